Source: an optimization exercise on an open RTL-to-GDS flow (aim: small area, a short achievable clock period and few clock cycles per item). Production flows keep margins and buffers that such runs may drop. Function was checked by simulation only, so behaviour that the tests miss may differ from the original. Runs are listed by start time; runs that overlapped did not see each other's results, and the first one shown may already differ from the original design. Some runs may be left out. An edit can pass the tests and still lose a function that they never use. Power and IR drop assume default switching activity.

### flow/config.mk
export PLATFORM = sky130hd
export DESIGN_NAME = Cpu
export DESIGN_NICKNAME = Cpu
export VERILOG_FILES = /design/flow/design.v
export SDC_FILE = /design/flow/constraint.sdc
export NUM_CORES = 4
export LEC_CHECK = 0
export CAP_MARGIN = 20
export CORE_MARGIN = 2
export CORE_UTILIZATION = 40
export PLACE_DENSITY = 0.6
export SLEW_MARGIN = 20
### flow/constraint.sdc
create_clock -name core_clock -period 15.0 [get_ports {clock}]
set_input_delay 3.0000 -clock core_clock [delete_from_list [all_inputs] [get_ports {clock}]]
set_output_delay 3.0000 -clock core_clock [all_outputs]
set_load 0.01 [all_outputs]
### flow/design.v
`timescale 1ns / 1ps
module Alu (
		input [31:0] inputA,
		input [31:0] inputB,
		input [3:0] operation,
		output [31:0] output_
	);
	assign output_ =
			operation == 0 ? $signed(inputA) + $signed(inputB)
			: operation == 10 ? inputA + inputB
			: operation == 1 ? $signed(inputA) - $signed(inputB)
			: operation == 11 ? inputA - inputB
			: operation == 4 ? inputA & inputB
			: operation == 5 ? inputA | inputB
			: operation == 6 ? inputA ^ inputB
			: operation == 7 ? ~(inputA | inputB)
			: operation == 12 ? inputB << inputA[4:0]
			: operation == 13 ? inputB >> inputA[4:0]
			: operation == 14 ? $unsigned($signed(inputB) >>> inputA[4:0])
			: operation == 2 ? {31'b0, $signed(inputA) < $signed(inputB)}
			: operation == 8 ? {31'b0, inputA < inputB}
			: operation == 3 ? inputB << 16
			: 32'b0;
endmodule
`timescale 1ns / 1ps
module Pc (
		input clock,
		input reset,
		input stall,
		input stall_beq,
		input [31:0] nextPc,
		output reg [31:0] pc
	);
	always @(posedge clock) begin
		if (reset) begin
			pc <= 0;
		end
		else if (stall || stall_beq) begin
			pc <= pc;
		end
		else begin
			pc <= nextPc;
		end
	end
endmodule
`timescale 1ns / 1ps
module IfStage (
		input [31:0] pc,
		input branchEnable,
		input [31:0] branchAddr,
		input [31:0] imem_data,
		output [31:0] pc_4,
		output [31:0] instruction,
		output [31:0] nextPc
	);
	assign pc_4 = pc + 4;
	assign instruction = imem_data;
	assign nextPc = branchEnable ? branchAddr : pc_4;
endmodule
`timescale 1ns / 1ps
module IfIdRegisters (
		input clock,
		input reset,
		input stall,
		input stall_beq,
		input jump_delect_pre_inst,
		input [31:0] if_pc_4,
		input [31:0] if_instruction,
		output reg [31:0] id_pc_4,
		output reg [31:0] id_instruction
	);
	always @(posedge clock) begin
		if (reset) begin
			id_pc_4 <= 0;
			id_instruction <= 0;
		end
		else if (stall || stall_beq) begin
			id_pc_4 <= id_pc_4;
			id_instruction <= id_instruction;
		end
		else if (jump_delect_pre_inst) begin
			id_pc_4 <= 0;
			id_instruction <= 0;
		end
		else begin
			id_pc_4 <= if_pc_4;
			id_instruction <= if_instruction;
		end
	end
endmodule
`timescale 1ns / 1ps
module RegisterFile (
		input clock,
		input reset,
		input [4:0] readAddressA,
		output [31:0] readDataA,
		input [4:0] readAddressB,
		output [31:0] readDataB,
		input shouldWrite,
		input [4:0] writeAddress,
		input [31:0] writeData,
		input wire [4:0] debug_addr,
		output wire [31:0] debug_data
	);
	reg [31:0] registers [1:31];
	wire bypassA = shouldWrite && writeAddress == readAddressA;
	wire bypassB = shouldWrite && writeAddress == readAddressB;
	wire bypassD = shouldWrite && writeAddress == debug_addr;
	assign readDataA = readAddressA == 0 ? 32'b0 : bypassA ? writeData : registers[readAddressA];
	assign readDataB = readAddressB == 0 ? 32'b0 : bypassB ? writeData : registers[readAddressB];
	integer j;
	always @(posedge clock) begin
		if (reset) begin
			for (j = 1; j < 32; j = j + 1) begin
				registers[j] <= 0;
			end
		end else if (shouldWrite && writeAddress != 0) begin
			registers[writeAddress] <= writeData;
		end
	end
	assign debug_data = (debug_addr == 0) ? 32'b0 : bypassD ? writeData : registers[debug_addr];
endmodule
`timescale 1ns / 1ps
module ControlUnit (
		input [31:0] instruction,
		input equal,
		input if_regw_ex,
		input if_regw_me,
		input [4:0] regw_addr_ex,
		input [4:0] regw_addr_me,
		input if_ex_lw,
		output isJumpIndex,
		output [25:0] jumpIndex,
		output isJR,
		output branchEnable,
		output isJAL,
		output signExtendEnable,
		output [3:0] ALUC,
		output shiftEnable,
		output immEnable,
		output writeRegEnable,
		output shouldWriteToRegisterRtElseRd,
		output mem2Reg,
		output writeMemoryEnable,
		output Stall,
		output stall_beq,
		output forwardA1,
		output forwardA2,
		output forwardA3,
		output forwardB1,
		output forwardB2,
		output forwardB3,
		input mem_mem2Reg,
		input ex_mem2Reg,
		output forward_memory
	);
	wire [5:0] code = instruction[31:26];
	wire [5:0] function_ = instruction[5:0];
	wire [4:0] rs = instruction[25:21];
	wire [4:0] rt = instruction[20:16];
	wire Id_use_Ex_Rs = if_regw_ex && regw_addr_ex == rs && rs != 0;
	wire Id_use_Ex_Rt = if_regw_ex && regw_addr_ex == rt && rt != 0;
	wire Id_use_Mem_Rs = if_regw_me && regw_addr_me == rs && rs != 0;
	wire Id_use_Mem_Rt = if_regw_me && regw_addr_me == rt && rt != 0;
	assign forwardA1 = Id_use_Ex_Rs && !ex_mem2Reg;
	assign forwardA2 = Id_use_Mem_Rs && !mem_mem2Reg;
	assign forwardA3 = Id_use_Mem_Rs && mem_mem2Reg;
	assign forwardB1 = Id_use_Ex_Rt && !ex_mem2Reg;
	assign forwardB2 = Id_use_Mem_Rt && !mem_mem2Reg;
	assign forwardB3 = Id_use_Mem_Rt && mem_mem2Reg;
	assign forward_memory = writeMemoryEnable && if_ex_lw && (rt == regw_addr_ex) && rt != 0;
	assign isJumpIndex = code == 6'b000010 || code == 6'b000011;
	assign jumpIndex = instruction[25:0];
	assign isJAL = code == 6'b000011;
	wire isRType = code == 6'b000000;
	assign isJR = isRType && function_ == 6'b001000;
	wire isBeq = code == 6'b000100;
	wire isBranch = isBeq || code == 6'b000101;
	wire shouldBranch = isBranch && (isBeq == equal);
	assign branchEnable = isJumpIndex || isJR || shouldBranch;
	assign stall_beq = isBranch && (Id_use_Ex_Rs || Id_use_Ex_Rt);
	assign Stall = if_ex_lw && (
						((!immEnable || isBranch) && (Id_use_Ex_Rs || Id_use_Ex_Rt)) ||
						((immEnable || isJR) && Id_use_Ex_Rs));
	assign signExtendEnable =
			code == 6'b001000
			|| code == 6'b001001
			|| code == 6'b100011
			|| code == 6'b101011
			|| code == 6'b000100
			|| code == 6'b000101
			|| code == 6'b001010;
	assign ALUC =
			isJAL ? 0
			: isRType ? (
				function_ == 6'b100000 ? 0
				: function_ == 6'b100001 ? 10
				: function_ == 6'b100010 ? 1
				: function_ == 6'b100011 ? 11
				: function_ == 6'b100100 ? 4
				: function_ == 6'b100101 ? 5
				: function_ == 6'b100110 ? 6
				: function_ == 6'b100111 ? 7
				: function_ == 6'b101010 ? 2
				: function_ == 6'b101011 ? 8
				: function_ == 6'b000000 ? 12
				: function_ == 6'b000010 ? 13
				: function_ == 6'b000011 ? 14
				: function_ == 6'b000100 ? 12
				: function_ == 6'b000110 ? 13
				: function_ == 6'b000111 ? 14
				: 15
			)
			: code == 6'b001000 ? 0
			: code == 6'b001001 ? 10
			: code == 6'b001100 ? 4
			: code == 6'b001101 ? 5
			: code == 6'b001110 ? 6
			: code == 6'b001111 ? 3
			: code == 6'b100011 ? 0
			: code == 6'b101011 ? 0
			: code == 6'b000100 ? 1
			: code == 6'b000101 ? 1
			: code == 6'b001010 ? 2
			: code == 6'b001011 ? 8
			: 15;
	assign shiftEnable =
			!isJAL
			&& (isRType && (
				function_ == 6'b000000
				|| function_ == 6'b000010
				|| function_ == 6'b000011
			));
	assign immEnable =
			!isJAL
			&& (
				code == 6'b001000
				|| code == 6'b001001
				|| code == 6'b001100
				|| code == 6'b001101
				|| code == 6'b001110
				|| code == 6'b001111
				|| code == 6'b100011
				|| code == 6'b101011
				|| code == 6'b001010
				|| code == 6'b001011
			);
	assign shouldWriteToRegisterRtElseRd =
			code == 6'b001000
			|| code == 6'b001001
			|| code == 6'b001100
			|| code == 6'b001101
			|| code == 6'b001110
			|| code == 6'b001111
			|| code == 6'b100011
			|| code == 6'b001010
			|| code == 6'b001011;
	assign writeRegEnable =
			(isRType && (
				function_ == 6'b100000
				|| function_ == 6'b100001
				|| function_ == 6'b100010
				|| function_ == 6'b100011
				|| function_ == 6'b100100
				|| function_ == 6'b100101
				|| function_ == 6'b100110
				|| function_ == 6'b100111
				|| function_ == 6'b101010
				|| function_ == 6'b101011
				|| function_ == 6'b000000
				|| function_ == 6'b000010
				|| function_ == 6'b000011
				|| function_ == 6'b000100
				|| function_ == 6'b000110
				|| function_ == 6'b000111
			))
			|| shouldWriteToRegisterRtElseRd
			|| isJAL;
	assign mem2Reg = code == 6'b100011;
	assign writeMemoryEnable = code == 6'b101011;
endmodule
`timescale 1ns / 1ps
module IdStage (
		input clock,
		input reset,
		input [31:0] pc_4,
		input [31:0] instruction,
		input if_regw_ex,
		input if_regw_me,
		input [4:0] regw_addr_ex,
		input [4:0] regw_addr_me,
		input if_ex_lw,
		output branchEnable,
		output [31:0] branchAddr,
		output [31:0] shiftAmount,
		output [31:0] immediate,
		output [31:0] registerRsOrPc_4,
		output [31:0] registerRtOrZero,
		output [3:0] ALUC,
		output shiftEnable,
		output immEnable,
		output writeRegEnable,
		output [4:0] writeRegAddr,
		output mem2Reg,
		output writeMemoryEnable,
		output Stall,
		output stall_beq,
		input wb_writeRegEnable,
		input [4:0] wb_writeRegAddr,
		input [31:0] wb_registerWriteData,
		input wire [4:0] debug_addr,
		output wire [31:0] debug_data,
		input ex_mem2Reg,
		input mem_mem2Reg,
		input [31:0] ex_aluOutput,
		input [31:0] mem_aluOutput,
		input [31:0] mem_memoryData,
		output forward_memory
	);
	wire forwardA1;
	wire forwardA2;
	wire forwardA3;
	wire forwardB1;
	wire forwardB2;
	wire forwardB3;
	wire [31:0] localRegisterRs;
	wire [31:0] localRegisterRt;
	wire [31:0] registerRs =
			forwardA1 ? ex_aluOutput
			: forwardA2 ? mem_aluOutput
			: forwardA3 ? mem_memoryData
			: localRegisterRs;
	wire [31:0] registerRt =
			forwardB1 ? ex_aluOutput
			: forwardB2 ? mem_aluOutput
			: forwardB3 ? mem_memoryData
			: localRegisterRt;
	wire isJumpIndex;
	wire [25:0] jumpIndex;
	wire isJR;
	wire equal;
	wire isJAL;
	wire signExtendEnable;
	wire shouldWriteToRegisterRtElseRd;
	ControlUnit controlUnit (
		.instruction(instruction[31:0]),
		.equal(equal),
		.if_regw_ex(if_regw_ex),
		.if_regw_me(if_regw_me),
		.regw_addr_ex(regw_addr_ex),
		.regw_addr_me(regw_addr_me),
		.if_ex_lw(if_ex_lw),
		.isJumpIndex(isJumpIndex),
		.jumpIndex(jumpIndex[25:0]),
		.isJR(isJR),
		.branchEnable(branchEnable),
		.isJAL(isJAL),
		.signExtendEnable(signExtendEnable),
		.ALUC(ALUC[3:0]),
		.shiftEnable(shiftEnable),
		.immEnable(immEnable),
		.writeRegEnable(writeRegEnable),
		.shouldWriteToRegisterRtElseRd(shouldWriteToRegisterRtElseRd),
		.mem2Reg(mem2Reg),
		.writeMemoryEnable(writeMemoryEnable),
		.Stall(Stall),
		.stall_beq(stall_beq),
		.forwardA1(forwardA1),
		.forwardA2(forwardA2),
		.forwardA3(forwardA3),
		.forwardB1(forwardB1),
		.forwardB2(forwardB2),
		.forwardB3(forwardB3),
		.mem_mem2Reg(mem_mem2Reg),
		.ex_mem2Reg(ex_mem2Reg),
		.forward_memory(forward_memory)
	);
	assign shiftAmount = {27'b0, instruction[10:6]};
	wire [15:0] instructionImmediate = instruction[15:0];
	assign immediate = {
			signExtendEnable ? {16{instructionImmediate[15]}} : 16'b0,
			instructionImmediate};
	wire [4:0] rs = instruction[25:21];
	wire [4:0] rt = instruction[20:16];
	wire [4:0] rd = instruction[15:11];
	assign writeRegAddr =
			isJAL ? 5'd31
			: shouldWriteToRegisterRtElseRd ? rt : rd;
	RegisterFile registerFile (
		.clock(clock),
		.reset(reset),
		.readAddressA(rs[4:0]),
		.readDataA(localRegisterRs[31:0]),
		.readAddressB(rt[4:0]),
		.readDataB(localRegisterRt[31:0]),
		.shouldWrite(wb_writeRegEnable & ~reset),
		.writeAddress(wb_writeRegAddr[4:0]),
		.writeData(wb_registerWriteData[31:0]),
		.debug_addr(debug_addr[4:0]),
		.debug_data(debug_data[31:0])
	);
	assign registerRsOrPc_4 = isJAL ? pc_4 : registerRs;
	assign registerRtOrZero = isJAL ? 32'b0 : registerRt;
	assign equal = registerRs == registerRt;
	wire [31:0] jumpIndexPc = {pc_4[31:28], jumpIndex, 2'b0};
	wire [31:0] branchPc = pc_4 + {immediate[29:0], 2'b0};
	assign branchAddr =
			isJR ? registerRs
			: isJumpIndex ? jumpIndexPc
			: branchPc;
endmodule
`timescale 1ns / 1ps
module IdExRegisters (
		input clock,
		input reset,
		input cache_stall,
		input [31:0] id_instruction,
		input [31:0] id_shiftAmount,
		input [31:0] id_immediate,
		input [31:0] id_registerRsOrPc_4,
		input [31:0] id_registerRtOrZero,
		input [3:0] id_ALUC,
		input id_shiftEnable,
		input id_immEnable,
		input id_writeRegEnable,
		input [4:0] id_writeRegAddr,
		input id_mem2Reg,
		input id_writeMemoryEnable,
		input Stall,
		input id_forward_memory,
		output reg ex_forward_memory,
		output reg [31:0] ex_instruction,
		output reg [31:0] ex_shiftAmount,
		output reg [31:0] ex_immediate,
		output reg [31:0] ex_registerRsOrPc_4,
		output reg [31:0] ex_registerRtOrZero,
		output reg [3:0] ex_ALUC,
		output reg ex_shiftEnable,
		output reg ex_immEnable,
		output reg ex_writeRegEnable,
		output reg [4:0] ex_writeRegAddr,
		output reg ex_mem2Reg,
		output reg ex_writeMemoryEnable
	);
	always @(posedge clock) begin
		if (reset || (Stall && !cache_stall)) begin
			ex_forward_memory <= 0;
			ex_instruction <= 0;
			ex_shiftAmount <= 0;
			ex_immediate <= 0;
			ex_registerRsOrPc_4 <= 0;
			ex_registerRtOrZero <= 0;
			ex_ALUC <= 0;
			ex_shiftEnable <= 0;
			ex_immEnable <= 0;
			ex_writeRegEnable <= 0;
			ex_writeRegAddr <= 0;
			ex_mem2Reg <= 0;
			ex_writeMemoryEnable <= 0;
		end
		else if (!cache_stall) begin
			ex_forward_memory <= id_forward_memory;
			ex_instruction <= id_instruction;
			ex_shiftAmount <= id_shiftAmount;
			ex_immediate <= id_immediate;
			ex_registerRsOrPc_4 <= id_registerRsOrPc_4;
			ex_registerRtOrZero <= id_registerRtOrZero;
			ex_ALUC <= id_ALUC;
			ex_shiftEnable <= id_shiftEnable;
			ex_immEnable <= id_immEnable;
			ex_writeRegEnable <= id_writeRegEnable;
			ex_writeRegAddr <= id_writeRegAddr;
			ex_mem2Reg <= id_mem2Reg;
			ex_writeMemoryEnable <= id_writeMemoryEnable;
		end
	end
endmodule
`timescale 1ns / 1ps
module ExStage (
		input [31:0] shiftAmount,
		input [31:0] immediate,
		input [3:0] ex_ALUC,
		input ex_shiftEnable,
		input ex_immEnable,
		input [31:0] registerRsOrPc_4,
		input [31:0] registerRtOrZero,
		input ex_forward_memory,
		input [31:0] mem_memoryData,
		output [31:0] exe_registerRtOrZero,
		output [31:0] aluOutput
	);
	wire [31:0] aluInputA = ex_shiftEnable ? shiftAmount : registerRsOrPc_4;
	wire [31:0] aluInputB = ex_immEnable ? immediate : registerRtOrZero;
	Alu alu (
		.inputA(aluInputA[31:0]),
		.inputB(aluInputB[31:0]),
		.operation(ex_ALUC[3:0]),
		.output_(aluOutput[31:0])
	);
	assign exe_registerRtOrZero = ex_forward_memory ? mem_memoryData : registerRtOrZero;
endmodule
`timescale 1ns / 1ps
module ExMemRegisters (
		input clock,
		input reset,
		input cache_stall,
		input [31:0] ex_instruction,
		input ex_writeRegEnable,
		input [4:0] ex_writeRegAddr,
		input ex_mem2Reg,
		input [31:0] ex_aluOutput,
		input ex_writeMemoryEnable,
		input [31:0] ex_registerRtOrZero,
		output reg [31:0] mem_instruction,
		output reg mem_writeRegEnable,
		output reg [4:0] mem_writeRegAddr,
		output reg mem_mem2Reg,
		output reg [31:0] mem_aluOutput,
		output reg mem_writeMemoryEnable,
		output reg [31:0] mem_registerRtOrZero
	);
	always @(posedge clock) begin
		if (reset) begin
			mem_instruction <= 0;
			mem_writeRegEnable <= 0;
			mem_writeRegAddr <= 0;
			mem_mem2Reg <= 0;
			mem_aluOutput <= 0;
			mem_writeMemoryEnable <= 0;
			mem_registerRtOrZero <= 0;
		end
		else if (cache_stall) begin
			mem_instruction <= mem_instruction;
			mem_writeRegEnable <= mem_writeRegEnable;
			mem_writeRegAddr <= mem_writeRegAddr;
			mem_mem2Reg <= mem_mem2Reg;
			mem_aluOutput <= mem_aluOutput;
			mem_writeMemoryEnable <= mem_writeMemoryEnable;
			mem_registerRtOrZero <= mem_registerRtOrZero;
		end
		else begin
			mem_instruction <= ex_instruction;
			mem_writeRegEnable <= ex_writeRegEnable;
			mem_writeRegAddr <= ex_writeRegAddr;
			mem_mem2Reg <= ex_mem2Reg;
			mem_aluOutput <= ex_aluOutput;
			mem_writeMemoryEnable <= ex_writeMemoryEnable;
			mem_registerRtOrZero <= ex_registerRtOrZero;
		end
	end
endmodule
`timescale 1ns / 1ps
module cache(
		input cpu_rst,
		input clock,
		input write_en,
		input read_en,
		input [31:0] cpu_addr,
		input ack,
		input [31:0] storedata,
		input [31:0] fetchdata,
		output [31:0] memory_addr,
		output reg [31:0] memory_data,
		output reg writeMemoryEnable,
		output reg cs,
		output [31:0] data_read,
		output cmd_stall
	);
	reg [2:0] state;
	reg [31:0] cache_data1 [7:0];
	reg [31:0] cache_data2 [7:0];
	reg [31:0] cache_data3 [7:0];
	reg [31:0] cache_data4 [7:0];
	reg [24:0] tag [3:0];
	reg [3:0] valid;
	reg [3:0] dirty;
	reg [29:0] mem_word;
	assign memory_addr = {mem_word, 2'b00};
	wire [2:0] offset;
	wire [1:0] index;
	wire [24:0] addr_tag;
	reg [2:0] count;
	assign offset = cpu_addr[4:2];
	assign index = cpu_addr[6:5];
	assign addr_tag = cpu_addr[31:7];
	wire hit = valid[index] && tag[index] == addr_tag;
	assign data_read = index==0 ? cache_data1[offset]:
					   index==1 ? cache_data2[offset]:
					   index==2 ? cache_data3[offset]:
					   cache_data4[offset];
	assign cmd_stall = (read_en || write_en) && (state != 0 || !hit);
	always @(posedge clock) begin
		if (cpu_rst) begin
			state <= 0;
			valid <= 0;
			dirty <= 0;
			count <= 0;
			cs <= 0;
			writeMemoryEnable <= 0;
		end
		else if (read_en || write_en) begin
		case (state)
		0: begin
			if (hit) begin
				if (write_en) begin
					case (index)
					0: cache_data1[offset] <= storedata;
					1: cache_data2[offset] <= storedata;
					2: cache_data3[offset] <= storedata;
					3: cache_data4[offset] <= storedata;
					endcase
					dirty[index] <= 1;
				end
			end
			else begin
				state <= valid[index] && dirty[index] ? 1 : 2;
			end
		end
		1: begin
			cs <= 1;
			mem_word[29:5] <= tag[index];
			mem_word[4:3] <= index;
			mem_word[2:0] <= count;
			memory_data <= index==0 ? cache_data1[count]:
						   index==1 ? cache_data2[count]:
						   index==2 ? cache_data3[count]:
						   cache_data4[count];
			writeMemoryEnable <= 1;
			count <= ack ? count + 1 : count;
			state <= count == 7 && ack ? 3 : 1;
		end
		2: begin
			cs <= 1;
			mem_word[29:3] <= cpu_addr[31:5];
			mem_word[2:0] <= ack ? count + 3'd1 : count;
			if (ack) begin
				case (index)
				0: cache_data1[count] <= fetchdata;
				1: cache_data2[count] <= fetchdata;
				2: cache_data3[count] <= fetchdata;
				3: cache_data4[count] <= fetchdata;
				endcase
			end
			count <= ack ? count + 1 : count;
			state <= count == 7 && ack ? 4 : 2;
		end
		3: begin
			cs <= 0;
			writeMemoryEnable <= 0;
			valid[index] <= 0;
			dirty[index] <= 0;
			state <= 2;
			count <= 0;
		end
		4: begin
			cs <= 0;
			valid[index] <= 1;
			dirty[index] <= 0;
			tag[index] <= addr_tag[24:0];
			state <= 0;
			count <= 0;
		end
		default: state <= 0;
		endcase
		end
	end
endmodule
`timescale 1ns / 1ps
module MemStage (
		input clock,
		input reset,
		input [31:0] aluOutput,
		input writeMemoryEnable,
		input read_en,
		input [31:0] registerRtOrZero,
		output [31:0] memoryData,
		output cache_stall,
		output dmem_cs,
		output dmem_we,
		output [31:0] dmem_addr,
		output [31:0] dmem_wdata,
		input dmem_ack,
		input [31:0] dmem_rdata
	);
	wire memery_we;
	cache cac(
		.cpu_rst(reset),
		.clock(clock),
		.write_en(writeMemoryEnable),
		.read_en(read_en),
		.cpu_addr(aluOutput),
		.storedata(registerRtOrZero),
		.fetchdata(dmem_rdata),
		.ack(dmem_ack),
		.memory_addr(dmem_addr),
		.memory_data(dmem_wdata),
		.cs(dmem_cs),
		.writeMemoryEnable(memery_we),
		.data_read(memoryData),
		.cmd_stall(cache_stall)
	);
	assign dmem_we = memery_we & ~reset;
endmodule
`timescale 1ns / 1ps
module MemWbRegisters (
		input clock,
		input reset,
		input cache_stall,
		input [31:0] mem_instruction,
		input mem_writeRegEnable,
		input [4:0] mem_writeRegAddr,
		input mem_mem2Reg,
		input [31:0] mem_memoryData,
		input [31:0] mem_aluOutput,
		output reg [31:0] wb_instruction,
		output reg wb_writeRegEnable,
		output reg [4:0] wb_writeRegAddr,
		output reg wb_mem2Reg,
		output reg [31:0] wb_memoryData,
		output reg [31:0] wb_aluOutput
	);
	always @(posedge clock) begin
		if (reset || cache_stall) begin
			wb_instruction <= 0;
			wb_writeRegEnable <= 0;
			wb_writeRegAddr <= 0;
			wb_mem2Reg <= 0;
			wb_memoryData <= 0;
			wb_aluOutput <= 0;
		end else begin
			wb_instruction <= mem_instruction;
			wb_writeRegEnable <= mem_writeRegEnable;
			wb_writeRegAddr <= mem_writeRegAddr;
			wb_mem2Reg <= mem_mem2Reg;
			wb_memoryData <= mem_memoryData;
			wb_aluOutput <= mem_aluOutput;
		end
	end
endmodule
`timescale 1ns / 1ps
module WbStage (
		input mem2Reg,
		input [31:0] memoryData,
		input [31:0] aluOutput,
		output [31:0] registerWriteData
	);
	assign registerWriteData = mem2Reg ? memoryData : aluOutput;
endmodule
`timescale 1ns / 1ps
module Cpu (
		input clock,
		input reset,
		output [31:0] imem_addr,
		input [31:0] imem_data,
		output dmem_cs,
		output dmem_we,
		output [31:0] dmem_addr,
		output [31:0] dmem_wdata,
		input dmem_ack,
		input [31:0] dmem_rdata,
		input wire [4:0] debug_addr,
		output wire [31:0] debug_data
	);
	wire clk = clock;
	wire [31:0] if_pc;
	wire [31:0] if_pc_4;
	wire [31:0] if_instruction;
	wire [31:0] if_nextPc;
	wire [31:0] id_pc_4;
	wire [31:0] id_instruction;
	wire branchEnable;
	wire [31:0] branchAddr;
	wire [31:0] id_shiftAmount;
	wire [31:0] id_immediate;
	wire [31:0] id_registerRsOrPc_4;
	wire [31:0] id_registerRtOrZero;
	wire [3:0] id_ALUC;
	wire id_shiftEnable;
	wire id_immEnable;
	wire id_writeRegEnable;
	wire [4:0] id_writeRegAddr;
	wire id_mem2Reg;
	wire id_writeMemoryEnable;
	wire [31:0] ex_instruction;
	wire [31:0] ex_shiftAmount;
	wire [31:0] ex_immediate;
	wire [31:0] ex_registerRsOrPc_4;
	wire [31:0] ex_registerRtOrZero;
	wire [31:0] exe_registerRtOrZero_new;
	wire [3:0] ex_ALUC;
	wire ex_shiftEnable;
	wire ex_immEnable;
	wire ex_writeRegEnable;
	wire [4:0] ex_writeRegAddr;
	wire ex_mem2Reg;
	wire ex_writeMemoryEnable;
	wire [31:0] ex_aluOutput;
	wire [31:0] mem_instruction;
	wire mem_writeRegEnable;
	wire [4:0] mem_writeRegAddr;
	wire mem_mem2Reg;
	wire [31:0] mem_aluOutput;
	wire mem_writeMemoryEnable;
	wire [31:0] mem_registerRtOrZero;
	wire [31:0] mem_memoryData;
	wire [31:0] wb_instruction;
	wire wb_writeRegEnable;
	wire [4:0] wb_writeRegAddr;
	wire wb_mem2Reg;
	wire [31:0] wb_memoryData;
	wire [31:0] wb_aluOutput;
	wire [31:0] wb_registerWriteData;
	wire stall;
	wire stall_beq;
	wire cache_stall;
	assign imem_addr = if_pc;
	Pc pc (
		.clock(clk),
		.reset(reset),
		.stall(stall || cache_stall),
		.stall_beq(stall_beq),
		.nextPc(if_nextPc[31:0]),
		.pc(if_pc[31:0])
	);
	IfStage ifStage (
		.pc(if_pc[31:0]),
		.branchEnable(branchEnable),
		.branchAddr(branchAddr[31:0]),
		.imem_data(imem_data[31:0]),
		.pc_4(if_pc_4[31:0]),
		.instruction(if_instruction[31:0]),
		.nextPc(if_nextPc[31:0])
	);
	IfIdRegisters ifIdRegisters (
		.clock(clk),
		.reset(reset),
		.stall(stall || cache_stall),
		.stall_beq(stall_beq),
		.jump_delect_pre_inst(branchEnable),
		.if_pc_4(if_pc_4[31:0]),
		.if_instruction(if_instruction[31:0]),
		.id_pc_4(id_pc_4[31:0]),
		.id_instruction(id_instruction[31:0])
	);
	wire id_forward_memory;
	wire ex_forward_memory;
	IdStage idStage (
		.clock(clk),
		.reset(reset),
		.pc_4(id_pc_4[31:0]),
		.instruction(id_instruction[31:0]),
		.if_regw_ex(ex_writeRegEnable),
		.if_regw_me(mem_writeRegEnable),
		.regw_addr_ex(ex_writeRegAddr[4:0]),
		.regw_addr_me(mem_writeRegAddr[4:0]),
		.if_ex_lw(ex_mem2Reg),
		.branchEnable(branchEnable),
		.branchAddr(branchAddr[31:0]),
		.shiftAmount(id_shiftAmount[31:0]),
		.immediate(id_immediate[31:0]),
		.registerRsOrPc_4(id_registerRsOrPc_4[31:0]),
		.registerRtOrZero(id_registerRtOrZero[31:0]),
		.ALUC(id_ALUC[3:0]),
		.shiftEnable(id_shiftEnable),
		.immEnable(id_immEnable),
		.writeRegEnable(id_writeRegEnable),
		.writeRegAddr(id_writeRegAddr[4:0]),
		.mem2Reg(id_mem2Reg),
		.writeMemoryEnable(id_writeMemoryEnable),
		.Stall(stall),
		.stall_beq(stall_beq),
		.wb_writeRegEnable(wb_writeRegEnable),
		.wb_writeRegAddr(wb_writeRegAddr[4:0]),
		.wb_registerWriteData(wb_registerWriteData[31:0]),
		.debug_addr(debug_addr[4:0]),
		.debug_data(debug_data[31:0]),
		.ex_mem2Reg(ex_mem2Reg),
		.mem_mem2Reg(mem_mem2Reg),
		.ex_aluOutput(ex_aluOutput[31:0]),
		.mem_aluOutput(mem_aluOutput[31:0]),
		.mem_memoryData(mem_memoryData[31:0]),
		.forward_memory(id_forward_memory)
	);
	IdExRegisters idExRegisters (
		.clock(clk),
		.reset(reset),
		.cache_stall(cache_stall),
		.id_instruction(id_instruction[31:0]),
		.id_shiftAmount(id_shiftAmount[31:0]),
		.id_immediate(id_immediate[31:0]),
		.id_registerRsOrPc_4(id_registerRsOrPc_4[31:0]),
		.id_registerRtOrZero(id_registerRtOrZero[31:0]),
		.id_ALUC(id_ALUC[3:0]),
		.id_shiftEnable(id_shiftEnable),
		.id_immEnable(id_immEnable),
		.id_writeRegEnable(id_writeRegEnable),
		.id_writeRegAddr(id_writeRegAddr[4:0]),
		.id_mem2Reg(id_mem2Reg),
		.id_writeMemoryEnable(id_writeMemoryEnable),
		.Stall(stall),
		.id_forward_memory(id_forward_memory),
		.ex_forward_memory(ex_forward_memory),
		.ex_instruction(ex_instruction[31:0]),
		.ex_shiftAmount(ex_shiftAmount[31:0]),
		.ex_immediate(ex_immediate[31:0]),
		.ex_registerRsOrPc_4(ex_registerRsOrPc_4[31:0]),
		.ex_registerRtOrZero(ex_registerRtOrZero[31:0]),
		.ex_ALUC(ex_ALUC[3:0]),
		.ex_shiftEnable(ex_shiftEnable),
		.ex_immEnable(ex_immEnable),
		.ex_writeRegEnable(ex_writeRegEnable),
		.ex_writeRegAddr(ex_writeRegAddr[4:0]),
		.ex_mem2Reg(ex_mem2Reg),
		.ex_writeMemoryEnable(ex_writeMemoryEnable)
	);
	ExStage exStage (
		.shiftAmount(ex_shiftAmount[31:0]),
		.immediate(ex_immediate[31:0]),
		.ex_ALUC(ex_ALUC[3:0]),
		.ex_shiftEnable(ex_shiftEnable),
		.ex_immEnable(ex_immEnable),
		.registerRsOrPc_4(ex_registerRsOrPc_4[31:0]),
		.registerRtOrZero(ex_registerRtOrZero[31:0]),
		.ex_forward_memory(ex_forward_memory),
		.mem_memoryData(mem_memoryData[31:0]),
		.exe_registerRtOrZero(exe_registerRtOrZero_new[31:0]),
		.aluOutput(ex_aluOutput[31:0])
	);
	ExMemRegisters exMemRegisters (
		.clock(clk),
		.reset(reset),
		.cache_stall(cache_stall),
		.ex_instruction(ex_instruction[31:0]),
		.ex_writeRegEnable(ex_writeRegEnable),
		.ex_writeRegAddr(ex_writeRegAddr[4:0]),
		.ex_mem2Reg(ex_mem2Reg),
		.ex_aluOutput(ex_aluOutput[31:0]),
		.ex_writeMemoryEnable(ex_writeMemoryEnable),
		.ex_registerRtOrZero(exe_registerRtOrZero_new[31:0]),
		.mem_instruction(mem_instruction[31:0]),
		.mem_writeRegEnable(mem_writeRegEnable),
		.mem_writeRegAddr(mem_writeRegAddr[4:0]),
		.mem_mem2Reg(mem_mem2Reg),
		.mem_aluOutput(mem_aluOutput[31:0]),
		.mem_writeMemoryEnable(mem_writeMemoryEnable),
		.mem_registerRtOrZero(mem_registerRtOrZero[31:0])
	);
	MemStage memStage (
		.clock(clk),
		.reset(reset),
		.aluOutput(mem_aluOutput[31:0]),
		.writeMemoryEnable(mem_writeMemoryEnable),
		.read_en(mem_mem2Reg),
		.registerRtOrZero(mem_registerRtOrZero[31:0]),
		.memoryData(mem_memoryData[31:0]),
		.cache_stall(cache_stall),
		.dmem_cs(dmem_cs),
		.dmem_we(dmem_we),
		.dmem_addr(dmem_addr),
		.dmem_wdata(dmem_wdata),
		.dmem_ack(dmem_ack),
		.dmem_rdata(dmem_rdata)
	);
	MemWbRegisters memWbRegisters (
		.clock(clk),
		.reset(reset),
		.cache_stall(cache_stall),
		.mem_instruction(mem_instruction[31:0]),
		.mem_writeRegEnable(mem_writeRegEnable),
		.mem_writeRegAddr(mem_writeRegAddr[4:0]),
		.mem_mem2Reg(mem_mem2Reg),
		.mem_memoryData(mem_memoryData[31:0]),
		.mem_aluOutput(mem_aluOutput[31:0]),
		.wb_instruction(wb_instruction[31:0]),
		.wb_writeRegEnable(wb_writeRegEnable),
		.wb_writeRegAddr(wb_writeRegAddr[4:0]),
		.wb_mem2Reg(wb_mem2Reg),
		.wb_memoryData(wb_memoryData[31:0]),
		.wb_aluOutput(wb_aluOutput[31:0])
	);
	WbStage wbStage (
		.mem2Reg(wb_mem2Reg),
		.memoryData(wb_memoryData[31:0]),
		.aluOutput(wb_aluOutput[31:0]),
		.registerWriteData(wb_registerWriteData[31:0])
	);
endmodule
### flow/run.sh
#!/bin/bash
# synth_recipe.tcl (not shown) runs the flow's synth.tcl, then flattens the netlist and writes it again
# the make line also repeats each setting of config.mk as NAME=value (left out here)
make -C /OpenROAD-flow-scripts/flow DESIGN_CONFIG=/design/flow/config.mk WORK_HOME=/design/flow/orfs CLKGATE_MAP_FILE= SYNTH_SCRIPT=/design/flow/synth_recipe.tcl finish
==> metrics.md, run 1 <==
| Metric | Value |
|---|---|
| Final instance area | `165000 um^2` |
| Worst-Margin Slew | `1.26 ns` |
| Placed Area | `155000 um^2` |
| Clock tree sinks | `2579` |
| Routed Antenna Nets | `0` |
| Top-area cell type share of the netlist area | `45.4%` |
| Top cells by area, synth | `edfxtp_1 45%, mux4_2 22%, dfxtp_1 5.1%, nor2_1 4.0%, mux2i_1 2.6%` |
| Top sig layer | `met5` |
| Clock transition at the registers of the reported paths | `0.05 ns` |
| Routed WL per cell | `40.3 um` |
| Die area | `370000 um^2` |
| Final #Nets | `11200` |
| RSZ-0062 raised after global routing | `false` |
| Most frequent cell after synthesis | `edfxtp_1` |
| Ys flop type | `edfxtp_1` |
| WP data arrival | `7.26 ns` |
| Psw | `6.79 mW` |
| Antenna violations before repair | `43` |
| DR vias | `111000` |
| Clock latency on the worst-skew pair | `0.96 ns` |
| Worst slew margin | `15.5%` |
| Synth unique cells | `100` |
| Pre-antenna DRT Iters | `9` |
| Metal2 WL | `286000 um` |
| Yosys top cell by area | `edfxtp_1` |
| Fin util | `45.1%` |
| Post-synthesis sequential area ratio | `50.4%` |
| Core area | `365000 um^2` |
| Data required, critical path | `12.00 ns` |
| Root buffer cell | `clkbuf_16` |
| Setup-failing EPs final | `0` |
| Clock Tree Buf Depth | `4` |
| Max cap viols | `0` |
| H-tree levels | `5` |
| Crit path time final | `10.26 ns` |
| Rows | `222` |
| Hold path startpoint | `idExRegisters.ex_ALUC[3]$_SDFFE_PP0N_` |
| Post-DP HPWL | `426000 um` |
| Worst hold path type | `register to register` |
| Avg Inst Size Synth | `13.3 um^2` |
| Pin count of the biggest net entering global routing | `114` |
| CP startpoint | `debug_addr[1]` |
| Post-synth EDFFs | `2210` |
| Clk pwr share | `34.7%` |
| Met1 WL | `226000 um` |
| PwrDens | `125 nW/um^2` |
| Yosys warning count | `7` |
| # hold bufs at CTS | `0` |
| Fin crit share | `68.4%` |
| Highest Clock Rate | `97.5 MHz` |
| FFs w/ async S/R, synth | `0%` |
| WHS | `0.456 ns` |
| Final Hold Violating Endpoints | `0` |
| Mapped Area | `146000 um^2` |
| Setup CP Type | `input port to output port` |
| Inserted Clock Buffers | `295` |
| GP Congestion | `1.02` |
| Reg area | `73800 um^2` |
| Total wire length | `646000 um` |
| DRT iter0 DRCs | `17000` |
| Synth Register Bits | `2579` |
| Startpoint class of the critical path | `input port` |
| Metal3 WL | `80000 um` |
| Top cells by instance count after synthesis | `2210 x edfxtp_1, 1562 x nor2_1, 1442 x mux4_2` |
| Area of the multi-input gates | `69100 um^2` |
| P_int | `13.8 mW` |
| Post-CTS Setup Inserts | `0` |
| Vias in the first global route | `109000` |
| Port Buf Inserts | `199` |
| Sequential fraction of design power | `40.6%` |
| GR Util All Layers | `34.1%` |
| Final Max Slew Viols | `0` |
| Static leakage power | `53.6 nW` |
| Share of layout cells above drive strength 1 | `25.2%` |
| Filler instances | `32300` |
| Congestion Overflow GR | `0` |
| Num ports | `202` |
| # resized after CTS | `0` |
| First-pass GRT wire length | `887000 um` |
| Sw Ratio | `32.9%` |
| Vias/cell | `6.93` |
| Die Y | `609 um` |
| Peak VDD IR | `0.102 mV` |
| Clock skew | `0.0911 ns` |
| Worst Path Max Fanout | `74` |
| Status | `complete, no violations` |
| Crit. End Element | `output port` |
| Die span in x | `609 um` |
| Final setup TNS | `0 ns` |
| Cells after synthesis | `11000` |
| # DRC | `0` |
| Initial Utilization | `40.1%` |
| TritonCTS clock tree | `yes` |
| Comb power frac | `24.7%` |
| Area grow syn2layout | `12.5%` |
[through the flow]
step	setup WS (ns)	power [mW]	instances
after global placement	4.60	13.4	15500
after CTS	5.09	20.5	16000
after detailed placement	5.04	13.4	15500
after floorplan	5.88	11.1	11100
final	4.74	20.6	16000
after global routing	4.90	21.0	16000
[worst max-delay path, cell delays in order]
cell and delay [ns]:
buf_8 0.52, buf_4 0.80, mux4_2 0.37, mux4_2 0.23, nor2b_1 0.17, a211oi_1 0.12
a211oi_1 1.08, clkdlybuf4s50_1 0.74
[placed cells by master (no fill, tap or decap), types with 36 or more instances in the layout]
master / n
edfxtp_1: 2210
nor2_1: 1511
mux4_2: 1442
nand2_1: 633
a21oi_1: 483
buf_4: 425
dfxtp_1: 345
mux2i_1: 322
clkbuf_16: 304
a22oi_1: 230
o21ai_0: 213
mux2_2: 197
clkdlybuf4s50_1: 193
a211oi_1: 187
inv_1: 159
nand3_1: 159
nor3_1: 142
ha_1: 128
o22ai_1: 123
xnor2_1: 106
nor2b_1: 96
o211ai_1: 95
and3_1: 72
xor2_1: 69
clkbuf_1: 69
a31oi_1: 67
nand2_2: 63
nand2b_1: 53
clkinv_2: 49
clkinv_1: 47
or2_2: 42
nor2_4: 41
or3_1: 39
mux2i_4: 36
[cell families (layout without fill, tap and decap cells)]
group / Yosys count / count (layout) / share of synthesized area [%]
multiplexers: 2020 / 2020 / 26.3
flip-flops: 2579 / 2579 / 50.4
XOR/XNOR: 175 / 175 / 1.05
AO/OA/AOI/OAI: 1867 / 1867 / 8.61
adder cells (fa/ha/maj): 131 / 131 / 1.14
AND/OR/NAND/NOR: 3065 / 3065 / 9.11
other: 1 / 59 / 0.00256
buffers and inverters: 1187 / 1332 / 3.32
[power groups by stage]
| stage | logic, mW | registers, mW | clock network [mW] |
|---|---|---|---|
| 4_1_cts | 4.91 | 8.36 | 7.19 |
| 3_3_place_gp | 4.88 | 8.50 | 0 |
| 5_1_grt | 5.19 | 8.39 | 7.46 |
| 6_report | 5.10 | 8.37 | 7.15 |
| 2_1_floorplan | 2.81 | 8.30 | 0 |
| 3_5_place_dp | 4.89 | 8.51 | 0 |
[worst paths after layout]
path,endpoint,cells past startpoint,slack [ns]
worst min register to register,idExRegisters.ex_ALUC[3]$_SDFFE_PP0N_,2,0.46
worst max register to register,pc.pc[24]$_SDFFE_PP0N_,21,5.84
worst min-delay path,idExRegisters.ex_ALUC[3]$_SDFFE_PP0N_,2,0.46
worst max-delay path,debug_data[2],8,4.74
[routing by layer]
metal  up-vias  track usage, %
li1      43400               -
met1     57100            42.5
met2      8558            51.5
met3      2176            9.68
met4        24            23.6
met5         -           0.129
[registers in the layout (all words and copies together) (netlist names), 100 cells and up, named ones only]
register and cells:
idStage.registerFile.registers 1024, memStage.cac.cache_data1 256, memStage.cac.cache_data2 256, memStage.cac.cache_data3 256, memStage.cac.cache_data4 256, memStage.cac.tag 100
[layout make-up]
| type | instances | share of cell area, % |
|---|---|---|
| sequential | 2579 | 44.9 |
| multi-input combinational | 7292 | 42.0 |
| clock buffer | 384 | 4.87 |
| tap | 4816 | 3.66 |
| timing repair buffer | 645 | 3.43 |
| clock inverter | 135 | 0.774 |
| inverter | 168 | 0.384 |
| antenna | 25 | 0.0380 |
Testbench counts, summed over its fixed seeds: cycles 190,248, instrs 67,724.
==> inputs of run 2 (changes only) <==
==> flow/design.v (replaced) <==
`timescale 1ns / 1ps
module Alu (
		input [31:0] a,
		input [31:0] b,
		input sub,
		input [1:0] sel,
		input unsignedCompare,
		input [1:0] logicOp,
		input isLui,
		input [1:0] shiftOp,
		input [4:0] shiftAmount,
		output [31:0] sum,
		output [31:0] result
	);
	wire [31:0] bx = sub ? ~b : b;
	wire [32:0] full = {1'b0, a} + {1'b0, bx} + {32'b0, sub};
	assign sum = full[31:0];
	wire lessSigned = (a[31] != b[31]) ? a[31] : full[31];
	wire lessUnsigned = ~full[32];
	wire less = unsignedCompare ? lessUnsigned : lessSigned;
	reg [31:0] logicResult;
	always @(*) begin
		case (logicOp)
			2'd0: logicResult = a & b;
			2'd1: logicResult = a | b;
			2'd2: logicResult = a ^ b;
			default: logicResult = isLui ? {b[15:0], 16'b0} : ~(a | b);
		endcase
	end
	reg [31:0] shiftResult;
	always @(*) begin
		case (shiftOp)
			2'd0: shiftResult = b << shiftAmount;
			2'd3: shiftResult = $unsigned($signed(b) >>> shiftAmount);
			default: shiftResult = b >> shiftAmount;
		endcase
	end
	assign result =
			sel == 2'd0 ? sum
			: sel == 2'd1 ? {31'b0, less}
			: sel == 2'd2 ? logicResult
			: shiftResult;
endmodule
`timescale 1ns / 1ps
module RegisterFile (
		input clock,
		input reset,
		input [4:0] readAddressA,
		output [31:0] readDataA,
		input [4:0] readAddressB,
		output [31:0] readDataB,
		input shouldWrite,
		input [4:0] writeAddress,
		input [31:0] writeData,
		input [4:0] debug_addr,
		output [31:0] debug_data
	);
	reg [31:0] registers [1:31];
	reg [31:1] valid;
	wire [31:0] validAll = {valid, 1'b0};
	always @(posedge clock) begin
		if (shouldWrite && writeAddress != 0)
			registers[writeAddress] <= writeData;
	end
	always @(posedge clock) begin
		if (reset)
			valid <= 0;
		else if (shouldWrite && writeAddress != 0)
			valid[writeAddress] <= 1'b1;
	end
	assign readDataA = validAll[readAddressA] ? registers[readAddressA] : 32'b0;
	assign readDataB = validAll[readAddressB] ? registers[readAddressB] : 32'b0;
	assign debug_data = validAll[debug_addr] ? registers[debug_addr] : 32'b0;
endmodule
`timescale 1ns / 1ps
module cache (
		input clock,
		input reset,
		input isLoad,
		input isStore,
		input [11:2] addr,
		input [31:0] storeData,
		output loadHit,
		output [31:0] loadData,
		output storeWait,
		output dmem_cs,
		output dmem_we,
		output [31:0] dmem_addr,
		output [31:0] dmem_wdata,
		input dmem_ack,
		input [31:0] dmem_rdata
	);
	reg [31:0] line [0:7];
	reg [7:0] lineValid;
	reg [11:5] lineTag;
	reg filling;
	reg [2:0] fillWord;
	reg storePending;
	reg [11:2] storeAddr;
	reg [31:0] storeBuf;
	reg [3:0] ackCount;
	wire [2:0] word = addr[4:2];
	wire tagEqual = lineTag == addr[11:5];
	wire bufferHit = tagEqual && lineValid[word];
	wire fillAck = dmem_ack && filling && !storePending;
	wire busHit = fillAck && tagEqual && fillWord == word;
	assign loadHit = bufferHit || busHit;
	assign loadData = bufferHit ? line[word] : dmem_rdata;
	wire loadMiss = isLoad && !loadHit;
	wire storeDone = storePending && dmem_ack;
	assign storeWait = storePending && !dmem_ack;
	wire storeIssue = isStore && !storeWait;
	assign dmem_cs = !reset && ackCount != 4'd9
			&& (storePending || filling || isLoad || isStore);
	assign dmem_we = storePending;
	assign dmem_addr = {20'b0, storePending ? storeAddr : {lineTag, fillWord}, 2'b00};
	assign dmem_wdata = storeBuf;
	wire [7:0] fillBit = 8'b1 << fillWord;
	wire [7:0] wordBit = 8'b1 << word;
	always @(posedge clock) begin
		if (reset)
			ackCount <= 0;
		else if (!dmem_cs)
			ackCount <= 0;
		else if (dmem_ack)
			ackCount <= ackCount + 4'd1;
	end
	always @(posedge clock) begin
		if (fillAck)
			line[fillWord] <= dmem_rdata;
	end
	always @(posedge clock) begin
		if (reset) begin
			lineValid <= 0;
			filling <= 0;
		end else begin
			if (fillAck) begin
				lineValid <= lineValid | fillBit;
				fillWord <= fillWord + 3'd1;
				if ((lineValid | fillBit) == 8'hff)
					filling <= 0;
			end
			if (storeIssue && tagEqual)
				lineValid <= (fillAck ? lineValid | fillBit : lineValid) & ~wordBit;
			if (loadMiss) begin
				lineTag <= addr[11:5];
				fillWord <= word;
				filling <= 1;
				if (!tagEqual)
					lineValid <= 0;
			end
		end
	end
	always @(posedge clock) begin
		if (reset)
			storePending <= 0;
		else if (storeIssue)
			storePending <= 1;
		else if (storeDone)
			storePending <= 0;
	end
	always @(posedge clock) begin
		if (storeIssue) begin
			storeAddr <= addr;
			storeBuf <= storeData;
		end
	end
endmodule
`timescale 1ns / 1ps
module Cpu (
		input clock,
		input reset,
		output [31:0] imem_addr,
		input [31:0] imem_data,
		output dmem_cs,
		output dmem_we,
		output [31:0] dmem_addr,
		output [31:0] dmem_wdata,
		input dmem_ack,
		input [31:0] dmem_rdata,
		input wire [4:0] debug_addr,
		output wire [31:0] debug_data
	);
	reg [31:0] pc;
	assign imem_addr = pc;
	wire [31:0] ins = imem_data;
	wire [5:0] op = ins[31:26];
	wire [4:0] rs = ins[25:21];
	wire [4:0] rt = ins[20:16];
	wire [4:0] rd = ins[15:11];
	wire [4:0] shamt = ins[10:6];
	wire [5:0] fn = ins[5:0];
	wire [15:0] imm = ins[15:0];
	wire isR = op == 6'b000000;
	wire isJr = isR && fn == 6'b001000;
	wire isImm = op[5:3] == 3'b001;
	wire isLoad = op == 6'b100011;
	wire isStore = op == 6'b101011;
	wire isBeq = op == 6'b000100;
	wire isBne = op == 6'b000101;
	wire isJ = op == 6'b000010;
	wire isJal = op == 6'b000011;
	wire zeroExtend = isImm && (op[2] || op[1:0] == 2'b11);
	wire [31:0] immediate = {zeroExtend ? 16'b0 : {16{imm[15]}}, imm};
	wire [31:0] rsValue;
	wire [31:0] rtValue;
	wire sub = isR ? fn[1] : (isImm && op[1] && !op[2]);
	wire [1:0] sel =
			isR ? (!fn[5] ? 2'd3 : fn[2] ? 2'd2 : fn[3] ? 2'd1 : 2'd0)
			: isImm ? (op[2] ? 2'd2 : op[1] ? 2'd1 : 2'd0)
			: 2'd0;
	wire unsignedCompare = isR ? fn[0] : op[0];
	wire [1:0] logicOp = isR ? fn[1:0] : op[1:0];
	wire isLui = !isR;
	wire [4:0] shiftAmount = fn[2] ? rsValue[4:0] : shamt;
	wire [31:0] aluB = isR ? rtValue : immediate;
	wire [31:0] sum;
	wire [31:0] aluResult;
	Alu alu (
		.a(rsValue),
		.b(aluB),
		.sub(sub),
		.sel(sel),
		.unsignedCompare(unsignedCompare),
		.logicOp(logicOp),
		.isLui(isLui),
		.shiftOp(fn[1:0]),
		.shiftAmount(shiftAmount),
		.sum(sum),
		.result(aluResult)
	);
	wire loadHit;
	wire [31:0] loadData;
	wire storeWait;
	cache dataMemory (
		.clock(clock),
		.reset(reset),
		.isLoad(isLoad),
		.isStore(isStore),
		.addr(sum[11:2]),
		.storeData(rtValue),
		.loadHit(loadHit),
		.loadData(loadData),
		.storeWait(storeWait),
		.dmem_cs(dmem_cs),
		.dmem_we(dmem_we),
		.dmem_addr(dmem_addr),
		.dmem_wdata(dmem_wdata),
		.dmem_ack(dmem_ack),
		.dmem_rdata(dmem_rdata)
	);
	wire stall = (isLoad && !loadHit) || (isStore && storeWait);
	wire [31:0] pc4 = pc + 32'd4;
	wire writeEnable = (isR && !isJr) || isImm || isJal || (isLoad && loadHit);
	wire [4:0] writeAddress = isJal ? 5'd31 : isR ? rd : rt;
	wire [31:0] writeData = isJal ? pc4 : isLoad ? loadData : aluResult;
	RegisterFile registerFile (
		.clock(clock),
		.reset(reset),
		.readAddressA(rs),
		.readDataA(rsValue),
		.readAddressB(rt),
		.readDataB(rtValue),
		.shouldWrite(writeEnable),
		.writeAddress(writeAddress),
		.writeData(writeData),
		.debug_addr(debug_addr),
		.debug_data(debug_data)
	);
	wire equal = rsValue == rtValue;
	wire taken = (isBeq && equal) || (isBne && !equal);
	wire [31:0] branchTarget = pc4 + {{14{imm[15]}}, imm, 2'b00};
	wire [31:0] jumpTarget = {pc4[31:28], ins[25:0], 2'b00};
	always @(posedge clock) begin
		if (reset)
			pc <= 0;
		else if (!stall)
			pc <= isJr ? rsValue
					: (isJ || isJal) ? jumpTarget
					: taken ? branchTarget
					: pc4;
	end
endmodule
==> metrics.md, run 2 <==
| Metric | Value |
|---|---|
| Data required, critical path | `15.45 ns (+3.45 ns)` |
| Comb power frac | `18.8% (-5.9 points)` |
| Clk pwr share | `38.8% (+4.1 points)` |
| Setup CP Type | `input port to register` |
| Top-area cell type share of the netlist area | `46.0% (+0.61 points)` |
| GR Util All Layers | `31.6% (-2.5 points)` |
| Final #Nets | `6566 (-41%)` |
| PwrDens | `108 nW/um^2 (-14%)` |
| Synth Register Bits | `1377 (-47%)` |
| Rows | `169 (-24%)` |
| Clock latency on the worst-skew pair | `0.84 ns (-0.12 ns)` |
| Congestion Overflow GR | `0 (unchanged)` |
| Initial Utilization | `40.1% (+0.044 points)` |
| Clock transition at the registers of the reported paths | `0.07 ns (+0.02 ns)` |
| Pin count of the biggest net entering global routing | `120 (+5.3%)` |
| WHS Path Cells | `1 (-1)` |
| Mapped Area | `84900 um^2 (-42%)` |
| Worst slew margin | `14.5% (-1.0 points)` |
| Peak VDD IR | `0.120 mV (+18%)` |
| Inserted Clock Buffers | `153 (-48%)` |
| Yosys top cell by area | `edfxtp_1` |
| Synth unique cells | `120 (+20%)` |
| WP data arrival | `12.71 ns (+5.45 ns)` |
| Crit path time final | `12.26 ns (+2.00 ns)` |
| Routed WL per cell | `37.5 um (-6.9%)` |
| Worst-Margin Slew | `1.28 ns (+0.0138 ns)` |
| DRT iter0 DRCs | `10500 (-38%)` |
| Final Hold Violating Endpoints | `0 (unchanged)` |
| Port Buf Inserts | `179 (-10%)` |
| Most frequent cell after synthesis | `edfxtp_1` |
| Area grow syn2layout | `12.7%` |
| Num ports | `202 (unchanged)` |
| GP Congestion | `1.01 (-1.4%)` |
| Routed Antenna Nets | `0 (unchanged)` |
| Total chip power | `10.4 mW (-50%)` |
| Fin crit share | `81.7% (+13 points)` |
| Sequential fraction of design power | `42.4% (+1.8 points)` |
| Psw | `3.01 mW (-56%)` |
| RSZ-0062 raised after global routing | `false` |
| Post-synthesis sequential area ratio | `47.8% (-2.6 points)` |
| Worst hold path type | `register to register` |
| # hold bufs at CTS | `0 (unchanged)` |
| Max reg flops | `992 (-3.1%)` |
| Top cells by area, synth | `edfxtp_1 46%, mux4_2 20%, mux2i_1 5.7%, ha_1 2.2%, nor2_1 2.0%` |
| DR vias | `63800 (-43%)` |
| Setup-failing EPs final | `0 (unchanged)` |
| Post-CTS Setup Inserts | `0 (unchanged)` |
| Clock Tree Buf Depth | `3 (-1)` |
| Total wire length | `349000 um (-46%)` |
| TritonCTS clock tree | `yes` |
| H-tree levels | `4 (-1)` |
| # resized after CTS | `0 (unchanged)` |
| Startpoint class of the critical path | `input port` |
| CP dominant cell by count | `buf_4` |
| Status | `complete, no violations` |
| Most frequent cells in the layout | `1300 x edfxtp_1, 754 x mux4_2, 479 x mux2i_1` |
| Stages on the worst setup path | `26 (+18)` |
| Regs by FF count | `registerFile.registers x992, dataMemory.line x256` |
| Delay-heaviest family, CP | `simple AND/OR/NAND/NOR gates` |
| Clock skew | `0.0755 ns (-0.0156 ns)` |
| Avg Inst Size Synth | `13.6 um^2 (+2.4%)` |
| Pre-antenna DRT Iters | `6 (-3)` |
| Share of layout cells above drive strength 1 | `23.1% (-2.1 points)` |
| Worst Path Max Fanout | `60 (-19%)` |
| Crit path largest cell delay | `0.97 ns (-0.11 ns)` |
| Ys flop type | `edfxtp_1` |
| P_int | `7.34 mW (-47%)` |
| Final Max Slew Viols | `0 (unchanged)` |
| Commonest non-fill, non-tap cell in the layout | `edfxtp_1` |
| Vias/cell | `6.87 (-0.99%)` |
| Root buffer cell | `clkbuf_16` |
| Sw Ratio | `29.1% (-3.8 points)` |
| Top cells by instance count after synthesis | `1300 x edfxtp_1, 754 x mux4_2, 480 x mux2i_1` |
| R2R depth | `22 (+4.8%)` |
| Die Y | `465 um (-24%)` |
| Static leakage power | `32.2 nW (-40%)` |
| Core area | `211000 um^2 (-42%)` |
| Largest register by flop count | `registerFile.registers` |
| Post-DP HPWL | `234000 um (-45%)` |
| Highest Clock Rate | `81.6 MHz (-16%)` |
| Clock tree sinks | `1377 (-47%)` |
| Cells after synthesis | `6247 (-43%)` |
| Max cap viols | `0 (unchanged)` |
| Die span in x | `465 um (-24%)` |
| Post-synth EDFFs | `1300 (-41%)` |
| Crit. End Element | `register` |
| Yosys warning count | `4 (-3)` |
| Vias in the first global route | `61200 (-44%)` |
| # DRC | `0 (unchanged)` |
| CP Buf/Inv Count | `6 (+3)` |
| First-pass GRT wire length | `484000 um (-45%)` |
| Slowest cell on the critical path | `nor2_4` |
| Final setup TNS | `0 ns (unchanged)` |
| Antenna violations before repair | `20 (-53%)` |
| FFs w/ async S/R, synth | `0% (unchanged)` |
| Die area | `216000 um^2 (-42%)` |
==> run 2: cell types whose count changed in the layout (fill, tap and decap cells not counted), moves of 132 or more <==
cell	before	now
buf_4	425	242
a22oi_1	230	42
nor2_1	1511	413
dfxtp_1	345	77
mux2_2	197	65
mux4_2	1442	754
nand2_1	633	383
clkbuf_16	304	154
edfxtp_1	2210	1300
a21oi_1	483	314
mux2i_1	322	479
==> run 2: layout make-up <==
class / count / area [um^2]
inverters: 115 / 434
fillers: 18700 / 116000
flip-flops and latches: 1377 / 40600
clock buffers: 172 / 3920
repair buffers: 440 / 4030
multi-input cells: 4258 / 41700
clock inverters: 108 / 1450
diodes: 6 / 15.0
well taps: 2821 / 3530
==> run 2: per-stage QoR <==
step	utilization, %	cell area, um^2	cells	worst slack, ns	hold slack (ns)
final	45.3	95700	9297	2.74	0.504
after CTS	45.2	95700	9291	2.90	0.501
after global routing	45.2	95700	9293	2.37	0.516
after detailed placement	42.7	90300	9011	2.05	0.491
after floorplan	-	85000	6268	4.63	0.457
after global placement	42.7	90200	9008	2.00	0.485
==> run 2: cell families after synthesis <==
| family | after synthesis | synth area share, % |
|---|---|---|
| buffers and inverters | 633 | 4.01 |
| and+or+nand+nor | 1329 | 7.22 |
| adders and majority gates | 149 | 2.21 |
| other | 1 | 0.00442 |
| DFF | 1377 | 47.8 |
| muxes | 1311 | 26.9 |
| xor gates and xnor gates | 137 | 1.48 |
| AOI/OAI and AO/OA | 1310 | 10.4 |
==> run 2: worst reg2reg max path: stages, from the launching register on <==
cell	delay, ns
dfxtp_1	0.34
mux4_2	0.45
nand2b_1	0.16
o211ai_1	0.29
a41oi_2	0.23
buf_4	0.30
a21oi_1	0.75
nor2_1	0.28
fa_1	0.56
a21o_1	0.24
a221oi_1	0.56
o21bai_1	0.12
a21oi_1	0.27
xnor3_1	0.25
a2111o_1	0.29
a211o_1	0.23
a31oi_1	0.19
nand4b_2	0.36
o31ai_2	0.75
and2_1	0.40
nand2_1	0.52
nor2_4	0.97
buf_12	0.36
==> run 2: final timing paths <==
kind / startpoint / end / slack, ns
worst min register to register: registerFile.valid[27]$_SDFFE_PP0P_ / registerFile.valid[27]$_SDFFE_PP0P_ / 0.50
worst max-delay path: imem_data[16] / registerFile.registers[26][4]$_DFFE_PP_ / 2.74
worst min-delay path: registerFile.valid[27]$_SDFFE_PP0P_ / registerFile.valid[27]$_SDFFE_PP0P_ / 0.50
worst max register to register: registerFile.valid[4]$_SDFFE_PP0P_ / registerFile.registers[26][4]$_DFFE_PP_ / 5.70
==> run 2: power by group through the flow <==
stage	Sequential, mW	Combinational (mW)	Clock [mW]
4_1_cts	4.38	1.90	4.06
3_5_place_dp	4.47	1.89	0
3_3_place_gp	4.47	1.88	0
5_1_grt	4.38	2.01	4.20
2_1_floorplan	4.47	1.13	0
6_report	4.39	1.95	4.02
==> run 2: routing by layer <==
layer  routed length [um]  GRT usage, %  vias up
met5                  172         0.290        -
met4                25100          18.9       14
met3                39900          8.10     1004
met2               155000          47.8     4653
met1               128000          40.8    32700
li1                     -             -    25500
Testbench counts for the RTL of run 2, summed over its fixed seeds: cycles 79,183, instrs 67,724.
==> inputs of run 3 (changes only) <==
==> flow/design.v (replaced) <==
`timescale 1ns / 1ps
module Alu (
		input [31:0] a,
		input [31:0] bx,
		input sub,
		input [1:0] sel,
		input unsignedCompare,
		input [1:0] logicOp,
		input isLui,
		input [1:0] shiftOp,
		input [4:0] shiftAmount,
		output [31:0] sum,
		output [31:0] result
	);
	wire [31:0] b = bx;
	wire b31 = bx[31] ^ sub;
	wire [32:0] full = {1'b0, a} + {1'b0, bx} + {32'b0, sub};
	assign sum = full[31:0];
	wire lessSigned = (a[31] != b31) ? a[31] : full[31];
	wire lessUnsigned = ~full[32];
	wire less = unsignedCompare ? lessUnsigned : lessSigned;
	reg [31:0] logicResult;
	always @(*) begin
		case (logicOp)
			2'd0: logicResult = a & b;
			2'd1: logicResult = a | b;
			2'd2: logicResult = a ^ b;
			default: logicResult = isLui ? {b[15:0], 16'b0} : ~(a | b);
		endcase
	end
	function [31:0] reverse(input [31:0] x);
		integer k;
		for (k = 0; k < 32; k = k + 1)
			reverse[k] = x[31 - k];
	endfunction
	wire shiftLeft = !shiftOp[1];
	wire [31:0] shiftIn = shiftLeft ? reverse(b) : b;
	wire shiftFill = shiftOp[0] && shiftOp[1] && b[31];
	wire [63:0] shifted = {{32{shiftFill}}, shiftIn} >> shiftAmount;
	wire [31:0] shiftResult = shiftLeft ? reverse(shifted[31:0]) : shifted[31:0];
	assign result =
			sel == 2'd0 ? sum
			: sel == 2'd1 ? {31'b0, less}
			: sel == 2'd2 ? logicResult
			: shiftResult;
endmodule
`timescale 1ns / 1ps
module RegisterFile (
		input clock,
		input reset,
		input [4:0] readAddressA,
		output [31:0] readDataA,
		input [4:0] readAddressB,
		output [31:0] readDataB,
		input shouldWrite,
		input [4:0] writeAddress,
		input [31:0] writeData,
		input [4:0] debug_addr,
		output [31:0] debug_data
	);
	reg [31:0] registers [1:31];
	reg [31:1] valid;
	wire [31:0] validAll = {valid, 1'b0};
	always @(posedge clock) begin
		if (shouldWrite && writeAddress != 0)
			registers[writeAddress] <= writeData;
	end
	always @(posedge clock) begin
		if (reset)
			valid <= 0;
		else if (shouldWrite && writeAddress != 0)
			valid[writeAddress] <= 1'b1;
	end
	assign readDataA = validAll[readAddressA] ? registers[readAddressA] : 32'b0;
	assign readDataB = validAll[readAddressB] ? registers[readAddressB] : 32'b0;
	wire [31:0] debugOr [0:31];
	assign debugOr[0] = 32'b0;
	genvar i;
	generate
		for (i = 1; i < 32; i = i + 1) begin : d
			wire select = debug_addr == i && valid[i];
			assign debugOr[i] = debugOr[i - 1] | ({32{select}} & registers[i]);
		end
	endgenerate
	assign debug_data = debugOr[31];
endmodule
`timescale 1ns / 1ps
module cache #(parameter W = 2) (
		input clock,
		input reset,
		input isLoad,
		input isStore,
		input [11:2] addr,
		input [31:0] storeData,
		output loadHit,
		output [31:0] loadData,
		output storeWait,
		output dmem_cs,
		output dmem_we,
		output [31:0] dmem_addr,
		output [31:0] dmem_wdata,
		input dmem_ack,
		input [31:0] dmem_rdata
	);
	reg [31:0] line [0:(1 << W) - 1];
	reg [(1 << W) - 1:0] lineValid;
	reg [11:W + 2] lineTag;
	reg filling;
	reg [W - 1:0] fillWord;
	reg storePending;
	reg [11:2] storeAddr;
	reg [31:0] storeBuf;
	reg [3:0] ackCount;
	wire [W - 1:0] word = addr[W + 1:2];
	wire tagEqual = lineTag == addr[11:W + 2];
	wire bufferHit = tagEqual && lineValid[word];
	wire busAccess = !storePending && (isLoad || isStore);
	wire busFill = !storePending && !isLoad && !isStore && filling;
	wire fillAck = dmem_ack && busFill;
	wire loadAck = dmem_ack && busAccess && isLoad;
	assign loadHit = bufferHit || loadAck;
	assign loadData = bufferHit ? line[word] : dmem_rdata;
	wire loadMiss = isLoad && !bufferHit;
	wire storeDone = storePending && dmem_ack;
	assign storeWait = storePending && !dmem_ack;
	wire storeIssue = isStore && !storeWait;
	wire storeBuffered = storeIssue && !(busAccess && dmem_ack);
	assign dmem_cs = !reset && ackCount != 4'd9;
	assign dmem_we = storePending || busAccess && isStore;
	assign dmem_addr = {20'b0,
			storePending ? storeAddr : busAccess ? addr : {lineTag, fillWord},
			2'b00};
	assign dmem_wdata = storePending ? storeBuf : storeData;
	wire [(1 << W) - 1:0] fillBit = 1 << fillWord;
	wire [(1 << W) - 1:0] wordBit = 1 << word;
	always @(posedge clock) begin
		if (reset || !dmem_cs)
			ackCount <= 0;
		else if (dmem_ack)
			ackCount <= ackCount + 4'd1;
	end
	always @(posedge clock) begin
		if (fillAck)
			line[fillWord] <= dmem_rdata;
		else if (loadAck)
			line[word] <= dmem_rdata;
	end
	always @(posedge clock) begin
		if (reset) begin
			lineValid <= 0;
			filling <= 0;
		end else if (isLoad && loadHit && &word) begin
			lineTag <= addr[11:W + 2] + 1'b1;
			filling <= 1;
			lineValid <= 0;
			fillWord <= 0;
		end else if (loadMiss) begin
			lineTag <= addr[11:W + 2];
			filling <= 1;
			lineValid <= (tagEqual ? lineValid : 0) | (loadAck ? wordBit : 0);
			fillWord <= loadAck ? word + 1'b1 : word;
		end else begin
			if (fillAck) begin
				lineValid <= lineValid | fillBit;
				fillWord <= fillWord + 1'b1;
				if (&(lineValid | fillBit))
					filling <= 0;
			end
			if (storeIssue && tagEqual)
				lineValid <= lineValid & ~wordBit;
		end
	end
	always @(posedge clock) begin
		if (reset)
			storePending <= 0;
		else if (storeBuffered)
			storePending <= 1;
		else if (storeDone)
			storePending <= 0;
	end
	always @(posedge clock) begin
		if (storeBuffered) begin
			storeAddr <= addr;
			storeBuf <= storeData;
		end
	end
endmodule
`timescale 1ns / 1ps
module Cpu (
		input clock,
		input reset,
		output [31:0] imem_addr,
		input [31:0] imem_data,
		output dmem_cs,
		output dmem_we,
		output [31:0] dmem_addr,
		output [31:0] dmem_wdata,
		input dmem_ack,
		input [31:0] dmem_rdata,
		input wire [4:0] debug_addr,
		output wire [31:0] debug_data
	);
	reg [31:0] pc;
	assign imem_addr = pc;
	wire [31:0] fetched = imem_data;
	wire [5:0] op = fetched[31:26];
	wire [4:0] rs = fetched[25:21];
	wire [4:0] rt = fetched[20:16];
	wire [4:0] rd = fetched[15:11];
	wire [5:0] fn = fetched[5:0];
	wire [15:0] imm = fetched[15:0];
	wire fetchJump = op[5:1] == 5'b00001;
	wire [31:0] pc4 = pc + 32'd4;
	wire [31:0] jumpTarget = {pc4[31:28], fetched[25:0], 2'b00};
	wire [31:0] branchTarget = pc4 + {{14{imm[15]}}, imm, 2'b00};
	wire isR = op == 6'b000000;
	wire isJr = isR && fn == 6'b001000;
	wire isImm = op[5:3] == 3'b001;
	wire isJal = op == 6'b000011;
	wire zeroExtend = isImm && (op[2] || op[1:0] == 2'b11);
	wire [31:0] immediate = {zeroExtend ? 16'b0 : {16{imm[15]}}, imm};
	wire sub = isR ? (fn[5] && !fn[2] && fn[1]) : (isImm && op[1] && !op[2]);
	wire [1:0] sel =
			isR ? (!fn[5] ? 2'd3 : fn[2] ? 2'd2 : fn[3] ? 2'd1 : 2'd0)
			: isImm ? (op[2] ? 2'd2 : op[1] ? 2'd1 : 2'd0)
			: 2'd0;
	wire [31:0] rsRead;
	wire [31:0] rtRead;
	wire writeEnable;
	wire [31:0] writeData;
	reg [4:0] writeAddress;
	wire forwardRs = writeEnable && writeAddress == rs && rs != 0;
	wire forwardRt = writeEnable && writeAddress == rt && rt != 0;
	wire [31:0] rsNext = forwardRs ? writeData : rsRead;
	wire [31:0] rtNext = forwardRt ? writeData : rtRead;
	wire equal = rsNext == rtNext;
	wire taken = (op == 6'b000100 && equal) || (op == 6'b000101 && !equal);
	wire [31:0] nextPc = isJr ? rsNext : fetchJump ? jumpTarget : taken ? branchTarget : pc4;
	reg valid;
	reg [31:0] rsValue;
	reg [31:0] rtValue;
	reg [31:0] bValue;
	reg [4:0] shiftAmount;
	reg subtract;
	reg [1:0] aluSelect;
	reg unsignedCompare;
	reg [1:0] logicOp;
	reg isLui;
	reg [1:0] shiftOp;
	reg loadOp;
	reg storeOp;
	reg jalOp;
	reg writes;
	wire [31:0] sum;
	wire [31:0] aluResult;
	Alu alu (
		.a(rsValue),
		.bx(bValue),
		.sub(subtract),
		.sel(aluSelect),
		.unsignedCompare(unsignedCompare),
		.logicOp(logicOp),
		.isLui(isLui),
		.shiftOp(shiftOp),
		.shiftAmount(shiftAmount),
		.sum(sum),
		.result(aluResult)
	);
	wire isLoad = valid && loadOp;
	wire isStore = valid && storeOp;
	wire loadHit;
	wire [31:0] loadData;
	wire storeWait;
	cache dataMemory (
		.clock(clock),
		.reset(reset),
		.isLoad(isLoad),
		.isStore(isStore),
		.addr(sum[11:2]),
		.storeData(rtValue),
		.loadHit(loadHit),
		.loadData(loadData),
		.storeWait(storeWait),
		.dmem_cs(dmem_cs),
		.dmem_we(dmem_we),
		.dmem_addr(dmem_addr),
		.dmem_wdata(dmem_wdata),
		.dmem_ack(dmem_ack),
		.dmem_rdata(dmem_rdata)
	);
	wire stall = (isLoad && !loadHit) || (isStore && storeWait);
	assign writeEnable = valid && (writes || (loadOp && loadHit));
	assign writeData = jalOp ? bValue : loadOp ? loadData : aluResult;
	RegisterFile registerFile (
		.clock(clock),
		.reset(reset),
		.readAddressA(rs),
		.readDataA(rsRead),
		.readAddressB(rt),
		.readDataB(rtRead),
		.shouldWrite(writeEnable),
		.writeAddress(writeAddress),
		.writeData(writeData),
		.debug_addr(debug_addr),
		.debug_data(debug_data)
	);
	always @(posedge clock) begin
		if (reset) begin
			pc <= 0;
			valid <= 0;
		end else if (!stall) begin
			pc <= nextPc;
			valid <= 1;
		end
	end
	always @(posedge clock) begin
		if (!stall) begin
			rsValue <= rsNext;
			rtValue <= rtNext;
			bValue <= isJal ? pc4 : (isR ? rtNext : immediate) ^ {32{sub}};
			shiftAmount <= fn[2] ? rsNext[4:0] : fetched[10:6];
			subtract <= sub;
			aluSelect <= sel;
			unsignedCompare <= isR ? fn[0] : op[0];
			logicOp <= isR ? fn[1:0] : op[1:0];
			isLui <= !isR;
			shiftOp <= fn[1:0];
			loadOp <= op == 6'b100011;
			storeOp <= op == 6'b101011;
			jalOp <= isJal;
			writes <= (isR && !isJr) || isImm || isJal;
			writeAddress <= isJal ? 5'd31 : isR ? rd : rt;
		end
	end
endmodule
--- a/flow/config.mk
+++ b/flow/config.mk
@@ -10,3 +10,4 @@
 export CORE_UTILIZATION = 40
 export PLACE_DENSITY = 0.6
+export SETUP_SLACK_MARGIN = 5
 export SLEW_MARGIN = 20
==> metrics.md, run 3 <==
| Metric | Value |
|---|---|
| Cells after synthesis | `6058 (-3.0%)` |
| CP Buf/Inv Count | `3 (-3)` |
| Die area | `210000 um^2 (-2.7%)` |
| Synth unique cells | `114 (-5.0%)` |
| Max cap viols | `0 (unchanged)` |
| Worst Path Max Fanout | `18 (-70%)` |
| GR Util All Layers | `33.8% (+2.2 points)` |
| Final Max Slew Viols | `0 (unchanged)` |
| Crit. End Element | `output port` |
| Clock skew | `0.0842 ns (+0.00867 ns)` |
| Clock Tree Buf Depth | `3 (unchanged)` |
| Crit path time final | `10.03 ns (-2.23 ns)` |
| Final #Nets | `6309 (-3.9%)` |
| CP dominant cell by count | `clkdlybuf4s50_1` |
| # DRC | `0 (unchanged)` |
| Synth Register Bits | `1396 (+1.4%)` |
| Delay-heaviest family, CP | `simple AND/OR/NAND/NOR gates` |
| Fin util | `45.4% (+0.11 points)` |
| WHS | `0.446 ns (-0.0582 ns)` |
| First-pass GRT wire length | `499000 um (+3.1%)` |
| TritonCTS clock tree | `yes` |
| Largest register by flop count | `registerFile.registers` |
| Root buffer cell | `clkbuf_16` |
| Top cells by instance count after synthesis | `1322 x edfxtp_1, 737 x mux4_2, 342 x nand2_1` |
| Data required, critical path | `12.00 ns (-3.45 ns)` |
| Non-Filler Instances | `8942 (-3.8%)` |
| Final instance area | `92900 um^2 (-2.9%)` |
| PwrDens | `111 nW/um^2 (+2.3%)` |
| Yosys top cell by area | `edfxtp_1` |
| Core area | `205000 um^2 (-3.2%)` |
| Die Y | `458 um (-1.4%)` |
| Static leakage power | `31.0 nW (-3.9%)` |
| Pre-CTS setup slack | `4.49 ns (+2.45 ns)` |
| Placed Area | `87700 um^2 (-2.9%)` |
| CP Cell Sequence | `clkdlybuf4s50_1, nor3_1, and3_2, buf_4, a22o_1, a221oi_1, nand3_1, or4_1, clkdlybuf4s50_1` |
| Max reg flops | `1024 (+3.2%)` |
| Clock transition at the registers of the reported paths | `0.06 ns (about the same)` |
| Placed insts | `8645 (-4.1%)` |
| Peak VDD IR | `0.0927 mV (-23%)` |
| Port Buf Inserts | `179 (unchanged)` |
| Slowest cell on the critical path | `and3_2` |
| Mapped Area | `82500 um^2 (-2.8%)` |
| Worst-Margin Slew | `1.34 ns (+0.0642 ns)` |
| Routed Antenna Nets | `0 (unchanged)` |
| Vias in the first global route | `61600 (+0.76%)` |
| Status | `complete, no violations` |
| WHS Path Cells | `0 (-1)` |
| Top-area cell type share of the netlist area | `48.1% (+2.1 points)` |
| Met1 GRT Util | `41.3% (+0.42 points)` |
| M2 GR Usage | `50.5% (+2.6 points)` |
| Antenna violations before repair | `33 (+65%)` |
| Setup-failing EPs final | `0 (unchanged)` |
| GP Congestion | `1.02 (+1.6%)` |
| Total wire length | `363000 um (+4.1%)` |
| Post-DP HPWL | `225000 um (-3.7%)` |
| Crit path largest cell delay | `1.05 ns (+0.08 ns)` |
| Top cells by area, synth | `edfxtp_1 48%, mux4_2 20%, a22oi_1 3.0%, dfxtp_1 1.8%, ha_1 1.8%` |
| Setup slack after layout | `4.97 ns (+2.23 ns)` |
| Regs by FF count | `registerFile.registers x1024, dataMemory.line x128` |
| Area grow syn2layout | `12.6%` |
| Final Hold Violating Endpoints | `0 (unchanged)` |
| Clock latency on the worst-skew pair | `0.85 ns (about the same)` |
| Yosys warning count | `4 (unchanged)` |
| H-tree levels | `4 (unchanged)` |
| FFs w/ async S/R, synth | `0% (unchanged)` |
| Die span in x | `458 um (-1.4%)` |
| Most frequent cells in the layout | `1322 x edfxtp_1, 737 x mux4_2, 342 x nand2_1` |
| Post-synthesis sequential area ratio | `49.9% (+2.1 points)` |
| Rows | `166 (-1.8%)` |
| Share of layout cells above drive strength 1 | `23.0% (-0.047 points)` |
| Ys flop type | `edfxtp_1` |
| DR vias | `65100 (+2.0%)` |
| Most frequent cell after synthesis | `edfxtp_1` |
| Stages on the worst setup path | `9 (-65%)` |
| Filler instances | `18000 (-3.8%)` |
| WP data arrival | `7.03 ns (-5.68 ns)` |
| Fin crit share | `66.8% (-15 points)` |
| Highest Clock Rate | `99.7 MHz (+22%)` |
| Congestion Overflow GR | `0 (unchanged)` |
| Inserted Clock Buffers | `155 (+1.3%)` |
| Commonest non-fill, non-tap cell in the layout | `edfxtp_1` |
| Num ports | `202 (unchanged)` |
| Initial Utilization | `40.3% (+0.16 points)` |
| Gr busiest metal | `met2` |
| Register-to-Register Setup Slack | `6.45 ns (+0.75 ns)` |
| Final setup TNS | `0 ns (unchanged)` |
| Worst hold path type | `register to register` |
| Post-synth EDFFs | `1322 (+1.7%)` |
| Total chip power | `10.3 mW (-0.69%)` |
| RSZ-0062 raised after global routing | `false` |
| R2R depth | `22 (unchanged)` |
| Startpoint class of the critical path | `input port` |
| Avg Inst Size Synth | `13.6 um^2 (+0.28%)` |
| Clock tree sinks | `1396 (+1.4%)` |
| Setup CP Type | `input port to output port` |
| Worst slew margin | `9.77% (-4.7 points)` |
| GR Util met3 | `11.4% (+3.3 points)` |
| Pin count of the biggest net entering global routing | `95 (-21%)` |
| Vias/cell | `7.28 (+6.0%)` |
| Routed WL per cell | `40.6 um (+8.2%)` |
| Pre-antenna DRT Iters | `10 (+4)` |
| DRT iter0 DRCs | `12900 (+23%)` |
-- run 3: cell families after synthesis --
group                      synth area share (%)
other                                   0.00454
muxes                                      22.9
and+or+nand+nor                            7.23
AOI/OAI and AO/OA                          12.5
DFF                                        49.9
xor gates and xnor gates                   1.96
buffers and inverters                      3.70
adders and majority gates                  1.85
-- run 3: worst register-to-register path, stage by stage, from the launching register on --
cell and delay (ns):
edfxtp_1 0.35, buf_4 0.22, fa_1 0.60, a21o_1 0.23
a21oi_1 0.34, xnor2_4 0.16, buf_4 0.53, inv_2 0.32
mux4_2 0.45, nand4_2 0.08, buf_4 0.26, o21ai_4 0.39
nand2_2 0.55, mux2i_1 0.78, xor2_1 0.14, a2111oi_0 0.73
nand3_1 0.18, a2111oi_2 0.75, and3_1 0.27, buf_4 0.34
or2_4 0.40, nor3_1 0.11, o41ai_2 0.28
-- run 3: what timing repair did --
item                       in CTS  in global routing
resized for setup               0                  4
setup buffers                   0                  0
setup endpoints to repair       0                 15
hold buffers                    0                  0
-- run 3: final cells by class --
class / count / area (um^2) / share of cell area [%]
Sequential cell: 1396 / 41200 / 44.3
Multi-Input combinational cell: 4003 / 39100 / 42.0
Clock buffer: 184 / 4010 / 4.31
Timing Repair Buffer: 394 / 3540 / 3.81
Tap cell: 2688 / 3360 / 3.62
Clock inverter: 96 / 1090 / 1.17
Inverter: 167 / 639 / 0.688
Antenna cell: 14 / 35.0 / 0.0377
-- run 3: where the power goes --
| part | total [mW] | leakage [nW] | internal [mW] | switching (mW) |
|---|---|---|---|---|
| registers | 4.60 | 12.8 | 4.53 | 0.0645 |
| logic | 1.83 | 15.7 | 0.639 | 1.19 |
| clock network | 3.86 | 2.45 | 2.15 | 1.71 |
-- run 3: routing by layer --
metal,part of all wire [%],vias up
li1,-,24900
met1,33,32400
met2,44,6227
met3,15,1552
met4,8.9,36
met5,0.064,-
-- run 3: final timing paths --
path | start | endpoint
max | debug_addr[4] | debug_data[18]
min | rtValue[31]$_DFFE_PP_ | dataMemory.storeBuf[31]$_DFFE_PP_
max reg2reg | bValue[0]$_DFFE_PP_ | pc[29]$_SDFFE_PP0P_
min reg2reg | rtValue[31]$_DFFE_PP_ | dataMemory.storeBuf[31]$_DFFE_PP_
Testbench counts for the RTL of run 3, summed over its fixed seeds: cycles 71,445, instrs 67,724.
==> inputs of run 4 (changes only) <==
--- a/flow/design.v
+++ b/flow/design.v
@@ -74,14 +74,5 @@
 	assign readDataA = validAll[readAddressA] ? registers[readAddressA] : 32'b0;
 	assign readDataB = validAll[readAddressB] ? registers[readAddressB] : 32'b0;
-	wire [31:0] debugOr [0:31];
-	assign debugOr[0] = 32'b0;
-	genvar i;
-	generate
-		for (i = 1; i < 32; i = i + 1) begin : d
-			wire select = debug_addr == i && valid[i];
-			assign debugOr[i] = debugOr[i - 1] | ({32{select}} & registers[i]);
-		end
-	endgenerate
-	assign debug_data = debugOr[31];
+	assign debug_data = validAll[debug_addr] ? registers[debug_addr] : 32'b0;
 endmodule
 `timescale 1ns / 1ps
==> metrics.md, run 4 <==
| Metric | Value |
|---|---|
| Setup CP Type | `input port to output port` |
| Congestion Overflow GR | `0 (unchanged)` |
| Commonest non-fill, non-tap cell in the layout | `edfxtp_1` |
| CP Cell Sequence | `buf_8, buf_4, buf_6, mux4_2, mux4_2, mux2i_1, nor2_1, clkdlybuf4s50_1` |
| Pre-antenna DRT Iters | `8 (-2)` |
| Slowest cell on the critical path | `buf_4` |
| Most frequent cell after synthesis | `edfxtp_1` |
| # hold bufs at CTS | `0 (unchanged)` |
| Register-to-Register Setup Slack | `6.22 ns (-0.23 ns)` |
| Die Y | `464 um (+1.2%)` |
| Clock transition at the registers of the reported paths | `0.06 ns (about the same)` |
| Peak VDD IR | `0.125 mV (+35%)` |
| Inserted Clock Buffers | `152 (-1.9%)` |
| Fin crit share | `65.1% (-1.7 points)` |
| P_int | `7.34 mW (+0.22%)` |
| Avg Inst Size Synth | `13.7 um^2 (+0.90%)` |
| Synth unique cells | `113 (-0.88%)` |
| Final Max Slew Viols | `0 (unchanged)` |
| Final Hold Violating Endpoints | `0 (unchanged)` |
| Clock tree sinks | `1364 (-2.3%)` |
| Top-area cell type share of the netlist area | `45.8% (-2.2 points)` |
| Num ports | `202 (unchanged)` |
| Data required, critical path | `12.00 ns (about the same)` |
| WHS | `0.446 ns (+0.000816 ns)` |
| DR vias | `62100 (-4.5%)` |
| DRT iter0 DRCs | `9648 (-25%)` |
| CP dominant cell by count | `mux4_2` |
| Setup-failing EPs final | `0 (unchanged)` |
| Clk pwr share | `37.4% (about the same)` |
| Crit. End Element | `output port` |
| RSZ-0062 raised after global routing | `false` |
| Crit path time final | `9.76 ns (-0.262 ns)` |
| Total wire length | `333000 um (-8.2%)` |
| Static leakage power | `31.7 nW (+2.3%)` |
| Status | `complete, no violations` |
| Max reg flops | `992 (-3.1%)` |
| Top cells by instance count after synthesis | `1290 x edfxtp_1, 870 x mux4_2, 448 x nor2_1` |
| Pin count of the biggest net entering global routing | `105 (+11%)` |
| Clock Tree Buf Depth | `3 (unchanged)` |
| Delay-heaviest family, CP | `buffers and inverters` |
| First-pass GRT wire length | `468000 um (-6.2%)` |
| Antenna violations before repair | `16 (-52%)` |
| Die span in x | `464 um (+1.2%)` |
| Sequential fraction of design power | `42.9% (-1.8 points)` |
| TritonCTS clock tree | `yes` |
| Final setup TNS | `0 ns (unchanged)` |
| Post-CTS Setup Inserts | `0 (unchanged)` |
| FFs w/ async S/R, synth | `0% (unchanged)` |
| Clock skew | `0.0899 ns (+0.00572 ns)` |
| Yosys warning count | `4 (unchanged)` |
| Vias/cell | `6.83 (-6.1%)` |
| Ys flop type | `edfxtp_1` |
| # resized after CTS | `2 (+2)` |
| GR Util All Layers | `30.5% (-3.4 points)` |
| CP Buf/Inv Count | `4 (+1)` |
| Most frequent cells in the layout | `1290 x edfxtp_1, 870 x mux4_2, 420 x nor2_1` |
| Worst r2r dst | `pc[5]$_SDFFE_PP0P_` |
| Final #Nets | `6350 (+0.65%)` |
| Startpoint class of the critical path | `input port` |
| Area grow syn2layout | `12.3%` |
| Synth Register Bits | `1364 (-2.3%)` |
| Highest Clock Rate | `102 MHz (+2.7%)` |
| Post-synth EDFFs | `1290 (-2.4%)` |
| Worst Path Max Fanout | `70 (+52)` |
| Hold path startpoint | `rtValue[14]$_DFFE_PP_` |
| Port Buf Inserts | `179 (unchanged)` |
| GP Congestion | `1.01 (-1.8%)` |
| Yosys top cell by area | `edfxtp_1` |
| Routed Antenna Nets | `0 (unchanged)` |
| Worst-Margin Slew | `1.26 ns (-0.0838 ns)` |
| H-tree levels | `4 (unchanged)` |
| Initial Utilization | `40.3% (about the same)` |
| Non-Filler Instances | `9095 (+1.7%)` |
| Clock latency on the worst-skew pair | `0.86 ns (about the same)` |
| Post-DP HPWL | `217000 um (-3.7%)` |
| Worst slew margin | `15.4% (+5.6 points)` |
| Vias in the first global route | `59800 (-2.9%)` |
| Max cap viols | `0 (unchanged)` |
| Top cells by area, synth | `edfxtp_1 46%, mux4_2 23%, mux2i_1 4.5%, a21oi_1 2.1%, nor2_1 2.0%` |
| Share of layout cells above drive strength 1 | `24.4% (+1.4 points)` |
| Sw Ratio | `29.8% (+0.99 points)` |
| Root buffer cell | `clkbuf_16` |
| # DRC | `0 (unchanged)` |
| Post-synthesis sequential area ratio | `47.6% (-2.3 points)` |
| WHS Path Cells | `0 (unchanged)` |
| Comb power frac | `19.7% (+1.9 points)` |
| PwrDens | `110 nW/um^2 (-0.51%)` |
| Largest register by flop count | `registerFile.registers` |
| Mapped Area | `84500 um^2 (+2.4%)` |
| Core area | `210000 um^2 (+2.4%)` |
| Crit path largest cell delay | `0.58 ns (-0.47 ns)` |
| Rows | `168 (+1.2%)` |
| Worst reg2reg startpoint | `bValue[7]$_DFFE_PP_` |
| Worst hold path type | `register to register` |
| Cells after synthesis | `6146 (+1.5%)` |
| Psw | `3.11 mW (+5.1%)` |
| WP data arrival | `6.76 ns (-0.27 ns)` |
| Fin util | `45.2% (-0.13 points)` |
| Die area | `215000 um^2 (+2.3%)` |
| Filler instances | `18600 (+3.0%)` |
| Placed insts | `8806 (+1.9%)` |
| Routed WL per cell | `36.7 um (-9.7%)` |
| R2R depth | `21 (-4.5%)` |
| Hold path endpoint | `dataMemory.storeBuf[14]$_DFFE_PP_` |
| Regs by FF count | `registerFile.registers x992, dataMemory.line x128` |
[run 4: changes by cell type after synthesis, sizes merged, moves of 82 or more]
cell	before	now
mux4	737	870
a21oi	258	349
nor2	327	448
a22o	88	6
nand3	201	89
a22oi	326	24
mux2i	118	381
[run 4: final cells by class]
| cell class | count | area, um^2 | share of cell area [%] |
|---|---|---|---|
| antenna | 4 | 10.0 | 0.0105 |
| clock buffer | 181 | 4050 | 4.26 |
| clock inverter | 102 | 1160 | 1.22 |
| inverter | 177 | 672 | 0.708 |
| multi-input combinational | 4090 | 41800 | 44.1 |
| sequential | 1364 | 40200 | 42.4 |
| tap | 2805 | 3510 | 3.70 |
| timing repair buffer | 372 | 3440 | 3.63 |
[run 4: per-layer routing]
layer	part of all wire, %	global-route usage (%)
met5	0.023	0
met1	37	39.9
met4	6.3	16.2
met3	12	8.14
met2	45	46.3
[run 4: worst max-delay path by stage]
stage	start	endpoint	slack, ns	depth (start not counted)
floorplan	debug_addr[0]	debug_data[2]	6.17	10
global placement	imem_data[16]	pc[15]$_SDFFE_PP0P_	4.91	15
detailed placement	imem_data[16]	pc[12]$_SDFFE_PP0P_	4.91	16
CTS	debug_addr[0]	debug_data[21]	5.01	7
global route	debug_addr[0]	debug_data[14]	5.09	7
finish	debug_addr[1]	debug_data[29]	5.24	8
[run 4: kinds of logic after synthesis]
| logic type | synth area share [%] |
|---|---|
| buffers and inverters | 3.57 |
| adder cells (fa/ha/maj) | 1.82 |
| AO/OA/AOI/OAI | 9.65 |
| multiplexers | 28.9 |
| other | 0.00444 |
| AND/OR/NAND/NOR | 6.58 |
| XOR/XNOR | 1.83 |
| flip-flops | 47.6 |
[run 4: stage by stage]
| stage | cell area (um^2) | setup WS, ns | power [mW] |
|---|---|---|---|
| floorplan | 84600 | 6.17 | 5.74 |
| global placement | 89400 | 4.91 | 6.54 |
| detailed placement | 89600 | 4.91 | 6.55 |
| CTS | 94800 | 5.01 | 10.4 |
| global route | 94900 | 5.09 | 10.7 |
| finish | 94900 | 5.24 | 10.5 |
[run 4: power by group through the flow]
stage	logic, mW	registers (mW)	clock network (mW)
detailed placement	1.99	4.56	0
global placement	1.98	4.55	0
CTS	2.00	4.48	3.95
finish	2.06	4.48	3.91
global route	2.15	4.48	4.10
floorplan	1.22	4.52	0
Testbench counts for the RTL of run 4, summed over its fixed seeds: cycles 71,445, instrs 67,724.
==> inputs of run 5 (changes only) <==
==> flow/flow/run.sh (new file) <==
#!/bin/bash
set -euo pipefail
export SETUP_SLACK_MARGIN=7
bash standard.sh finish > standard_flow.log 2>&1
==> flow/standard.sh (new file) <==
#!/bin/bash
# synth_recipe.tcl (not shown) runs the flow's synth.tcl, then flattens the netlist and writes it again
# the make line also repeats each setting of config.mk as NAME=value (left out here)
make -C /OpenROAD-flow-scripts/flow DESIGN_CONFIG=/design/flow/config.mk WORK_HOME=/design/flow/orfs CLKGATE_MAP_FILE= SYNTH_SCRIPT=/design/flow/synth_recipe.tcl "${@:-finish}"
--- a/flow/config.mk
+++ b/flow/config.mk
@@ -9,5 +9,6 @@
 export CORE_MARGIN = 2
 export CORE_UTILIZATION = 40
+export CTS_BUF_LIST = sky130_fd_sc_hd__clkbuf_8
+export CTS_CLUSTER_SIZE = 30
 export PLACE_DENSITY = 0.6
-export SETUP_SLACK_MARGIN = 5
 export SLEW_MARGIN = 20
removed: flow/run.sh
==> metrics.md, run 5 <==
| Metric | Value |
|---|---|
| Status | `complete, no violations` |
| Synth Register Bits | `1364 (unchanged)` |
| Placed Area | `89400 um^2 (-0.18%)` |
| Worst Path Max Fanout | `63 (-10%)` |
| Clock Tree Buf Depth | `3 (unchanged)` |
| P_int | `6.85 mW (-6.6%)` |
| Startpoint class of the critical path | `input port` |
| # DRC | `0 (unchanged)` |
| Crit. End Element | `output port` |
| H-tree levels | `4 (unchanged)` |
| Clk pwr share | `33.7% (-3.7 points)` |
| Clock tree sinks | `1364 (unchanged)` |
| Die Y | `464 um (unchanged)` |
| DRT iter0 DRCs | `10600 (+9.7%)` |
| Worst hold path type | `register to register` |
| Die area | `215000 um^2 (unchanged)` |
| Sw Ratio | `31.4% (+1.6 points)` |
| Setup-failing EPs final | `0 (unchanged)` |
| Synth unique cells | `113 (unchanged)` |
| Antenna violations before repair | `22 (+6)` |
| Top cells by area, synth | `edfxtp_1 46%, mux4_2 23%, mux2i_1 4.5%, a21oi_1 2.1%, nor2_1 2.0%` |
| Max reg flops | `992 (unchanged)` |
| Top cells by instance count after synthesis | `1290 x edfxtp_1, 870 x mux4_2, 448 x nor2_1` |
| Inserted Clock Buffers | `228 (+50%)` |
| Post-DP HPWL | `214000 um (-1.5%)` |
| Setup CP Type | `input port to output port` |
| PwrDens | `104 nW/um^2 (-5.5%)` |
| FFs w/ async S/R, synth | `0% (unchanged)` |
| Share of layout cells above drive strength 1 | `27.0% (+2.6 points)` |
| Post-synthesis compound-gate area fraction | `9.65% (unchanged)` |
| Area grow syn2layout | `13.6%` |
| Avg Inst Size Synth | `13.7 um^2 (unchanged)` |
| Fin crit share | `55.0% (-10 points)` |
| Regs by FF count | `registerFile.registers x992, dataMemory.line x128` |
| DR vias | `63900 (+2.8%)` |
| Final instance area | `96000 um^2 (+1.2%)` |
| Max cap viols | `0 (unchanged)` |
| Commonest non-fill, non-tap cell in the layout | `edfxtp_1` |
| Largest family of logic cells by synthesized area | `multiplexers` |
| Total wire length | `347000 um (+3.9%)` |
| Clock transition at the registers of the reported paths | `0.06 ns (about the same)` |
| Post-synthesis sequential area ratio | `47.6% (unchanged)` |
| Data required, critical path | `12.00 ns (about the same)` |
| TritonCTS clock tree | `yes` |
| Post-synth EDFFs | `1290 (unchanged)` |
| Clock skew | `0.112 ns (+0.0217 ns)` |
| First-pass GRT wire length | `479000 um (+2.4%)` |
| Static leakage power | `32.4 nW (+2.4%)` |
| Cells after synthesis | `6146 (unchanged)` |
| Highest Clock Rate | `121 MHz (+18%)` |
| Root buffer cell | `clkbuf_8` |
| Psw | `3.14 mW (+0.89%)` |
| Sequential fraction of design power | `44.9% (+2.0 points)` |
| Most frequent cells in the layout | `1290 x edfxtp_1, 870 x mux4_2, 398 x nor2_1` |
| Simple-gate share of the synthesized area | `6.58% (unchanged)` |
| Num ports | `202 (unchanged)` |
| Routed Antenna Nets | `0 (unchanged)` |
| RSZ-0062 raised after global routing | `true` |
| Top-area cell type share of the netlist area | `45.8% (unchanged)` |
| WP data arrival | `5.25 ns (-1.51 ns)` |
| Synth Area in XOR/XNOR | `1.83% (unchanged)` |
| Multiplexer share of the synthesized area | `28.9% (unchanged)` |
| Final Hold Violating Endpoints | `0 (unchanged)` |
| GR Util All Layers | `31.5% (+1.0 points)` |
| Crit path time final | `8.25 ns (-1.51 ns)` |
| Final #Nets | `6475 (+2.0%)` |
| Vias/cell | `6.87 (+0.59%)` |
| Mapped Area | `84500 um^2 (unchanged)` |
| Worst slew margin | `9.15% (-6.3 points)` |
| Vias in the first global route | `61400 (+2.7%)` |
| Yosys top cell by area | `edfxtp_1` |
| Yosys warning count | `4 (unchanged)` |
| Comb power frac | `21.4% (+1.7 points)` |
| Rows | `168 (unchanged)` |
| Routed WL per cell | `37.3 um (+1.7%)` |
| Peak VDD IR | `0.100 mV (-20%)` |
| Initial Utilization | `40.3% (unchanged)` |
| Core area | `210000 um^2 (unchanged)` |
| Final Max Slew Viols | `0 (unchanged)` |
| Largest register by flop count | `registerFile.registers` |
| Pre-antenna DRT Iters | `8 (unchanged)` |
| Port Buf Inserts | `179 (unchanged)` |
| Pin count of the biggest net entering global routing | `102 (-2.9%)` |
| Most frequent cell after synthesis | `edfxtp_1` |
| Ys flop type | `edfxtp_1` |
| Worst-Margin Slew | `1.35 ns (+0.0930 ns)` |
| Filler instances | `18500 (-0.20%)` |
| Congestion Overflow GR | `0 (unchanged)` |
| GP Congestion | `1.01 (+0.75%)` |
| Final setup TNS | `0 ns (unchanged)` |
| Die span in x | `464 um (unchanged)` |
| Post-Synth Adder-Cell Area | `1.82% (unchanged)` |
| Clock latency on the worst-skew pair | `1.05 ns (+0.19 ns)` |
## run 5: final timing paths
kind | start | endpoint | slack, ns | cells after the start
hold reg to reg | rtValue[14]$_DFFE_PP_ | dataMemory.storeBuf[14]$_DFFE_PP_ | 0.45 | 0
setup reg to reg | shiftAmount[2]$_DFFE_PP_ | pc[5]$_SDFFE_PP0P_ | 7.12 | 19
hold / removal | rtValue[14]$_DFFE_PP_ | dataMemory.storeBuf[14]$_DFFE_PP_ | 0.45 | 0
setup / recovery | debug_addr[1] | debug_data[16] | 6.75 | 7
## run 5: layout make-up
class	instances	area [um^2]	area share [%]
flip-flops and latches	1364	40200	41.9
multi-input cells	4090	42300	44.1
well taps	2805	3510	3.66
clock inverters	191	1310	1.36
diodes	13	32.5	0.0339
inverters	177	686	0.714
repair buffers	421	4710	4.91
clock buffers	234	3220	3.35
## run 5: layer usage
layer	GRT usage [%]	part of all wire, %	vias to the layer above
li1	-	-	25300
met1	41.0	36	32600
met2	46.8	44	4895
met3	9.31	13	1038
met4	18.3	6.7	18
met5	0.156	0.066	-
## run 5: what timing repair did
item                       in CTS  in global routing
hold buffers                    0                  0
setup endpoints to repair      65                 65
pin swaps                       9                 14
gates cloned                   29                  2
resized for setup             243                 85
setup buffers                  26                  8
## run 5: power by group through the flow
stage | Combinational (mW) | Clock, mW | Sequential, mW
2_1_floorplan | 1.23 | 0 | 4.52
3_3_place_gp | 1.97 | 0 | 4.56
3_5_place_dp | 1.98 | 0 | 4.57
4_1_cts | 2.06 | 3.40 | 4.48
5_1_grt | 2.22 | 3.55 | 4.49
6_report | 2.14 | 3.37 | 4.49
## run 5: metrics by stage
stage / setup WS, ns / total power [mW] / std cells / utilization [%] / hold WS [ns]
2_1_floorplan: 7.01 / 5.75 / 6167 / - / 0.422
3_3_place_gp: 4.98 / 6.53 / 8790 / 42.6 / 0.430
3_5_place_dp: 4.93 / 6.54 / 8791 / 42.6 / 0.437
4_1_cts: 6.73 / 9.94 / 9271 / 45.5 / 0.449
5_1_grt: 6.70 / 10.3 / 9288 / 45.8 / 0.462
6_report: 6.75 / 10.0 / 9295 / 45.8 / 0.447
## run 5: logic make-up after synthesis
family,Yosys count
other,1
DFF,1364
adders and majority gates,121
AOI/OAI and AO/OA,1225
and+or+nand+nor,1206
buffers and inverters,713
xor gates and xnor gates,172
muxes,1344
## run 5: critical path, stage by stage
cell and delay [ns]:
buf_16 0.22, buf_16 0.32, mux4_2 0.38, mux4_2 0.48
mux2i_1 0.47, nor2_4 0.07, buf_6 0.13
==> inputs of run 6 (changes only) <==
--- a/flow/config.mk
+++ b/flow/config.mk
@@ -8,7 +8,7 @@
 export CAP_MARGIN = 20
 export CORE_MARGIN = 2
-export CORE_UTILIZATION = 40
+export CORE_UTILIZATION = 50
 export CTS_BUF_LIST = sky130_fd_sc_hd__clkbuf_8
 export CTS_CLUSTER_SIZE = 30
-export PLACE_DENSITY = 0.6
+export PLACE_DENSITY = 0.68
 export SLEW_MARGIN = 20
==> metrics.md, run 6 <==
| Metric | Value |
|---|---|
| Status | `complete, no violations` |
| Final Max Slew Viols | `0 (unchanged)` |
| # DRC | `0 (unchanged)` |
| Post-synthesis sequential area ratio | `47.6% (unchanged)` |
| Peak VDD IR | `0.110 mV (+10%)` |
| Clk pwr share | `32.5% (-1.2 points)` |
| Antenna violations before repair | `20 (-9.1%)` |
| Regs by FF count | `registerFile.registers x992, dataMemory.line x128` |
| Fin crit share | `54.5% (-0.51 points)` |
| Die area | `172000 um^2 (-20%)` |
| Area grow syn2layout | `13.3%` |
| Initial Utilization | `50.4% (+10 points)` |
| Clock Tree Buf Depth | `3 (unchanged)` |
| Most frequent cells in the layout | `1290 x edfxtp_1, 870 x mux4_2, 391 x nor2_1` |
| Num ports | `202 (unchanged)` |
| Mapped Area | `84500 um^2 (unchanged)` |
| Routed WL per cell | `38.8 um (+4.0%)` |
| Post-synth EDFFs | `1290 (unchanged)` |
| Setup CP Type | `input port to output port` |
| Clock tree sinks | `1364 (unchanged)` |
| Worst Path Max Fanout | `7 (-89%)` |
| PwrDens | `103 nW/um^2 (-1.2%)` |
| Congestion Overflow GR | `0 (unchanged)` |
| DRT iter0 DRCs | `10300 (-2.8%)` |
| Max cap viols | `0 (unchanged)` |
| Area of the multi-input gates | `42400 um^2 (+0.20%)` |
| Vias/cell | `7.39 (+7.5%)` |
| Port Buf Inserts | `179 (unchanged)` |
| Final setup TNS | `0 ns (unchanged)` |
| Reg area | `40200 um^2 (unchanged)` |
| Static leakage power | `32.6 nW (+0.56%)` |
| Clock transition at the registers of the reported paths | `0.06 ns (about the same)` |
| Worst-Margin Slew | `1.26 ns (-0.0882 ns)` |
| Crit path time final | `8.18 ns (-0.0763 ns)` |
| Setup-failing EPs final | `0 (unchanged)` |
| Largest register by flop count | `registerFile.registers` |
| Yosys warning count | `4 (unchanged)` |
| Filler instances | `13100 (-29%)` |
| Synth unique cells | `113 (unchanged)` |
| Top cells by area, synth | `edfxtp_1 46%, mux4_2 23%, mux2i_1 4.5%, a21oi_1 2.1%, nor2_1 2.0%` |
| WP data arrival | `5.18 ns (-0.07 ns)` |
| Met1 GRT Util | `47.8% (+6.8 points)` |
| P_int | `6.77 mW (-1.3%)` |
| Pin count of the biggest net entering global routing | `93 (-8.8%)` |
| Share of layout cells above drive strength 1 | `27.6% (+0.58 points)` |
| Top cells by instance count after synthesis | `1290 x edfxtp_1, 870 x mux4_2, 448 x nor2_1` |
| Worst slew margin | `15.1% (+5.9 points)` |
| Final Hold Violating Endpoints | `0 (unchanged)` |
| Final #Nets | `6515 (+0.62%)` |
| Cells after synthesis | `6146 (unchanged)` |
| Post-DP HPWL | `208000 um (-2.8%)` |
| Avg Inst Size Synth | `13.7 um^2 (unchanged)` |
| Synth Register Bits | `1364 (unchanged)` |
| Vias in the first global route | `62000 (+0.94%)` |
| Ys flop type | `edfxtp_1` |
| Clock latency on the worst-skew pair | `1.02 ns (-0.03 ns)` |
| First-pass GRT wire length | `471000 um (-1.7%)` |
| Pre-antenna DRT Iters | `6 (-2)` |
| Sw Ratio | `31.3% (-0.12 points)` |
| Commonest non-fill, non-tap cell in the layout | `edfxtp_1` |
| DR vias | `64400 (+0.80%)` |
| Sequential fraction of design power | `45.5% (+0.6 points)` |
| Crit. End Element | `output port` |
| Routed Antenna Nets | `0 (unchanged)` |
| H-tree levels | `4 (unchanged)` |
| M2 GR Usage | `58.0% (+11 points)` |
| RSZ-0062 raised after global routing | `true` |
| Worst hold path type | `register to register` |
| Most frequent cell after synthesis | `edfxtp_1` |
| GR Util All Layers | `38.6% (+7.1 points)` |
| Core area | `168000 um^2 (-20%)` |
| Data required, critical path | `12.00 ns (about the same)` |
| Highest Clock Rate | `122 MHz (+0.93%)` |
| Total chip power | `9.85 mW (-1.5%)` |
| Psw | `3.08 mW (-1.8%)` |
| Startpoint class of the critical path | `input port` |
| Clock skew | `0.0972 ns (-0.0144 ns)` |
| TritonCTS clock tree | `yes` |
| GR Util met3 | `11.2% (+1.9 points)` |
| Die Y | `415 um (-10%)` |
| Yosys top cell by area | `edfxtp_1` |
| Root buffer cell | `clkbuf_8` |
| Die span in x | `415 um (-10%)` |
| Total wire length | `338000 um (-2.5%)` |
| Comb power frac | `22.0% (+0.6 points)` |
| GP Congestion | `1.02 (+0.63%)` |
| Rows | `150 (-11%)` |
| Inserted Clock Buffers | `224 (-1.8%)` |
| FFs w/ async S/R, synth | `0% (unchanged)` |
| Max reg flops | `992 (unchanged)` |
| Gr busiest metal | `met2` |
| Top-area cell type share of the netlist area | `45.8% (unchanged)` |
[run 6: through the flow]
step / util, % / std cells / setup WS (ns) / cell area, um^2 / hold WS [ns]
6_report: 57.1 / 8715 / 6.82 / 95700 / 0.443
5_1_grt: 57.1 / 8713 / 6.81 / 95700 / 0.458
4_1_cts: 56.8 / 8692 / 6.90 / 95100 / 0.446
3_5_place_dp: 52.9 / 8201 / 4.84 / 88700 / 0.436
3_3_place_gp: 52.9 / 8200 / 4.98 / 88700 / 0.432
2_1_floorplan: - / 6167 / 7.01 / 84700 / 0.422
[run 6: logic make-up (layout without fill, tap and decap cells)]
logic type	after synthesis	after routing	share of synthesized area (%)
DFF	1364	1364	47.6
AOI/OAI and AO/OA	1225	1225	9.65
adders and majority gates	121	121	1.82
xor gates and xnor gates	172	172	1.83
buffers and inverters	713	1050	3.57
muxes	1344	1344	28.9
other	1	29	0.00444
and+or+nand+nor	1206	1206	6.58
[run 6: final cells by class]
type / instances / area share [%]
multi-input combinational: 4090 / 44.3
sequential: 1364 / 42.0
timing repair buffer: 464 / 5.63
clock buffer: 230 / 3.31
tap: 2204 / 2.88
clock inverter: 178 / 1.15
inverter: 177 / 0.714
antenna: 7 / 0.0183
timing repair inverter: 1 / 0.00523
[run 6: critical path, cell delays in order]
cell,delay [ns]
buf_16,0.12
buf_16,0.16
buf_16,0.14
buf_12,0.12
mux4_2,0.49
mux4_2,0.54
mux2i_4,0.34
nor2_1,0.08
buf_2,0.15
[run 6: layer usage]
| metal | vias up | part of all wire [%] | wire (um) |
|---|---|---|---|
| li1 | 25400 | - | - |
| met1 | 32400 | 33 | 113000 |
| met2 | 5352 | 45 | 151000 |
| met3 | 1257 | 13 | 45100 |
| met4 | 12 | 8.6 | 29000 |
| met5 | - | 0.024 | 82 |
[run 6: path summary, 6_finish.rpt]
check	start	end	slack (ns)	cells past startpoint
worst min-delay path	rtValue[22]$_DFFE_PP_	dataMemory.storeBuf[22]$_DFFE_PP_	0.44	0
worst min register to register	rtValue[22]$_DFFE_PP_	dataMemory.storeBuf[22]$_DFFE_PP_	0.44	0
worst max register to register	shiftAmount[2]$_DFFE_PP_	pc[4]$_SDFFE_PP0P_	6.91	20
worst max-delay path	debug_addr[0]	debug_data[30]	6.82	9
[run 6: power by group through the flow]
| stage | clock (mW) | combinational [mW] | sequential (mW) |
|---|---|---|---|
| global placement | 0 | 1.95 | 4.55 |
| global route | 3.38 | 2.23 | 4.48 |
| CTS | 3.22 | 2.06 | 4.48 |
| floorplan | 0 | 1.23 | 4.52 |
| detailed placement | 0 | 1.97 | 4.56 |
| finish | 3.20 | 2.16 | 4.48 |
[run 6: what timing repair did]
| action | CTS | global route |
|---|---|---|
| resized for setup | 309 | 86 |
| hold buffers | 0 | 0 |
| buffers inserted | 51 | 12 |
| gates cloned | 32 | 3 |
| pin swaps | 14 | 13 |
| endpoints found under the setup margin | 62 | 64 |

## static timing again, ports no longer ideal
Ports are ideal in the flow. The routed layouts listed here were re-timed in OpenROAD.
Step 1: set_driving_cell puts a clkbuf_16 on clock and a buf_2 on each other input, an assumption about the parent block.
Step 2 also shifts input and output timing later by t, the mid clock arrival at the registers, as if the neighbouring blocks saw the same clock.
a / b / c = ideal ports / drivers / drivers and shift; a / b = the first two.
run	shift t [ns]	setup WS [ns]	slew at the worst register clock pin (ns)
run 1	1.031	4.744 / 4.697 / 4.648	0.07 / 0.07
run 2	0.900	2.745 / 2.762 / 1.862	0.07 / 0.07
run 3	0.894	4.973 / 4.951 / 4.353	0.07 / 0.07
run 4	0.899	5.235 / 5.182 / 4.841	0.07 / 0.07
run 5	1.087	6.748 / 6.492 / 5.915	0.08 / 0.08
run 6	1.054	6.825 / 6.246 / 5.883	0.08 / 0.08
After both steps setup and hold are still met in every run listed. For run 6, which loses most, drivers alone change the setup slack by -0.579 ns; drivers and shift together by -0.942 ns.
